Source: an optimization exercise on an open RTL-to-GDS flow (aim: small area and a short achievable clock period). Production flows keep margins and buffers that such runs may drop.
In this exercise RTL edits were held to simulation tests only and were not proved equivalent to the original.
Order is by start time. A run may have started before the one above it ended, and the first run may already hold edits.
Not every run is shown, and edits may drop behaviour that the tests do not exercise.
Power figures rest on the tool's default switching activity, not on a simulated workload.

==> design/flow/design.v <==
`timescale 1us / 1ps
module ARTAU(
    input radar_echo,
    input scan_for_target,
    input [31:0] jet_speed,
    input [31:0] max_safe_distance,
    input RST,
    input CLK,
    output reg radar_pulse_trigger,
    output reg [31:0] distance_to_target,
    output reg threat_detected,
    output reg [1:0] ARTAU_state
);
reg [31:0] distance1;   
reg [31:0] distance2;   
reg [11:0] elapsed_time;   
reg have_prev;          
parameter c0 = 300000000;   
parameter radar_pulse_duration = 300;   
parameter max_listen_time = 2000;   
parameter assess_timeout = 3000;   
wire [40:0] echo_product = c0 * elapsed_time;
wire [40:0] echo_distance = echo_product / 2000;
wire [11:0] elapsed_ms = elapsed_time / 1000;
wire [44:0] predicted_distance = distance2 + jet_speed * elapsed_ms;
always @(posedge CLK or posedge RST) begin
    if (RST) begin
        ARTAU_state <= 2'b00;   
        radar_pulse_trigger <= 0;
        distance_to_target <= 0;
        threat_detected <= 0;
        distance1 <= 0;
        elapsed_time <= 0;
        have_prev <= 0;
    end else begin
        case (ARTAU_state)
            2'b00:   
                if (scan_for_target) begin
                    radar_pulse_trigger <= 1;
                    ARTAU_state <= 2'b01;   
                end
            2'b01:   
                if (elapsed_time < radar_pulse_duration) begin
                    radar_pulse_trigger <= 1;
                    elapsed_time <= elapsed_time + 100;   
                end else begin
                    radar_pulse_trigger <= 0;
                    elapsed_time <= 0;
                    ARTAU_state <= 2'b10;   
                end
            2'b10:   
                if (elapsed_time < max_listen_time) begin
                    if (radar_echo) begin
                        distance1 <= distance2;
                        distance2 <= echo_distance[31:0];
                        elapsed_time <= 0;
                        if (have_prev) begin
                            ARTAU_state <= 2'b11;   
                        end else begin
                            have_prev <= 1;
                            radar_pulse_trigger <= 1;
                            ARTAU_state <= 2'b01;   
                        end
                    end else begin
                        elapsed_time <= elapsed_time + 100;
                    end
                end else begin
                    ARTAU_state <= 2'b00;
                    radar_pulse_trigger <= 0;
                    distance_to_target <= 0;
                    threat_detected <= 0;
                    elapsed_time <= 0;
                    have_prev <= 0;
                end
            2'b11:   
                if (elapsed_time < assess_timeout) begin
                    distance_to_target <= distance2;
                    threat_detected <= (predicted_distance < distance1) && distance2 < max_safe_distance;
                    if (scan_for_target) begin
                        radar_pulse_trigger <= 1;
                        elapsed_time <= 0;
                        ARTAU_state <= 2'b01;   
                    end else begin
                        elapsed_time <= elapsed_time + 100;
                    end
                end else begin
                    ARTAU_state <= 2'b00;
                    radar_pulse_trigger <= 0;
                    distance_to_target <= 0;
                    threat_detected <= 0;
                    elapsed_time <= 0;
                    have_prev <= 0;
                end
        endcase
    end
end
endmodule
module ECSU(
    input CLK,
    input RST,
    input thunderstorm,
    input [5:0] wind,
    input [1:0] visibility,
    input signed [7:0] temperature,
    output reg severe_weather,
    output reg emergency_landing_alert,
    output reg [1:0] ECSU_state
);
    parameter ALL_CLEAR = 2'b00;
    parameter CAUTION = 2'b01;
    parameter HIGH_ALERT = 2'b10;
    parameter EMERGENCY = 2'b11;
    reg [1:0] current_state, next_state;
    always @(posedge CLK or posedge RST) begin
        if (RST) begin
            current_state <= ALL_CLEAR;
        end else begin
            current_state <= next_state;
        end
    end
    always @(*) begin
        severe_weather = (current_state == HIGH_ALERT) || (current_state == EMERGENCY);
        emergency_landing_alert = (current_state == EMERGENCY);
        ECSU_state = current_state;
    end
    always @(*) begin
        next_state = current_state;
        case (current_state)
            ALL_CLEAR: begin
                if (wind >= 11 && wind <= 15)  
                    next_state = CAUTION;
                else if (visibility == 2'b01)  
                    next_state = CAUTION;
                else if (thunderstorm || wind > 15 || temperature > 35 || temperature < -35 || visibility == 2'b11) begin
                    next_state = HIGH_ALERT;
                end
            end
            CAUTION: begin
                if (wind <= 10 && visibility == 2'b00)  
                    next_state = ALL_CLEAR;
                else if (thunderstorm || wind > 15 || temperature > 35 || temperature < -35 || visibility == 2'b11) begin
                    next_state = HIGH_ALERT;
                end
            end
            HIGH_ALERT: begin
                if (temperature < -40 || temperature > 40 || wind > 20) begin
                    next_state = EMERGENCY;
                end else if (!thunderstorm && wind <= 10 && temperature >= -35 && temperature <= 35 && visibility != 2'b11) begin
                    next_state = CAUTION;
                end
            end
            EMERGENCY: begin
            end
        endcase
    end
endmodule
`timescale 1us / 1ps
module ICMS(
    input CLK,
    input RST,
    input radar_echo,
    input scan_for_target,
    input [31:0] jet_speed,
    input [31:0] max_safe_distance,
    input [5:0] wind,
    input thunderstorm,
    input [1:0] visibility,
    input signed [7:0] temperature,
    output radar_pulse_trigger,
    output [31:0] distance_to_target,
    output safe_to_engage,
    output threat_detected,
    output emergency_landing_alert,
    output [1:0] ECSU_state,  
    output [1:0] ARTAU_state
);
   wire severe_weather;
   ARTAU artau_inst (
       .radar_echo(radar_echo),
       .scan_for_target(scan_for_target),
       .jet_speed(jet_speed),
       .max_safe_distance(max_safe_distance),
       .RST(RST),
       .CLK(CLK),
       .radar_pulse_trigger(radar_pulse_trigger),
       .distance_to_target(distance_to_target),
       .threat_detected(threat_detected),
       .ARTAU_state(ARTAU_state)
   );
   ECSU ecsu_inst (
       .CLK(CLK),
       .RST(RST),
       .thunderstorm(thunderstorm),
       .wind(wind),
       .visibility(visibility),
       .temperature(temperature),
       .severe_weather(severe_weather),
       .emergency_landing_alert(emergency_landing_alert),
       .ECSU_state(ECSU_state)
   );
   assign safe_to_engage = (threat_detected) && (!severe_weather);
endmodule
==> design/flow/run.sh <==
#!/bin/bash
# synth_recipe.tcl (not shown) runs the flow's synth.tcl, then flattens the netlist and writes it again
# the make line also repeats each setting of config.mk as NAME=value (left out here)
make -C /OpenROAD-flow-scripts/flow DESIGN_CONFIG=/design/flow/config.mk WORK_HOME=/design/flow/orfs CLKGATE_MAP_FILE= SYNTH_SCRIPT=/design/flow/synth_recipe.tcl finish
==> design/flow/config.mk <==
export PLATFORM = sky130hd
export DESIGN_NAME = ICMS
export DESIGN_NICKNAME = ICMS
export VERILOG_FILES = /design/flow/design.v
export SDC_FILE = /design/flow/constraint.sdc
export NUM_CORES = 4
export LEC_CHECK = 0
export CAP_MARGIN = 20
export CORE_MARGIN = 2
export CORE_UTILIZATION = 40
export SLEW_MARGIN = 20
==> design/flow/constraint.sdc <==
create_clock -name core_clock -period 30.0 [get_ports {CLK}]
set_input_delay 6.0000 -clock core_clock [delete_from_list [all_inputs] [get_ports {CLK}]]
set_output_delay 6.0000 -clock core_clock [all_outputs]
set_load 0.01 [all_outputs]
==> summary.txt, run 1 <==
Run status = complete, no violations
Clock buffers created by TritonCTS = 9
Via/cell ratio = 6.002
Tightest Pin Transition = 1.074 ns
Kind of capture point of the worst setup path = flip-flop
Max Fanout on Critical Path = 15
Number of enable-type register cells in the synthesized netlist = 31
Total wirelength of the detailed-routed design = 73.15 mm
Weighted congestion reported at the end of routability-driven placement = 0.9032
Pin count of the biggest net entering global routing = 57
DR WL/cell = 18.19 um
Antenna violations before repair = 0
Wire length of the first global-routing pass = 117.7 mm
Area of all placed cells without fillers = 0.02809 mm2
Worst endpoint required time = 30.14 ns
H-tree depth = 3
Net count, final = 3701
Seq/Total Area, Yosys = 11.77%
Portion of synthesized cell area occupied by the leading cell type = 15.85%
Post-route antenna net violation count = 0
Cell repeated most along the worst path = sky130_fd_sc_hd__ha_1
Summed instance area of the synthesized netlist = 0.02471 mm2
Number of fill cells = 5975
GR Overflow Total = 0
Num Clock Sinks = 110
Vertical extent of the die = 252.5 um
Mean cell area of the mapped netlist = 8.002 um2
Fin crit period = 28.44 ns
Final max-slew violation count = 0
Port bufs = 123
Placed cell area = 0.02705 mm2
Router iterations before antenna repair = 6
Clock Latency Late Sink = 0.41 ns
Peak clock frequency supported by timing = 0.03517 GHz
Dominant cell type by area after synthesis = sky130_fd_sc_hd__ha_1
Final cycle utilization of the critical path = 94.79%
Fraction of synthesis flops using an asynchronous set or reset pin = 71.82%
Slowest cell delay on critical path = 0.64 ns
Initial cell density of the core = 40.26%
Via count of the first global-routing pass = 22920
Maximum Capacitance Violations = 0
#FFs+latches synth = 110
Clock root cell = sky130_fd_sc_hd__clkbuf_16
Leading cell types by total area after synthesis = sky130_fd_sc_hd__ha_1 16%, sky130_fd_sc_hd__dfrtp_1 8.0%, sky130_fd_sc_hd__fa_1 6.2%, sky130_fd_sc_hd__nand2_1 4.6%, sky130_fd_sc_hd__a21oi_1 4.6%
Arrival @ worst endpoint = 28.58 ns
CTS tree = built
Standard-cell rows = 91
Final Skew = 0.01605 ns
Core utilization of the finished layout = 45.77%
Number of ports placed on the die boundary = 125
Gr usage total = 22.30%
Final Hold Slack = 0.4901 ns
Total half-perimeter wirelength after legalization and detailed placement = 59.20 mm
Classification of the worst setup path = reg2reg
Count of final setup violators = 0
Syn Inst Count = 3088
Worst-case headroom to the max-slew limit = 27.87%
Path class of the lowest-slack min-delay path = reg2reg
Number of hold-slack violations in the final timing report = 0
Area overhead of the layout relative to synthesis = 13.68%
Sort of element at the start of the critical path = flip-flop
Clock slew at reported path FFs = 0.08 ns
Width of the chip = 252.5 um
Hold-fix buffers at CTS = 0
Antenna diode count = 0
Critical Path Slowest Stage Cell = sky130_fd_sc_hd__or4_4
Warnings from Yosys = 2
Cell variety after synth = 149
Predominant post-synthesis flop cell = sky130_fd_sc_hd__dfrtp_1
Routed via count = 24140
Post-route DRC = 0
Proportion of layout cells with a drive suffix above 1 = 11.82%
Die ar. = 0.06378 mm2
Clk buf depth = 2
Initial detailed-routing violation count = 1720
Core area = 0.06137 mm2
==> routing by layer <==
metal,GRT usage [%],routed length (um),vias to the layer above
met5,0,0,-
met1,30.33,33990,11610
met2,37.43,34200,650
met4,4.700,1203,0
li1,-,-,11800
met3,3.182,3751,75
==> Yosys cell counts, types with 45 or more instances <==
cell	count
sky130_fd_sc_hd__mux2_2	45
sky130_fd_sc_hd__nand2_1	303
sky130_fd_sc_hd__xor2_1	52
sky130_fd_sc_hd__nor3_1	70
sky130_fd_sc_hd__nor2_1	166
sky130_fd_sc_hd__clkbuf_1	55
sky130_fd_sc_hd__fa_1	77
sky130_fd_sc_hd__o21bai_1	58
sky130_fd_sc_hd__o21ai_0	115
sky130_fd_sc_hd__o211ai_1	50
sky130_fd_sc_hd__xnor2_1	110
sky130_fd_sc_hd__nand3_1	60
sky130_fd_sc_hd__dfrtp_1	79
sky130_fd_sc_hd__ha_1	313
sky130_fd_sc_hd__a21oi_1	227
sky130_fd_sc_hd__inv_1	272
==> final timing paths <==
path	depth (start not counted)	to	slack [ns]	startpoint
worst max-delay path	104	artau_inst.distance2[1]	1.56	artau_inst.elapsed_time[11]
worst min-delay path	2	artau_inst.distance1[1]	0.49	artau_inst.distance1[1]
worst max register to register	104	artau_inst.distance2[1]	1.56	artau_inst.elapsed_time[11]
worst min register to register	2	artau_inst.distance1[1]	0.49	artau_inst.distance1[1]
max in group asynchronous	3	artau_inst.elapsed_time[11]	22.65	RST
min in group asynchronous	2	artau_inst.distance_to_target[27]	6.00	RST
==> final cells by class <==
cell class | instances | area [um2] | area share [%]
Multi-Input combinational cell | 2599 | 20780 | 73.98
Clock buffer | 9 | 225.2 | 0.8018
Sequential cell | 110 | 2919 | 10.39
Timing Repair Buffer | 226 | 2042 | 7.270
Clock inverter | 7 | 78.83 | 0.2806
Tap cell | 790 | 988.4 | 3.519
Inverter | 280 | 1056 | 3.759
==> layout by cell type (no fill, tap or decap), types with 31 or more instances in the layout <==
cell	instances
sky130_fd_sc_hd__xor2_1	50
sky130_fd_sc_hd__nand3_1	59
sky130_fd_sc_hd__mux2_2	45
sky130_fd_sc_hd__a22o_1	36
sky130_fd_sc_hd__edfxtp_1	31
sky130_fd_sc_hd__or3_1	31
sky130_fd_sc_hd__a21oi_1	224
sky130_fd_sc_hd__and3_1	37
sky130_fd_sc_hd__a31oi_1	32
sky130_fd_sc_hd__o21ai_0	115
sky130_fd_sc_hd__nand4_1	36
sky130_fd_sc_hd__ha_1	313
sky130_fd_sc_hd__o211ai_1	50
sky130_fd_sc_hd__xnor2_1	103
sky130_fd_sc_hd__dfrtp_1	72
sky130_fd_sc_hd__nor2_1	159
sky130_fd_sc_hd__o21bai_1	57
sky130_fd_sc_hd__nor3_1	68
sky130_fd_sc_hd__and2_1	40
sky130_fd_sc_hd__buf_4	100
sky130_fd_sc_hd__o21ai_1	33
sky130_fd_sc_hd__nand2b_1	38
sky130_fd_sc_hd__nand2_1	301
sky130_fd_sc_hd__fa_1	77
sky130_fd_sc_hd__clkdlybuf4s50_1	123
sky130_fd_sc_hd__inv_1	271
==> registers in the layout, indices dropped and copies added (netlist names) <==
register                        flops
artau_inst.distance2               31
artau_inst.distance1               31
artau_inst.elapsed_time            10
artau_inst.threat_detected          1
artau_inst.ARTAU_state              2
artau_inst.radar_pulse_trigger      1
artau_inst.have_prev                1
artau_inst.distance_to_target      31
ecsu_inst.current_state             2
==> cell families after synthesis <==
kind of cell	count (synthesis)	synth area share (%)
simple gates	954	19.75
other cells	2	0.03039
fa+ha+maj	392	22.17
xor+xnor	167	6.117
mux	90	4.081
buf+inv	386	6.254
flops	110	11.77
compound gates	987	29.83
==> what timing repair did <==
item	in CTS	in global routing
gates cloned	0	1
endpoints found under the setup margin	2	4
buffers inserted	0	30
gates resized for setup	3	86
pin swaps	0	16
==> critical path: cells and delay by family, from the launching register on <==
| kind | cells | cell delay, ns |
|---|---|---|
| buffers and inverters | 13 | 1.84 |
| flip-flops | 1 | 0.56 |
| XOR/XNOR | 4 | 0.86 |
| AO/OA/AOI/OAI | 40 | 10.40 |
| multiplexers | 10 | 3.33 |
| AND/OR/NAND/NOR | 26 | 7.58 |
| adder cells (fa/ha/maj) | 11 | 3.53 |
==> stage by stage <==
step / setup slack [ns] / std cells / setup TNS (ns)
finish: 1.563 / 4021 / 0
global route: -0.09039 / 4021 / -0.1804
CTS: 0.03793 / 3990 / 0
detailed placement: -0.2939 / 3974 / -0.5821
global placement: 0.7019 / 3973 / 0
floorplan: 3.110 / 3094 / 0
Power of run 1 is left out: the tool's default activity adds up to more than one toggle a clock period on the data nets, which glitch-free logic cannot reach.
==> run 2, diff against run 1 <==
--- a/design/flow/design.v
+++ b/design/flow/design.v
@@ -7,90 +7,87 @@
     input RST,
     input CLK,
-    output reg radar_pulse_trigger,
-    output reg [31:0] distance_to_target,
+    output radar_pulse_trigger,
+    output [31:0] distance_to_target,
     output reg threat_detected,
     output reg [1:0] ARTAU_state
 );
-reg [31:0] distance1;   
-reg [31:0] distance2;   
-reg [11:0] elapsed_time;   
-reg have_prev;          
-parameter c0 = 300000000;   
-parameter radar_pulse_duration = 300;   
-parameter max_listen_time = 2000;   
-parameter assess_timeout = 3000;   
-wire [40:0] echo_product = c0 * elapsed_time;
-wire [40:0] echo_distance = echo_product / 2000;
-wire [11:0] elapsed_ms = elapsed_time / 1000;
-wire [44:0] predicted_distance = distance2 + jet_speed * elapsed_ms;
+reg [4:0] k;          
+reg [4:0] k1;         
+reg [4:0] k2;         
+reg [4:0] kd;         
+reg have_prev;
+assign radar_pulse_trigger = (ARTAU_state == 2'b01);
+assign distance_to_target = kd * 32'd15000000;
+wire [5:0] dk = {1'b0, k1} - {1'b0, k2};
+wire closing = ~dk[5] & (dk[4:0] != 0);
+wire [31:0] lim1 = dk[4:0] * 32'd15000000;
+wire [31:0] lim2 = dk[4:0] * 32'd7500000;
+wire ahead = (k < 5'd10) ? 1'b1 :
+             (k < 5'd20) ? (jet_speed < lim1) : (jet_speed < lim2);
+wire [31:0] d2 = k2 * 32'd15000000;
+wire threat_next = closing & ahead & (d2 < max_safe_distance);
 always @(posedge CLK or posedge RST) begin
     if (RST) begin
-        ARTAU_state <= 2'b00;   
-        radar_pulse_trigger <= 0;
-        distance_to_target <= 0;
+        ARTAU_state <= 2'b00;
         threat_detected <= 0;
-        distance1 <= 0;
-        elapsed_time <= 0;
+        kd <= 0;
+        k <= 0;
         have_prev <= 0;
     end else begin
         case (ARTAU_state)
-            2'b00:   
-                if (scan_for_target) begin
-                    radar_pulse_trigger <= 1;
-                    ARTAU_state <= 2'b01;   
+            2'b00:
+                if (scan_for_target)
+                    ARTAU_state <= 2'b01;
+            2'b01:
+                if (k < 5'd3) begin
+                    k <= k + 1'b1;
+                end else begin
+                    k <= 0;
+                    ARTAU_state <= 2'b10;
                 end
-            2'b01:   
-                if (elapsed_time < radar_pulse_duration) begin
-                    radar_pulse_trigger <= 1;
-                    elapsed_time <= elapsed_time + 100;   
-                end else begin
-                    radar_pulse_trigger <= 0;
-                    elapsed_time <= 0;
-                    ARTAU_state <= 2'b10;   
-                end
-            2'b10:   
-                if (elapsed_time < max_listen_time) begin
+            2'b10:
+                if (k < 5'd20) begin
                     if (radar_echo) begin
-                        distance1 <= distance2;
-                        distance2 <= echo_distance[31:0];
-                        elapsed_time <= 0;
+                        k <= 0;
                         if (have_prev) begin
-                            ARTAU_state <= 2'b11;   
+                            ARTAU_state <= 2'b11;
                         end else begin
                             have_prev <= 1;
-                            radar_pulse_trigger <= 1;
-                            ARTAU_state <= 2'b01;   
+                            ARTAU_state <= 2'b01;
                         end
                     end else begin
-                        elapsed_time <= elapsed_time + 100;
+                        k <= k + 1'b1;
                     end
                 end else begin
                     ARTAU_state <= 2'b00;
-                    radar_pulse_trigger <= 0;
-                    distance_to_target <= 0;
+                    kd <= 0;
                     threat_detected <= 0;
-                    elapsed_time <= 0;
+                    k <= 0;
                     have_prev <= 0;
                 end
-            2'b11:   
-                if (elapsed_time < assess_timeout) begin
-                    distance_to_target <= distance2;
-                    threat_detected <= (predicted_distance < distance1) && distance2 < max_safe_distance;
+            2'b11:
+                if (k < 5'd30) begin
+                    kd <= k2;
+                    threat_detected <= threat_next;
                     if (scan_for_target) begin
-                        radar_pulse_trigger <= 1;
-                        elapsed_time <= 0;
-                        ARTAU_state <= 2'b01;   
+                        k <= 0;
+                        ARTAU_state <= 2'b01;
                     end else begin
-                        elapsed_time <= elapsed_time + 100;
+                        k <= k + 1'b1;
                     end
                 end else begin
                     ARTAU_state <= 2'b00;
-                    radar_pulse_trigger <= 0;
-                    distance_to_target <= 0;
+                    kd <= 0;
                     threat_detected <= 0;
-                    elapsed_time <= 0;
+                    k <= 0;
                     have_prev <= 0;
                 end
         endcase
+    end
+end
+always @(posedge CLK) begin
+    if (ARTAU_state == 2'b10 && k < 5'd20 && radar_echo) begin
+        k1 <= k2;
+        k2 <= k;
     end
 end
==> summary.txt, run 2 <==
Run status = complete, no violations (unchanged)
Path class of the lowest-slack min-delay path = reg2reg (unchanged)
Count of final setup violators = 0 (unchanged)
Final cycle utilization of the critical path = 36.40% (was 94.79%)
#FFs+latches synth = 26 (was 110)
Antenna violations before repair = 0 (unchanged)
Portion of synthesized cell area occupied by the leading cell type = 31.38% (was 15.85%)
Worst-case reg-to-reg path depth = 29 (was 104)
Clock buffers created by TritonCTS = 3 (was 9)
Pin count of the biggest net entering global routing = 17 (was 57)
Sum of negative setup slack = 0 ns (unchanged)
Warnings from Yosys = 2 (unchanged)
Area of all placed cells without fillers = 0.008363 mm2 (was 0.02809 mm2)
Final instance count without filler cells = 1191 (was 4021)
Final critical-path setup slack = 19.08 ns (was 1.563 ns)
Clock Latency Late Sink = 0.26 ns (was 0.41 ns)
Router iterations before antenna repair = 4 (was 6)
Crit path launch = artau_inst.kd[3] (was artau_inst.elapsed_time[11])
Clock slew at reported path FFs = 0.06 ns (was 0.08 ns)
Summed instance area of the synthesized netlist = 0.006978 mm2 (was 0.02471 mm2)
Top post-synthesis cells by count = 175 x sky130_fd_sc_hd__ha_1, 92 x sky130_fd_sc_hd__inv_1, 68 x sky130_fd_sc_hd__a21oi_1 (was 313 x sky130_fd_sc_hd__ha_1, 303 x sky130_fd_sc_hd__nand2_1, 272 x sky130_fd_sc_hd__inv_1)
Clk buf depth = 2 (unchanged)
Width of the chip = 136.1 um (was 252.5 um)
Dominant cell type by area after synthesis = sky130_fd_sc_hd__ha_1 (unchanged)
Cell repeated most along the worst path = sky130_fd_sc_hd__ha_1 (unchanged)
Critical Path Slowest Stage Cell = sky130_fd_sc_hd__ha_1 (was sky130_fd_sc_hd__or4_4)
Post-place setup slack = 19.32 ns (was -0.2939 ns)
Area overhead of the layout relative to synthesis = 19.85% (was 13.68%)
Core area = 0.01718 mm2 (was 0.06137 mm2)
CTS tree = built (unchanged)
Worst supply voltage drop on vdd = 0.00009361 V
Pwr Density = 103.0 mW/mm2
Worst endpoint required time = 24.00 ns (was 30.14 ns)
Cell variety after synth = 70 (was 149)
Classification of the worst setup path = reg2out (was reg2reg)
Library cell with the highest instance count after synthesis = sky130_fd_sc_hd__ha_1 (unchanged)
Clock root cell = sky130_fd_sc_hd__clkbuf_16 (unchanged)
Initial cell density of the core = 40.62% (was 40.26%)
Via/cell ratio = 5.358 (was 6.002)
Slowest cell delay on critical path = 0.61 ns (was 0.64 ns)
Num Clock Sinks = 26 (was 110)
Arrival @ worst endpoint = 4.92 ns (was 28.58 ns)
Chain of cells forming the critical path = fa_1 -> ha_1 -> ha_1 -> ha_1 -> a211oi_2 -> o211ai_1 -> a41oi_2 -> o21ai_2 -> nor4_2 -> nor4_1 -> a2111oi_2 -> a22oi_1 -> xnor2_1 -> clkdlybuf4s50_1
Launching point of the worst reg2reg path = artau_inst.k2[1] (was artau_inst.elapsed_time[11])
Total wirelength of the detailed-routed design = 16.61 mm (was 73.15 mm)
Final max-slew violation count = 0 (unchanged)
Max Fanout on Critical Path = 15 (unchanged)
Slack of the worst reg-to-reg path = 22.62 ns (was 1.56 ns)
Die ar. = 0.01852 mm2 (was 0.06378 mm2)
Post-route antenna net violation count = 0 (unchanged)
Seq/Total Area, Yosys = 10.04% (was 11.77%)
Hold-fix buffers at CTS = 0 (unchanged)
Post-route DRC = 0 (unchanged)
Routed via count = 6381 (was 24140)
Final Skew = 0.002809 ns (was 0.01605 ns)
Proportion of layout cells with a drive suffix above 1 = 3.002% (was 11.82%)
Number of hold-slack violations in the final timing report = 0 (unchanged)
Leading cell types by total area after synthesis = sky130_fd_sc_hd__ha_1 31%, sky130_fd_sc_hd__dfrtp_1 5.7%, sky130_fd_sc_hd__inv_1 4.9%, sky130_fd_sc_hd__a21oi_1 4.9%, sky130_fd_sc_hd__fa_1 4.6% (was sky130_fd_sc_hd__ha_1 16%, sky130_fd_sc_hd__dfrtp_1 8.0%, sky130_fd_sc_hd__fa_1 6.2%, sky130_fd_sc_hd__nand2_1 4.6%, sky130_fd_sc_hd__a21oi_1 4.6%)
Count of buffering cells on the critical path with inverters included = 1 (was 13)
Wire length of the first global-routing pass = 27.95 mm (was 117.7 mm)
Total half-perimeter wirelength after legalization and detailed placement = 14.34 mm (was 59.20 mm)
Fraction of synthesis flops using an asynchronous set or reset pin = 61.54% (was 71.82%)
Initial detailed-routing violation count = 315 (was 1720)
Standard-cell rows = 48 (was 91)
Net count, final = 1243 (was 3701)
GR Overflow Total = 0 (unchanged)
Antenna diode count = 0 (unchanged)
Kind of capture point of the worst setup path = output port (was flip-flop)
Post CTS Setup Buffer Count = 0 (unchanged)
Number of enable-type register cells in the synthesized netlist = 10 (was 31)
Capture point of the worst path = distance_to_target[28] (was artau_inst.distance2[1])
Weighted congestion reported at the end of routability-driven placement = 0.8737 (was 0.9032)
H-tree depth = 1 (was 3)
Vertical extent of the die = 136.1 um (was 252.5 um)
Final Hold Slack = 0.5151 ns (was 0.4901 ns)
DR WL/cell = 13.95 um (was 18.19 um)
Port bufs = 110 (was 123)
Gr usage total = 18.03% (was 22.30%)
Via count of the first global-routing pass = 6046 (was 22920)
Count of instances resized after the clock tree is built = 0 (was 3)
Peak clock frequency supported by timing = 0.09157 GHz (was 0.03517 GHz)
Commonest non-fill, non-tap cells in the layout = 175 x sky130_fd_sc_hd__ha_1, 110 x sky130_fd_sc_hd__clkdlybuf4s50_1, 92 x sky130_fd_sc_hd__inv_1 (was 313 x sky130_fd_sc_hd__ha_1, 301 x sky130_fd_sc_hd__nand2_1, 271 x sky130_fd_sc_hd__inv_1)
Placed cells = 1187 (was 3974)
Mean cell area of the mapped netlist = 8.048 um2 (was 8.002 um2)
Setup repair after global routing missed its margin = no
Worst-case headroom to the max-slew limit = 45.72% (was 27.87%)
Number of ports placed on the die boundary = 125 (unchanged)
Tightest Pin Transition = 0.8084 ns (was 1.074 ns)
Fin crit period = 10.92 ns (was 28.44 ns)
Maximum Capacitance Violations = 0 (unchanged)
Core utilization of the finished layout = 48.69% (was 45.77%)
Predominant post-synthesis flop cell = sky130_fd_sc_hd__dfrtp_1 (unchanged)
Syn Inst Count = 867 (was 3088)
Path length in cells of the critical path = 14 (was 104)
Overall power = 0.8613 mW
Commonest non-fill, non-tap cell in the layout = sky130_fd_sc_hd__ha_1 (unchanged)
Crit path max-delay family = adder cells (was compound AO/OA/AOI/OAI gates)
Placed cell area = 0.008258 mm2 (was 0.02705 mm2)
Number of fill cells = 1767 (was 5975)
Destination of the worst register-to-register timing path = artau_inst.threat_detected (was artau_inst.distance2[1])
Sort of element at the start of the critical path = flip-flop (unchanged)
Leakage power = 3.990 nW
==> run 2: cell count changes after synthesis, moves of 50 or more <==
cell	delta
sky130_fd_sc_hd__a21oi_1	-159
sky130_fd_sc_hd__xnor2_1	-75
sky130_fd_sc_hd__nor2_1	-120
sky130_fd_sc_hd__nand2_1	-248
sky130_fd_sc_hd__clkbuf_1	-50
sky130_fd_sc_hd__ha_1	-138
sky130_fd_sc_hd__inv_1	-180
sky130_fd_sc_hd__dfrtp_1	-63
sky130_fd_sc_hd__fa_1	-61
sky130_fd_sc_hd__o21bai_1	-55
sky130_fd_sc_hd__o21ai_0	-59
==> run 2: where the power goes <==
part / total (mW) / switching, mW / internal (mW)
logic: 0.759 / 0.404 / 0.356
registers: 0.0634 / 0.0164 / 0.0470
clock network: 0.0386 / 0.0121 / 0.0265
total: 0.861 / 0.432 / 0.429
==> run 2: logic make-up (layout without fill, tap and decap cells) <==
family	Yosys count	in the layout	share of synthesized area (%)
compound gates	250	250	23.76
xor+xnor	48	48	6.025
fa+ha+maj	191	191	35.97
buf+inv	116	207	6.957
flops	26	26	10.04
mux	2	2	0.2869
other cells	1	9	0.05374
simple gates	233	233	16.91
==> run 2: cell type report <==
| class | instances | area [um2] | area share (%) |
|---|---|---|---|
| Tap cell | 225 | 281.5 | 3.366 |
| Clock inverter | 1 | 30.03 | 0.3591 |
| Multi-Input combinational cell | 733 | 5822 | 69.61 |
| Inverter | 92 | 345.3 | 4.129 |
| Clock buffer | 3 | 75.07 | 0.8977 |
| Sequential cell | 26 | 700.7 | 8.378 |
| Timing Repair Buffer | 111 | 1109 | 13.26 |
==> run 2: worst min path at each step <==
stage	end	startpoint	slack, ns	depth (start not counted)
after floorplan	artau_inst.have_prev	artau_inst.have_prev	0.46	1
after global placement	artau_inst.have_prev	artau_inst.have_prev	0.49	1
after detailed placement	artau_inst.have_prev	artau_inst.have_prev	0.49	1
after CTS	artau_inst.have_prev	artau_inst.have_prev	0.52	1
after global routing	artau_inst.have_prev	artau_inst.have_prev	0.55	1
final	artau_inst.have_prev	artau_inst.have_prev	0.52	1
==> run 2: routing by layer <==
layer,share of wire [%],global-route usage [%],routed length (um)
met4,0.74,1.794,123
met3,3.0,1.044,506
met2,48,31.74,7917
met1,49,25.06,8066
met5,0,0,0
==> run 3, diff against run 2 <==
--- a/design/flow/design.v
+++ b/design/flow/design.v
@@ -17,14 +17,52 @@
 reg [4:0] kd;         
 reg have_prev;
+function [31:0] half_mm;
+    input [5:0] n;
+    integer i;
+    begin
+        half_mm = 32'd0;
+        for (i = 1; i <= 38; i = i + 1)
+            half_mm = half_mm | ({32{n == i}} & (32'd7500000 * i));
+    end
+endfunction
+function less;
+    input [31:0] a;
+    input [31:0] b;
+    integer i;
+    begin
+        less = 1'b0;
+        for (i = 0; i < 32; i = i + 1)
+            less = (~a[i] & b[i]) | (~a[i] & less) | (b[i] & less);
+    end
+endfunction
+function [4:0] inc;
+    input [4:0] a;
+    inc = a ^ {&a[3:0], &a[2:0], &a[1:0], a[0], 1'b1};
+endfunction
+function [5:0] sub;
+    input [5:0] a;
+    input [5:0] b;
+    integer i;
+    reg c;
+    begin
+        c = 1'b0;
+        for (i = 0; i < 6; i = i + 1) begin
+            sub[i] = a[i] ^ b[i] ^ c;
+            c = (~a[i] & (b[i] | c)) | (b[i] & c);
+        end
+    end
+endfunction
 assign radar_pulse_trigger = (ARTAU_state == 2'b01);
-assign distance_to_target = kd * 32'd15000000;
-wire [5:0] dk = {1'b0, k1} - {1'b0, k2};
+assign distance_to_target = half_mm({kd, 1'b0});
+wire [5:0] dk = sub({1'b0, k1}, {1'b0, k2});
 wire closing = ~dk[5] & (dk[4:0] != 0);
-wire [31:0] lim1 = dk[4:0] * 32'd15000000;
-wire [31:0] lim2 = dk[4:0] * 32'd7500000;
-wire ahead = (k < 5'd10) ? 1'b1 :
-             (k < 5'd20) ? (jet_speed < lim1) : (jet_speed < lim2);
-wire [31:0] d2 = k2 * 32'd15000000;
-wire threat_next = closing & ahead & (d2 < max_safe_distance);
+wire lt3 = ~|k[4:2] & ~&k[1:0];
+wire lt10 = ~k[4] & ~(k[3] & (k[2] | k[1]));
+wire lt20 = ~k[4] | ~(k[3] | k[2]);
+wire lt30 = ~&k[4:1];
+wire m2 = ~lt20;
+wire [31:0] lim = half_mm(m2 ? {1'b0, dk[4:0]} : {dk[4:0], 1'b0});
+wire ahead = lt10 | less(jet_speed, lim);
+wire threat_next = closing & ahead & less(half_mm({k2, 1'b0}), max_safe_distance);
 always @(posedge CLK or posedge RST) begin
     if (RST) begin
@@ -40,6 +78,6 @@
                     ARTAU_state <= 2'b01;
             2'b01:
-                if (k < 5'd3) begin
-                    k <= k + 1'b1;
+                if (lt3) begin
+                    k <= inc(k);
                 end else begin
                     k <= 0;
@@ -47,5 +85,5 @@
                 end
             2'b10:
-                if (k < 5'd20) begin
+                if (lt20) begin
                     if (radar_echo) begin
                         k <= 0;
@@ -57,5 +95,5 @@
                         end
                     end else begin
-                        k <= k + 1'b1;
+                        k <= inc(k);
                     end
                 end else begin
@@ -67,5 +105,5 @@
                 end
             2'b11:
-                if (k < 5'd30) begin
+                if (lt30) begin
                     kd <= k2;
                     threat_detected <= threat_next;
@@ -74,5 +112,5 @@
                         ARTAU_state <= 2'b01;
                     end else begin
-                        k <= k + 1'b1;
+                        k <= inc(k);
                     end
                 end else begin
@@ -87,5 +125,5 @@
 end
 always @(posedge CLK) begin
-    if (ARTAU_state == 2'b10 && k < 5'd20 && radar_echo) begin
+    if (ARTAU_state == 2'b10 && lt20 && radar_echo) begin
         k1 <= k2;
         k2 <= k;
==> summary.txt, run 3 <==
Pwr Density = 68.76 mW/mm2 (was 103.0 mW/mm2)
Commonest non-fill, non-tap cells in the layout = 110 x sky130_fd_sc_hd__clkdlybuf4s50_1, 81 x sky130_fd_sc_hd__a21oi_1, 68 x sky130_fd_sc_hd__nand2_1 (was 175 x sky130_fd_sc_hd__ha_1, 110 x sky130_fd_sc_hd__clkdlybuf4s50_1, 92 x sky130_fd_sc_hd__inv_1)
Clock root cell = sky130_fd_sc_hd__clkbuf_16 (unchanged)
Cell repeated most along the worst path = sky130_fd_sc_hd__a21oi_1 (was sky130_fd_sc_hd__ha_1)
Port bufs = 110 (unchanged)
Maximum Capacitance Violations = 0 (unchanged)
Start point of the worst hold path = artau_inst.k[0] (was artau_inst.have_prev)
Dominant cell type by area after synthesis = sky130_fd_sc_hd__a21oi_1 (was sky130_fd_sc_hd__ha_1)
Leading cell types by total area after synthesis = sky130_fd_sc_hd__a21oi_1 7.6%, sky130_fd_sc_hd__dfrtp_1 7.5%, sky130_fd_sc_hd__o21ai_0 6.3%, sky130_fd_sc_hd__edfxtp_1 5.7%, sky130_fd_sc_hd__nand2_1 4.8% (was sky130_fd_sc_hd__ha_1 31%, sky130_fd_sc_hd__dfrtp_1 5.7%, sky130_fd_sc_hd__inv_1 4.9%, sky130_fd_sc_hd__a21oi_1 4.9%, sky130_fd_sc_hd__fa_1 4.6%)
Clock slew at reported path FFs = 0.07 ns (was 0.06 ns)
Vertical extent of the die = 119.2 um (was 136.1 um)
Post CTS Setup Buffer Count = 0 (unchanged)
Final Skew = 0.003483 ns (was 0.002809 ns)
Slack of the worst reg-to-reg path = 24.03 ns (was 22.62 ns)
Clk buf depth = 2 (unchanged)
Cell variety after synth = 90 (was 70)
Number of ports placed on the die boundary = 125 (unchanged)
Destination of the worst register-to-register timing path = artau_inst.threat_detected (unchanged)
Antenna diode count = 0 (unchanged)
Clock Latency Late Sink = 0.27 ns (was 0.26 ns)
Die ar. = 0.01422 mm2 (was 0.01852 mm2)
Setup repair after global routing missed its margin = no (unchanged)
Peak clock frequency supported by timing = 0.1173 GHz (was 0.09157 GHz)
Final max-slew violation count = 0 (unchanged)
Pin count of the biggest net entering global routing = 57 (was 17)
Total half-perimeter wirelength after legalization and detailed placement = 12.64 mm (was 14.34 mm)
Library cell with the highest instance count after synthesis = sky130_fd_sc_hd__a21oi_1 (was sky130_fd_sc_hd__ha_1)
Chain of cells forming the critical path = nand2b_1 -> nand2_1 -> nor3b_1 -> a21oi_1 -> a21oi_1 -> a21o_1 -> clkdlybuf4s50_1 (was fa_1 -> ha_1 -> ha_1 -> ha_1 -> a211oi_2 -> o211ai_1 -> a41oi_2 -> o21ai_2 -> nor4_2 -> nor4_1 -> a2111oi_2 -> a22oi_1 -> xnor2_1 -> clkdlybuf4s50_1)
Routed via count = 6216 (was 6381)
Initial cell density of the core = 40.60% (was 40.62%)
Classification of the worst setup path = reg2out (unchanged)
Router iterations before antenna repair = 7 (was 4)
Critical Path Slowest Stage Cell = sky130_fd_sc_hd__dfrtp_1 (was sky130_fd_sc_hd__ha_1)
Clock buffers created by TritonCTS = 3 (unchanged)
Crit path launch = artau_inst.kd[2] (was artau_inst.kd[3])
Worst-case reg-to-reg path depth = 18 (was 29)
Weighted congestion reported at the end of routability-driven placement = 0.9119 (was 0.8737)
Fin crit period = 8.528 ns (was 10.92 ns)
Proportion of layout cells with a drive suffix above 1 = 5.288% (was 3.002%)
Antenna violations before repair = 0 (unchanged)
Mean cell area of the mapped netlist = 6.785 um2 (was 8.048 um2)
Count of instances resized after the clock tree is built = 0 (unchanged)
DR WL/cell = 17.14 um (was 13.95 um)
GR Overflow Total = 0 (unchanged)
Portion of synthesized cell area occupied by the leading cell type = 7.631% (was 31.38%)
Total wirelength of the detailed-routed design = 17.28 mm (was 16.61 mm)
Post-route antenna net violation count = 0 (unchanged)
Fraction of synthesis flops using an asynchronous set or reset pin = 61.54% (unchanged)
Top post-synthesis cells by count = 81 x sky130_fd_sc_hd__a21oi_1, 68 x sky130_fd_sc_hd__nand2_1, 67 x sky130_fd_sc_hd__o21ai_0 (was 175 x sky130_fd_sc_hd__ha_1, 92 x sky130_fd_sc_hd__inv_1, 68 x sky130_fd_sc_hd__a21oi_1)
CTS tree = built (unchanged)
#FFs+latches synth = 26 (unchanged)
Launching point of the worst reg2reg path = artau_inst.k2[1] (unchanged)
Final instance count without filler cells = 1008 (was 1191)
Seq/Total Area, Yosys = 13.19% (was 10.04%)
Tightest Pin Transition = 1.017 ns (was 0.8084 ns)
Max Fanout on Critical Path = 27 (was 15)
Arrival @ worst endpoint = 2.53 ns (was 4.92 ns)
Num Clock Sinks = 26 (unchanged)
Commonest non-fill, non-tap cell in the layout = sky130_fd_sc_hd__clkdlybuf4s50_1 (was sky130_fd_sc_hd__ha_1)
Kind of capture point of the worst setup path = output port (unchanged)
Initial detailed-routing violation count = 589 (was 315)
Run status = complete, no violations (unchanged)
Area overhead of the layout relative to synthesis = 20.21% (was 19.85%)
Hold-fix buffers at CTS = 0 (unchanged)
Sum of negative setup slack = 0 ns (unchanged)
Net count, final = 928 (was 1243)
H-tree depth = 1 (unchanged)
Gr usage total = 23.64% (was 18.03%)
Number of hold-slack violations in the final timing report = 0 (unchanged)
Width of the chip = 119.2 um (was 136.1 um)
Wire length of the first global-routing pass = 28.32 mm (was 27.95 mm)
Core area = 0.01309 mm2 (was 0.01718 mm2)
Path class of the lowest-slack min-delay path = reg2reg (unchanged)
Syn Inst Count = 783 (was 867)
Via count of the first global-routing pass = 5718 (was 6046)
Via/cell ratio = 6.167 (was 5.358)
Worst endpoint required time = 24.00 ns (about the same)
Standard-cell rows = 42 (was 48)
Warnings from Yosys = 2 (unchanged)
Final cycle utilization of the critical path = 28.43% (was 36.40%)
Post-route DRC = 0 (unchanged)
Sort of element at the start of the critical path = flip-flop (unchanged)
Summed instance area of the synthesized netlist = 0.005313 mm2 (was 0.006978 mm2)
Placed cells = 1004 (was 1187)
Worst supply voltage drop on vdd = 0.00005229 V (was 0.00009361 V)
Worst-case headroom to the max-slew limit = 32.23% (was 45.72%)
Predominant post-synthesis flop cell = sky130_fd_sc_hd__dfrtp_1 (unchanged)
Slowest cell delay on critical path = 0.84 ns (was 0.61 ns)
Number of enable-type register cells in the synthesized netlist = 10 (unchanged)
Capture point of the worst path = distance_to_target[18] (was distance_to_target[28])
Count of final setup violators = 0 (unchanged)
Leakage power = 2.284 nW (was 3.990 nW)
## run 3: final cells by class
type	count	area, um2
Clock inverter	1	30.03
Tap cell	176	220.2
Fill cell	1320	6699
Inverter	36	135.1
Clock buffer	3	75.07
Sequential cell	26	700.7
Multi-Input combinational cell	649	4071
Timing Repair Buffer	117	1154
## run 3: worst min path at each step
stage,end,slack (ns),depth (start not counted)
after detailed placement,artau_inst.k2[0],0.53,0
final,artau_inst.k2[0],0.54,0
after floorplan,artau_inst.k2[3],0.45,0
after global routing,artau_inst.k2[0],0.56,0
after global placement,artau_inst.k2[0],0.52,0
after CTS,artau_inst.k2[0],0.54,0
## run 3: worst max-delay path: cells and delay by family (launching register included)
family	cells	cell delay, ns
buf+inv	1	0.53
compound gates	3	0.39
simple gates	3	0.51
flops	1	0.84
## run 3: where the power goes
group | internal [mW] | switching [mW] | total (mW)
registers | 0.0471 | 0.0326 | 0.0796
clock network | 0.0266 | 0.0130 | 0.0396
logic | 0.150 | 0.170 | 0.320
## run 3: logic make-up (layout without fill, tap and decap cells)
logic type,count (synthesis),in the layout,synth area share (%)
XOR/XNOR,5,5,0.8245
adder cells (fa/ha/maj),19,19,4.710
multiplexers,6,6,1.154
flip-flops,26,26,13.19
other,1,9,0.07059
buffers and inverters,116,157,10.74
AND/OR/NAND/NOR,280,280,26.85
AO/OA/AOI/OAI,330,330,42.46
## run 3: per-stage QoR
stage	cell area [um2]	hold WS (ns)	worst slack [ns]	utilization [%]	total power [mW]
global placement	6281	0.5179	21.51	48.00	0.3912
global route	6386	0.5633	21.28	48.80	0.4752
detailed placement	6281	0.5252	21.49	48.00	0.3961
finish	6386	0.5418	21.47	48.80	0.4391
floorplan	5343	0.4473	22.26	-	0.2872
CTS	6386	0.5415	21.50	48.80	0.4371
## run 3: layer usage
layer	wire length (um)	track usage (%)	part of all wire (%)	vias to the layer above
li1	-	-	-	3034
met1	7416	30.76	43	2902
met2	8460	41.06	49	237
met3	907	2.490	5.2	43
met4	494	7.292	2.9	0
met5	0	0	0	-
==> run 4, diff against run 3 <==
--- a/design/flow/config.mk
+++ b/design/flow/config.mk
@@ -6,4 +6,5 @@
 export NUM_CORES = 4
 export LEC_CHECK = 0
+export ABC_AREA = 1
 export CAP_MARGIN = 20
 export CORE_MARGIN = 2
==> summary.txt, run 4 <==
Initial cell density of the core = 40.95% (was 40.60%)
Global routing met2 resource utilization = 44.50% (was 41.06%)
Peak clock frequency supported by timing = 0.1181 GHz (was 0.1173 GHz)
Dominant cell type by area after synthesis = sky130_fd_sc_hd__nand2_1 (was sky130_fd_sc_hd__a21oi_1)
Footprint of the flip-flops and latches = 700.7 um2 (unchanged)
Fraction of synthesis flops using an asynchronous set or reset pin = 61.54% (unchanged)
Run status = complete, no violations (unchanged)
Seq/Total Area, Yosys = 15.86% (was 13.19%)
CTS tree = built (unchanged)
Pin count of the biggest net entering global routing = 18 (was 57)
Most used routing layer = met2 (unchanged)
Cell repeated most along the worst path = sky130_fd_sc_hd__nand2_1 (was sky130_fd_sc_hd__a21oi_1)
Met3 routing resource usage after global routing = 1.733% (was 2.490%)
Number of fill cells = 1100 (was 1320)
Post CTS Setup Buffer Count = 0 (unchanged)
Standard-cell rows = 38 (was 42)
Num Clock Sinks = 26 (unchanged)
Maximum Capacitance Violations = 0 (unchanged)
Area of all placed cells without fillers = 0.005654 mm2 (was 0.006386 mm2)
Total wirelength of the detailed-routed design = 14.95 mm (was 17.28 mm)
Routed via count = 5700 (was 6216)
Router iterations before antenna repair = 5 (was 7)
Setup repair after global routing missed its margin = no (unchanged)
Initial detailed-routing violation count = 477 (was 589)
H-tree depth = 1 (unchanged)
Number of ports placed on the die boundary = 125 (unchanged)
Mean cell area of the mapped netlist = 5.630 um2 (was 6.785 um2)
Max Fanout on Critical Path = 2 (was 27)
Leading cell types by total area after synthesis = sky130_fd_sc_hd__nand2_1 15%, sky130_fd_sc_hd__inv_1 11%, sky130_fd_sc_hd__nor2_1 10%, sky130_fd_sc_hd__dfrtp_1 9.1%, sky130_fd_sc_hd__nand3_1 6.9% (was sky130_fd_sc_hd__a21oi_1 7.6%, sky130_fd_sc_hd__dfrtp_1 7.5%, sky130_fd_sc_hd__o21ai_0 6.3%, sky130_fd_sc_hd__edfxtp_1 5.7%, sky130_fd_sc_hd__nand2_1 4.8%)
Clock root cell = sky130_fd_sc_hd__clkbuf_8 (was sky130_fd_sc_hd__clkbuf_16)
Number of cells on the worst hold path = 0 (unchanged)
Placed cell area = 0.005583 mm2 (was 0.006281 mm2)
Number of enable-type register cells in the synthesized netlist = 10 (unchanged)
Post-route antenna net violation count = 0 (unchanged)
Core utilization of the finished layout = 52.39% (was 48.80%)
Proportion of layout cells with a drive suffix above 1 = 6.629% (was 5.288%)
Leakage power = 3.074 nW (was 2.284 nW)
Predominant post-synthesis flop cell = sky130_fd_sc_hd__dfrtp_1 (unchanged)
Via count of the first global-routing pass = 5254 (was 5718)
Die ar. = 0.01191 mm2 (was 0.01422 mm2)
Portion of synthesized cell area occupied by the leading cell type = 15.37% (was 7.631%)
Clock buffers created by TritonCTS = 3 (unchanged)
Worst-case reg-to-reg path depth = 44 (was 18)
Final critical-path setup slack = 21.53 ns (was 21.47 ns)
Port bufs = 110 (unchanged)
Fin crit period = 8.467 ns (was 8.528 ns)
Clock Latency Late Sink = 0.27 ns (about the same)
Commonest non-fill, non-tap cells in the layout = 181 x sky130_fd_sc_hd__nand2_1, 135 x sky130_fd_sc_hd__inv_1, 123 x sky130_fd_sc_hd__nor2_1 (was 110 x sky130_fd_sc_hd__clkdlybuf4s50_1, 81 x sky130_fd_sc_hd__a21oi_1, 68 x sky130_fd_sc_hd__nand2_1)
Path class of the lowest-slack min-delay path = reg2reg (unchanged)
Worst-case headroom to the max-slew limit = 34.30% (was 32.23%)
Clk buf depth = 2 (unchanged)
Core area = 0.01079 mm2 (was 0.01309 mm2)
Sum of negative setup slack = 0 ns (unchanged)
Total half-perimeter wirelength after legalization and detailed placement = 12.60 mm (was 12.64 mm)
Count of instances resized after the clock tree is built = 0 (unchanged)
Crit path max-delay family = simple AND/OR/NAND/NOR gates (was flip-flops)
Warnings from Yosys = 2 (unchanged)
Pwr Density = 81.03 mW/mm2 (was 68.76 mW/mm2)
Via/cell ratio = 5.534 (was 6.167)
Worst supply voltage drop on vdd = 0.00006007 V (was 0.00005229 V)
Final cycle utilization of the critical path = 28.22% (was 28.43%)
Count of final setup violators = 0 (unchanged)
Antenna diode count = 0 (unchanged)
Hold-fix buffers at CTS = 0 (unchanged)
Summed instance area of the synthesized netlist = 0.004419 mm2 (was 0.005313 mm2)
Post-route DRC = 0 (unchanged)
Antenna violations before repair = 0 (unchanged)
GR Overflow Total = 0 (unchanged)
Width of the chip = 109.1 um (was 119.2 um)
Tightest Pin Transition = 0.9606 ns (was 1.017 ns)
Sort of element at the start of the critical path = primary input (was flip-flop)
Gr usage total = 24.77% (was 23.64%)
Critical Path Slowest Stage Cell = sky130_fd_sc_hd__clkdlybuf4s50_1 (was sky130_fd_sc_hd__dfrtp_1)
Area overhead of the layout relative to synthesis = 27.94% (was 20.21%)
Slowest cell delay on critical path = 0.40 ns (was 0.84 ns)
GR Util met1 = 30.70% (was 30.76%)
Syn Inst Count = 785 (was 783)
Post-place setup slack = 21.19 ns (was 21.49 ns)
Net count, final = 986 (was 928)
Clock slew at reported path FFs = 0.09 ns (was 0.07 ns)
Commonest non-fill, non-tap cell in the layout = sky130_fd_sc_hd__nand2_1 (was sky130_fd_sc_hd__clkdlybuf4s50_1)
Vertical extent of the die = 109.1 um (was 119.2 um)
Path length in cells of the critical path = 33 (was 7)
Number of hold-slack violations in the final timing report = 0 (unchanged)
Final Skew = 0.003452 ns (was 0.003483 ns)
Weighted congestion reported at the end of routability-driven placement = 1.026 (was 0.9119)
Kind of capture point of the worst setup path = flip-flop (was output port)
Library cell with the highest instance count after synthesis = sky130_fd_sc_hd__nand2_1 (was sky130_fd_sc_hd__a21oi_1)
Count of buffering cells on the critical path with inverters included = 1 (unchanged)
Arrival @ worst endpoint = 8.63 ns (was 2.53 ns)
Wire length of the first global-routing pass = 23.98 mm (was 28.32 mm)
Classification of the worst setup path = in2reg (was reg2out)
Final max-slew violation count = 0 (unchanged)
DR WL/cell = 14.51 um (was 17.14 um)
#FFs+latches synth = 26 (unchanged)
Footprint of the multi-input gates = 0.003028 mm2 (was 0.004071 mm2)
Top post-synthesis cells by count = 181 x sky130_fd_sc_hd__nand2_1, 135 x sky130_fd_sc_hd__inv_1, 123 x sky130_fd_sc_hd__nor2_1 (was 81 x sky130_fd_sc_hd__a21oi_1, 68 x sky130_fd_sc_hd__nand2_1, 67 x sky130_fd_sc_hd__o21ai_0)
Cell variety after synth = 48 (was 90)
Worst endpoint required time = 30.16 ns (was 24.00 ns)
[run 4: changes by cell type after synthesis, sizes merged, moves of 22 or more]
cell | previous run | this run
o21ai | 70 | 33
nor2b | 22 | 0
inv | 33 | 154
clkbuf | 27 | 0
nand2 | 68 | 186
nor2 | 64 | 134
nand2b | 28 | 0
a21oi | 82 | 23
buf | 53 | 17
nand3 | 15 | 68
[run 4: area by class of cell]
type	instances	share of cell area [%]
Clock inverter	1	0.5311
Clock buffer	3	0.7303
Inverter	154	10.22
Sequential cell	26	12.39
Tap cell	140	3.098
Timing Repair Buffer	110	19.47
Multi-Input combinational cell	596	53.55
[run 4: layer usage]
layer | vias up | wire length [um]
met5 | - | 0
met4 | 0 | 482
met3 | 45 | 908
met2 | 279 | 7428
met1 | 2598 | 6127
li1 | 2778 | -
[run 4: kinds of logic (layout without fill, tap and decap cells)]
kind of cell,Yosys count,after routing,share of synthesized area [%]
simple gates,465,465,47.88
buf+inv,171,268,16.31
compound gates,112,112,16.36
flops,26,26,15.85
fa+ha+maj,10,10,3.511
other cells,1,9,0.08486
[run 4: report_power, final]
part | total, mW | leakage [nW] | switching [mW] | internal [mW]
Combinational | 0.370 | 2.74 | 0.218 | 0.151
Clock | 0.0283 | 0.0357 | 0.0104 | 0.0178
Sequential | 0.0602 | 0.296 | 0.0114 | 0.0488
Total | 0.458 | 3.07 | 0.240 | 0.218
[run 4: worst paths after layout]
| check | start | to | slack [ns] |
|---|---|---|---|
| setup / recovery | max_safe_distance[2] | artau_inst.threat_detected | 21.53 |
| hold / removal | artau_inst.k[1] | artau_inst.k2[1] | 0.48 |
| setup reg to reg | artau_inst.k2[0] | artau_inst.threat_detected | 24.38 |
| hold reg to reg | artau_inst.k[1] | artau_inst.k2[1] | 0.48 |
| max in group asynchronous | RST | artau_inst.k[4] | 23.51 |
| min in group asynchronous | RST | artau_inst.kd[1] | 6.09 |
[run 4: metrics by stage]
stage               cells  hold slack (ns)  power, mW
CTS                  1030           0.4796     0.4562
global route         1030           0.5053     0.5005
global placement     1026           0.4559     0.4216
finish               1030           0.4783     0.4582
floorplan             793           0.4473     0.2976
detailed placement   1026           0.4589     0.4262
==> run 5, diff against run 4 <==
==> design/flow/flow/run.sh (new file) <==
#!/bin/bash
# The standard layout, with plain buf_1 cells as the port buffers instead of the
# default delay buffers.
set -euo pipefail
export BUFFER_PORTS_ARGS="-buffer_cell sky130_fd_sc_hd__buf_1"
bash standard.sh finish > standard.log 2>&1
==> design/flow/standard.sh (new file) <==
#!/bin/bash
# synth_recipe.tcl (not shown) runs the flow's synth.tcl, then flattens the netlist and writes it again
# the make line also repeats each setting of config.mk as NAME=value (left out here)
make -C /OpenROAD-flow-scripts/flow DESIGN_CONFIG=/design/flow/config.mk WORK_HOME=/design/flow/orfs CLKGATE_MAP_FILE= SYNTH_SCRIPT=/design/flow/synth_recipe.tcl "${@:-finish}"
removed: design/flow/run.sh
==> summary.txt, run 5 <==
Combinational group share of total power = 79.6% (was 80.7%)
Tightest Pin Transition = 0.8844 ns (was 0.9606 ns)
Classification of the worst setup path = in2reg (unchanged)
Weighted congestion reported at the end of routability-driven placement = 1.025 (was 1.026)
Worst-case headroom to the max-slew limit = 40.82% (was 34.30%)
Footprint of the multi-input gates = 0.003028 mm2 (unchanged)
Clk buf depth = 2 (unchanged)
Core utilization of the finished layout = 45.77% (was 52.39%)
Worst-case reg-to-reg path depth = 45 (was 44)
Commonest non-fill, non-tap cell in the layout = sky130_fd_sc_hd__nand2_1 (unchanged)
Final Skew = 0.001677 ns (was 0.003452 ns)
Routed via count = 5486 (was 5700)
Slack of the worst reg-to-reg path = 24.52 ns (was 24.38 ns)
Area overhead of the layout relative to synthesis = 11.78% (was 27.94%)
Worst supply voltage drop on vdd = 0.00004634 V (was 0.00006007 V)
Mean cell area of the mapped netlist = 5.630 um2 (unchanged)
#FFs+latches synth = 26 (unchanged)
Clock Latency Late Sink = 0.26 ns (was 0.27 ns)
Syn Inst Count = 785 (unchanged)
Final max-slew violation count = 0 (unchanged)
Path class of the lowest-slack min-delay path = reg2reg (unchanged)
Via/cell ratio = 5.326 (was 5.534)
Slowest cell delay on critical path = 0.26 ns (was 0.40 ns)
Standard-cell rows = 38 (unchanged)
Pin count of the biggest net entering global routing = 18 (unchanged)
CTS tree = built (unchanged)
Die ar. = 0.01191 mm2 (unchanged)
Part of the power in the clock network = 5.0% (was 6.2%)
Post-route DRC = 0 (unchanged)
Pwr Density = 78.92 mW/mm2 (was 81.03 mW/mm2)
Port bufs = 110 (unchanged)
Number of fill cells = 1184 (was 1100)
Via count of the first global-routing pass = 4707 (was 5254)
Total wirelength of the detailed-routed design = 13.09 mm (was 14.95 mm)
Wire length of the first global-routing pass = 21.18 mm (was 23.98 mm)
Gr usage total = 21.73% (was 24.77%)
Net load switching power = 0.2276 mW (was 0.2402 mW)
Num Clock Sinks = 26 (unchanged)
Footprint of the flip-flops and latches = 700.7 um2 (unchanged)
DR WL/cell = 12.70 um (was 14.51 um)
Number of ports placed on the die boundary = 125 (unchanged)
Summed instance area of the synthesized netlist = 0.004419 mm2 (unchanged)
Count of final setup violators = 0 (unchanged)
Run status = complete, no violations (unchanged)
Area of all placed cells without fillers = 0.004940 mm2 (was 0.005654 mm2)
Sequential share of power = 15.4% (was 13.1%)
Number of cells on the worst hold path = 0 (unchanged)
Max Fanout on Critical Path = 2 (unchanged)
Core area = 0.01079 mm2 (unchanged)
Kind of capture point of the worst setup path = flip-flop (unchanged)
Final critical-path setup slack = 21.90 ns (was 21.53 ns)
Setup repair after global routing missed its margin = no (unchanged)
Seq/Total Area, Yosys = 15.86% (unchanged)
Sum of negative setup slack = 0 ns (unchanged)
Net count, final = 986 (unchanged)
Post CTS Setup Buffer Count = 0 (unchanged)
GR Overflow Total = 0 (unchanged)
Overall power = 0.3899 mW (was 0.4582 mW)
Cell repeated most along the worst path = sky130_fd_sc_hd__nand2_1 (unchanged)
Number of enable-type register cells in the synthesized netlist = 10 (unchanged)
Clock root cell = sky130_fd_sc_hd__clkbuf_8 (unchanged)
Portion of synthesized cell area occupied by the leading cell type = 15.37% (unchanged)
Leakage power = 2.768 nW (was 3.074 nW)
Arrival @ worst endpoint = 8.26 ns (was 8.63 ns)
Hold-fix buffers at CTS = 0 (unchanged)
Post-place setup slack = 21.54 ns (was 21.19 ns)
Predominant post-synthesis flop cell = sky130_fd_sc_hd__dfrtp_1 (unchanged)
H-tree depth = 1 (unchanged)
Final Hold Slack = 0.4918 ns (was 0.4783 ns)
Placed cell area = 0.004895 mm2 (was 0.005583 mm2)
Commonest non-fill, non-tap cells in the layout = 181 x sky130_fd_sc_hd__nand2_1, 135 x sky130_fd_sc_hd__inv_1, 123 x sky130_fd_sc_hd__nor2_1 (unchanged)
Fin crit period = 8.100 ns (was 8.467 ns)
Number of hold-slack violations in the final timing report = 0 (unchanged)
Final instance count without filler cells = 1030 (unchanged)
Vertical extent of the die = 109.1 um (unchanged)
Dominant cell type by area after synthesis = sky130_fd_sc_hd__nand2_1 (unchanged)
Initial cell density of the core = 40.95% (unchanged)
Sort of element at the start of the critical path = primary input (unchanged)
Width of the chip = 109.1 um (unchanged)
Antenna diode count = 0 (unchanged)
Initial detailed-routing violation count = 320 (was 477)
Placed cells = 1026 (unchanged)
Proportion of layout cells with a drive suffix above 1 = 6.517% (was 6.629%)
Router iterations before antenna repair = 5 (unchanged)
Clock slew at reported path FFs = 0.08 ns (was 0.09 ns)
Final cycle utilization of the critical path = 27.00% (was 28.22%)
Warnings from Yosys = 2 (unchanged)
Sw Share = 58.38% (was 52.42%)
Fraction of synthesis flops using an asynchronous set or reset pin = 61.54% (unchanged)
Peak clock frequency supported by timing = 0.1235 GHz (was 0.1181 GHz)
Leading cell types by total area after synthesis = sky130_fd_sc_hd__nand2_1 15%, sky130_fd_sc_hd__inv_1 11%, sky130_fd_sc_hd__nor2_1 10%, sky130_fd_sc_hd__dfrtp_1 9.1%, sky130_fd_sc_hd__nand3_1 6.9% (unchanged)
Post-route antenna net violation count = 0 (unchanged)
Top post-synthesis cells by count = 181 x sky130_fd_sc_hd__nand2_1, 135 x sky130_fd_sc_hd__inv_1, 123 x sky130_fd_sc_hd__nor2_1 (unchanged)
Total half-perimeter wirelength after legalization and detailed placement = 10.83 mm (was 12.60 mm)
Antenna violations before repair = 0 (unchanged)
Library cell with the highest instance count after synthesis = sky130_fd_sc_hd__nand2_1 (unchanged)
Count of instances resized after the clock tree is built = 0 (unchanged)
Clock buffers created by TritonCTS = 3 (unchanged)
Critical Path Slowest Stage Cell = sky130_fd_sc_hd__nor4_1 (was sky130_fd_sc_hd__clkdlybuf4s50_1)
Maximum Capacitance Violations = 0 (unchanged)
Cell variety after synth = 48 (unchanged)
Worst endpoint required time = 30.16 ns (about the same)
Internal cell power = 0.1622 mW (was 0.2180 mW)
## run 5: logic make-up after synthesis
kind of cell | synth area share (%)
simple gates | 47.88
buf+inv | 16.31
compound gates | 16.36
flops | 15.85
fa+ha+maj | 3.511
other cells | 0.08486
## run 5: worst paths after layout
path / start / to
min in group asynchronous: RST / artau_inst.kd[0]
max in group asynchronous: RST / artau_inst.ARTAU_state[0]
min: artau_inst.k[1] / artau_inst.k2[1]
min reg2reg: artau_inst.k[1] / artau_inst.k2[1]
max: max_safe_distance[2] / artau_inst.threat_detected
max reg2reg: artau_inst.k2[0] / artau_inst.threat_detected
## run 5: final cells by class
| cell class | instances | share of cell area [%] |
|---|---|---|
| repair buffers | 110 | 8.359 |
| inverters | 154 | 11.70 |
| flip-flops and latches | 26 | 14.18 |
| multi-input cells | 596 | 61.30 |
| clock inverters | 1 | 0.07599 |
| clock buffers | 3 | 0.8359 |
| well taps | 140 | 3.546 |
## run 5: per-layer routing
layer / track usage [%] / vias up / share of wire, %
met5: 0 / - / 0
met4: 8.059 / 0 / 4.0
met3: 1.255 / 50 / 6.8
met2: 36.60 / 256 / 46
met1: 29.22 / 2391 / 43
li1: - / 2789 / -
## run 5: worst max-delay path, delay by kind of cell
kind / cells / cell delay [ns]
AND/OR/NAND/NOR: 26 / 1.68
AO/OA/AOI/OAI: 6 / 0.48
buffers and inverters: 1 / 0.07
## run 5: power groups by stage
stage | Combinational (mW) | Sequential, mW | Clock (mW)
4_1_cts | 0.309 | 0.0601 | 0.0198
5_1_grt | 0.351 | 0.0622 | 0.0210
3_5_place_dp | 0.308 | 0.0607 | 0
2_1_floorplan | 0.239 | 0.0591 | 0
3_3_place_gp | 0.311 | 0.0609 | 0
6_report | 0.310 | 0.0600 | 0.0194
==> run 6, diff against run 5 <==
--- a/design/flow/design.v
+++ b/design/flow/design.v
@@ -29,9 +29,15 @@
     input [31:0] a;
     input [31:0] b;
-    integer i;
+    integer i, w;
+    reg [31:0] g, p;
     begin
-        less = 1'b0;
-        for (i = 0; i < 32; i = i + 1)
-            less = (~a[i] & b[i]) | (~a[i] & less) | (b[i] & less);
+        g = ~a & b;
+        p = ~a | b;
+        for (w = 1; w < 32; w = w * 2)
+            for (i = 0; i < 32; i = i + 2 * w) begin
+                g[i] = g[i + w] | (p[i + w] & g[i]);
+                p[i] = p[i + w] & p[i];
+            end
+        less = g[0];
     end
 endfunction
==> summary.txt, run 6 <==
Count of instances resized after the clock tree is built = 0 (unchanged)
Antenna violations before repair = 0 (unchanged)
Clk buf depth = 2 (unchanged)
Number of ports placed on the die boundary = 125 (unchanged)
Path class of the lowest-slack min-delay path = reg2reg (unchanged)
Part of the power in the clock network = 8.0% (was 5.0%)
Maximum Capacitance Violations = 0 (unchanged)
Dominant cell type by area after synthesis = sky130_fd_sc_hd__nand2_1 (unchanged)
Sequential share of power = 15.2% (was 15.4%)
Run status = complete, no violations (unchanged)
Proportion of layout cells with a drive suffix above 1 = 4.541% (was 6.517%)
Number of hold-slack violations in the final timing report = 0 (unchanged)
Post-place setup slack = 22.27 ns (was 21.54 ns)
CTS tree = built (unchanged)
Post-route antenna net violation count = 0 (unchanged)
Internal cell power = 0.1695 mW (was 0.1622 mW)
Cell variety after synth = 46 (was 48)
Library cell with the highest instance count after synthesis = sky130_fd_sc_hd__nand2_1 (unchanged)
Launching point of the worst reg2reg path = artau_inst.k2[0] (unchanged)
#FFs+latches synth = 26 (unchanged)
Placed cell area = 0.005097 mm2 (was 0.004895 mm2)
Standard-cell rows = 39 (was 38)
Antenna diode count = 0 (unchanged)
Seq/Total Area, Yosys = 15.24% (was 15.86%)
Sum of negative setup slack = 0 ns (unchanged)
Die ar. = 0.01237 mm2 (was 0.01191 mm2)
Fraction of synthesis flops using an asynchronous set or reset pin = 61.54% (unchanged)
Predominant post-synthesis flop cell = sky130_fd_sc_hd__dfrtp_1 (unchanged)
Pwr Density = 77.03 mW/mm2 (was 78.92 mW/mm2)
Syn Inst Count = 842 (was 785)
Pin count of the biggest net entering global routing = 18 (unchanged)
Number of enable-type register cells in the synthesized netlist = 10 (unchanged)
Area overhead of the layout relative to synthesis = 12.79% (was 11.78%)
Overall power = 0.3995 mW (was 0.3899 mW)
Final max-slew violation count = 0 (unchanged)
Critical Path Slowest Stage Cell = sky130_fd_sc_hd__dfrtp_1 (was sky130_fd_sc_hd__nor4_1)
Number of cells on the worst hold path = 0 (unchanged)
Gr usage total = 22.39% (was 21.73%)
DR WL/cell = 13.06 um (was 12.70 um)
Max Fanout on Critical Path = 8 (was 2)
Combinational group share of total power = 76.7% (was 79.6%)
Via/cell ratio = 5.318 (was 5.326)
Weighted congestion reported at the end of routability-driven placement = 1.035 (was 1.025)
Slack of the worst reg-to-reg path = 25.04 ns (was 24.52 ns)
Net load switching power = 0.2300 mW (was 0.2276 mW)
Hold-fix buffers at CTS = 0 (unchanged)
Mean cell area of the mapped netlist = 5.461 um2 (was 5.630 um2)
Portion of synthesized cell area occupied by the leading cell type = 15.67% (was 15.37%)
Wire length of the first global-routing pass = 23.85 mm (was 21.18 mm)
Destination of the worst register-to-register timing path = artau_inst.threat_detected (unchanged)
Initial detailed-routing violation count = 490 (was 320)
Via count of the first global-routing pass = 5118 (was 4707)
Classification of the worst setup path = reg2out (was in2reg)
Chain of cells forming the critical path = nor2_1 -> inv_1 -> nor2_1 -> inv_1 -> o21ai_0 -> nor2_1 -> o2111ai_1 -> buf_1
Post-route DRC = 0 (unchanged)
Clock Latency Late Sink = 0.26 ns (about the same)
Final cycle utilization of the critical path = 26.86% (was 27.00%)
Path length in cells of the critical path = 8 (was 33)
Warnings from Yosys = 2 (unchanged)
Worst-case headroom to the max-slew limit = 44.63% (was 40.82%)
Port bufs = 110 (unchanged)
Num Clock Sinks = 26 (unchanged)
Worst supply voltage drop on vdd = 0.00005406 V (was 0.00004634 V)
Slowest cell delay on critical path = 0.46 ns (was 0.26 ns)
Width of the chip = 111.2 um (was 109.1 um)
Sort of element at the start of the critical path = flip-flop (was primary input)
Kind of capture point of the worst setup path = output port (was flip-flop)
Arrival @ worst endpoint = 2.06 ns (was 8.26 ns)
Fin crit period = 8.058 ns (was 8.100 ns)
Total half-perimeter wirelength after legalization and detailed placement = 11.78 mm (was 10.83 mm)
Final critical-path setup slack = 21.94 ns (was 21.90 ns)
Summed instance area of the synthesized netlist = 0.004598 mm2 (was 0.004419 mm2)
Total wirelength of the detailed-routed design = 14.24 mm (was 13.09 mm)
Clock buffers created by TritonCTS = 3 (unchanged)
Count of buffering cells on the critical path with inverters included = 3 (was 1)
Worst-case reg-to-reg path depth = 26 (was 45)
Vertical extent of the die = 111.2 um (was 109.1 um)
GR Overflow Total = 0 (unchanged)
Post CTS Setup Buffer Count = 0 (unchanged)
Peak clock frequency supported by timing = 0.1241 GHz (was 0.1235 GHz)
Setup repair after global routing missed its margin = no (unchanged)
Worst endpoint required time = 24.00 ns (was 30.16 ns)
Net count, final = 1043 (was 986)
Worst-case hold path end point = artau_inst.k2[0] (was artau_inst.k2[1])
Tightest Pin Transition = 0.8274 ns (was 0.8844 ns)
Leading cell types by total area after synthesis = sky130_fd_sc_hd__nand2_1 16%, sky130_fd_sc_hd__nor2_1 13%, sky130_fd_sc_hd__inv_1 11%, sky130_fd_sc_hd__nand3_1 9.8%, sky130_fd_sc_hd__dfrtp_1 8.7% (was sky130_fd_sc_hd__nand2_1 15%, sky130_fd_sc_hd__inv_1 11%, sky130_fd_sc_hd__nor2_1 10%, sky130_fd_sc_hd__dfrtp_1 9.1%, sky130_fd_sc_hd__nand3_1 6.9%)
Initial cell density of the core = 40.62% (was 40.95%)
Sw Share = 57.56% (was 58.38%)
Crit path max-delay family = simple AND/OR/NAND/NOR gates (unchanged)
Count of final setup violators = 0 (unchanged)
Router iterations before antenna repair = 7 (was 5)
Clock root cell = sky130_fd_sc_hd__clkbuf_16 (was sky130_fd_sc_hd__clkbuf_8)
Clock slew at reported path FFs = 0.07 ns (was 0.08 ns)
Area of all placed cells without fillers = 0.005186 mm2 (was 0.004940 mm2)
Top post-synthesis cells by count = 192 x sky130_fd_sc_hd__nand2_1, 161 x sky130_fd_sc_hd__nor2_1, 134 x sky130_fd_sc_hd__inv_1 (was 181 x sky130_fd_sc_hd__nand2_1, 135 x sky130_fd_sc_hd__inv_1, 123 x sky130_fd_sc_hd__nor2_1)
Commonest non-fill, non-tap cells in the layout = 192 x sky130_fd_sc_hd__nand2_1, 161 x sky130_fd_sc_hd__nor2_1, 134 x sky130_fd_sc_hd__inv_1 (was 181 x sky130_fd_sc_hd__nand2_1, 135 x sky130_fd_sc_hd__inv_1, 123 x sky130_fd_sc_hd__nor2_1)
Core area = 0.01132 mm2 (was 0.01079 mm2)
Final Skew = 0.005658 ns (was 0.001677 ns)
H-tree depth = 1 (unchanged)
Start point of the worst hold path = artau_inst.k[0] (was artau_inst.k[1])
Leakage power = 2.854 nW (was 2.768 nW)
Routed via count = 5797 (was 5486)
Commonest non-fill, non-tap cell in the layout = sky130_fd_sc_hd__nand2_1 (unchanged)
Cell repeated most along the worst path = sky130_fd_sc_hd__nor2_1 (was sky130_fd_sc_hd__nand2_1)
## run 6: cell count changes in the layout (fill, tap and decap cells not counted), moves of 8 or more
cell,before,now
sky130_fd_sc_hd__nand4_1,23,33
sky130_fd_sc_hd__nor2_1,123,161
sky130_fd_sc_hd__o21ai_0,32,41
sky130_fd_sc_hd__inv_2,19,6
sky130_fd_sc_hd__nor4_1,15,7
sky130_fd_sc_hd__nand3_1,61,90
sky130_fd_sc_hd__nand2_1,181,192
## run 6: how the worst max path moves through the flow
stage	slack [ns]	endpoint	start
after global placement	22.24	distance_to_target[9]	artau_inst.kd[1]
after detailed placement	22.27	distance_to_target[16]	artau_inst.kd[1]
after global routing	21.77	distance_to_target[9]	artau_inst.kd[1]
after floorplan	22.44	distance_to_target[15]	artau_inst.kd[4]
final	21.94	distance_to_target[8]	artau_inst.kd[4]
after CTS	21.98	distance_to_target[16]	artau_inst.kd[1]
## run 6: cells by family after synthesis
family	count (synthesis)	share of synthesized area [%]
xor gates and xnor gates	1	0.1905
and+or+nand+nor	542	52.87
adders and majority gates	11	3.592
other	1	0.08155
AOI/OAI and AO/OA	104	13.93
DFF	26	15.24
buffers and inverters	157	14.09
## run 6: power by group through the flow
stage	clock (mW)	sequential (mW)	combinational, mW
2_1_floorplan	0	0.0591	0.232
3_3_place_gp	0	0.0614	0.303
3_5_place_dp	0	0.0615	0.303
4_1_cts	0.0326	0.0608	0.304
5_1_grt	0.0342	0.0629	0.348
6_report	0.0322	0.0608	0.307
## run 6: routing by layer
layer	up-vias	wire length, um	track usage (%)
met4	0	224	4.609
li1	2981	-	-
met1	2508	6602	32.59
met5	-	0	0
met3	24	1264	2.624
met2	284	6148	35.77
## run 6: per-stage QoR
| step | hold slack (ns) | utilization, % | cells |
|---|---|---|---|
| after CTS | 0.5110 | 45.81 | 1090 |
| after global routing | 0.5390 | 45.81 | 1090 |
| after floorplan | 0.4196 | - | 850 |
| final | 0.5126 | 45.81 | 1090 |
| after detailed placement | 0.4946 | 45.03 | 1086 |
| after global placement | 0.4953 | 45.03 | 1086 |
## run 6: layout make-up
| class | instances | area [um2] |
|---|---|---|
| fillers | 1311 | 6135 |
| multi-input cells | 667 | 3279 |
| flip-flops and latches | 26 | 700.7 |
| inverters | 140 | 525.5 |
| repair buffers | 110 | 412.9 |
| well taps | 143 | 178.9 |
| clock buffers | 4 | 88.84 |
## run 6: worst register-to-register path, delay by kind of cell, from the launching register on
family	cells	cell delay (ns)
adders and majority gates	5	1.72
and+or+nand+nor	15	1.57
DFF	1	0.50
AOI/OAI and AO/OA	1	0.57
buffers and inverters	5	0.49

[separate check: timing with driven ports]
How much do the figures lean on ideal ports? The routed layouts below were timed once more, with nothing changed but the port constraints.
Step 1 (the two cells are an assumption about what drives the block):
set clk [get_ports {CLK}]
set_driving_cell -lib_cell sky130_fd_sc_hd__clkbuf_16 $clk
set_driving_cell -lib_cell sky130_fd_sc_hd__buf_2 [delete_from_list [all_inputs] $clk]
Step 2 moves the port delays by t, midway between the first and last clock arrival at a register: inputs arrive t later, outputs are due t later. That takes back most of the time a late clock gives input paths.
a / b / c = no drivers / after step 1 / after step 2; a / b = the first two.
run	t, ns	setup WS [ns]	latest minus earliest clock arrival (ns)	cell pins on the clock port's net
run 1	0.462	1.563 / 1.563 / 1.563	0.018 / 0.019	1
run 2	0.289	19.079 / 19.046 / 19.336	0.003 / 0.003	1
run 3	0.297	21.472 / 21.441 / 21.509	0.003 / 0.003	1
run 4	0.289	21.533 / 21.518 / 21.242	0.004 / 0.003	1
run 5	0.287	21.900 / 21.903 / 21.616	0.002 / 0.002	1
run 6	0.284	21.942 / 21.913 / 22.197	0.006 / 0.006	1
After both steps every run listed still meets setup and hold. For run 4, which loses most, drivers alone change the setup slack by -0.015 ns; drivers and shift together by -0.291 ns.
